This design comes from an exercise in tuning for small area on the open sky130 flow, not from production work.
RTL that was checked went through simulation tests only; none was proved equivalent to the original.
Order is by start time. A run may have started before the one above it ended, and the first run may already hold edits.
Not every run is shown, and edits may drop behaviour that the tests do not exercise.
The RTL of run 1 was laid out without a check of its function.
Power and IR drop assume default switching activity. The clock port is modelled as an ideal driver; clocking choices that lean on that would not hold on a real chip.

`flow/config.mk`:
```
export PLATFORM = sky130hd
export DESIGN_NAME = HuffmanCoding
export DESIGN_NICKNAME = HuffmanCoding
export VERILOG_FILES = /design/flow/design.v
export SDC_FILE = /design/flow/constraint.sdc
export NUM_CORES = 4
export LEC_CHECK = 0
export CAP_MARGIN = 20
export CORE_MARGIN = 2
export CORE_UTILIZATION = 45
export PLACE_DENSITY = 0.6
export SLEW_MARGIN = 20
```
`flow/constraint.sdc`:
```
create_clock -name core_clock -period 8.0 [get_ports {clk}]
set_input_delay 1.6000 -clock core_clock [delete_from_list [all_inputs] [get_ports {clk}]]
set_output_delay 1.6000 -clock core_clock [all_outputs]
set_load 0.01 [all_outputs]
```
`flow/design.v`:
```
`timescale 1ns/10ps
module codenum(clk,rst_n,en_1,en_2,data_in,id0_r,id1_r,code_0,code_1,code_2,code_3,code_4,code_5,code_6,code_7,code_8,code_9);
  input clk;
  input rst_n;
  input [3:0]data_in;
  input en_1; 
  input en_2; 
  input [3:0]id0_r;
  input [3:0]id1_r;
  output [8:0]code_0;
  output [8:0]code_1;
  output [8:0]code_2;
  output [8:0]code_3;
  output [8:0]code_4;
  output [8:0]code_5;
  output [8:0]code_6;
  output [8:0]code_7;
  output [8:0]code_8;
  output [8:0]code_9; 
  reg [8:0]code_num[9:0]; 
  parameter times_max=9'h1FF;
  integer i;
  always@(posedge clk)
    begin
      if(!rst_n)
        for(i=0;i<10;i=i+1)
          code_num[i]<=0;
      else if(en_1) 
    case(data_in)
		4'b0000: code_num[0]<=code_num[0]+1;
		4'b0001: code_num[1]<=code_num[1]+1;
		4'b0010: code_num[2]<=code_num[2]+1;
		4'b0011: code_num[3]<=code_num[3]+1;
		4'b0100: code_num[4]<=code_num[4]+1;
		4'b0101: code_num[5]<=code_num[5]+1;
		4'b0110: code_num[6]<=code_num[6]+1;
		4'b0111: code_num[7]<=code_num[7]+1;
		4'b1000: code_num[8]<=code_num[8]+1;
		4'b1001: code_num[9]<=code_num[9]+1;
    endcase
      else if(en_2) 
       begin
		code_num[id1_r]<=code_num[id1_r]+code_num[id0_r];
		code_num[id0_r]<=times_max;
      end
   end
  assign code_0=code_num[0];
  assign code_1=code_num[1];
  assign code_2=code_num[2];
  assign code_3=code_num[3];
  assign code_4=code_num[4];
  assign code_5=code_num[5];
  assign code_6=code_num[6];
  assign code_7=code_num[7];
  assign code_8=code_num[8];
  assign code_9=code_num[9];
endmodule
module codetree(clk,rst_n,en,vic0,vic1,tree0_tmp,tree1_tmp);
  input clk;
  input rst_n;
  input en; 
  input [3:0]vic0;
  input [3:0]vic1; 
  output [9:0]tree0_tmp;
  output [9:0]tree1_tmp;
  reg [9:0]code_tree[9:0]; 
  always@(posedge clk)
    begin
     if(!rst_n)
        begin
           code_tree[0]<=10'b0000000001;
           code_tree[1]<=10'b0000000010;
           code_tree[2]<=10'b0000000100;
           code_tree[3]<=10'b0000001000;
           code_tree[4]<=10'b0000010000;
           code_tree[5]<=10'b0000100000;
           code_tree[6]<=10'b0001000000;
           code_tree[7]<=10'b0010000000;
           code_tree[8]<=10'b0100000000;
           code_tree[9]<=10'b1000000000;
        end
     else if(en) 
        code_tree[vic1]<=code_tree[vic0]+code_tree[vic1];
  end
  assign tree0_tmp=code_tree[vic0];
  assign tree1_tmp=code_tree[vic1];
endmodule
module control(clk,rst_n,start,start_keep,coding_sign,
               pipe1,pipe2,pipe3,pipe4,pipe5,pipe6,pipe7,pipe8,
               refresh,coding_encoder,fsm_start);
  input clk;
  input rst_n;
  input start;
  output start_keep;
  output coding_sign;
  output reg pipe1;
  output reg pipe2;
  output reg pipe3;
  output reg pipe4;
  output reg pipe5;
  output reg pipe6;
  output reg pipe7;
  output reg pipe8;
  output reg refresh;
  output reg coding_encoder; 
  output  fsm_start; 
  parameter times=256; 
  parameter times_code=9; 
  reg start_reg;
  reg fsm_start_reg;
  reg [7:0]counter;
  always@(posedge clk)
    begin
      if(!rst_n)
        start_reg<=0;
      else if(counter==times-1)
        start_reg<=0;
      else if(start)
        start_reg<=1;
    end
  always@(posedge clk)
    begin
      if(!rst_n)
        counter<=0;
      else if(counter==times-1)
        counter<=0;
      else if(start_reg)
        counter<=counter+1;
    end
  assign start_keep=start_reg;
  reg [3:0]curr_st;
  reg [3:0]next_st;
  reg [7:0]counter_code;
  parameter S0=0;
  parameter S1=1;
  parameter S2=2;
  parameter S3=3;
  parameter S4=4;
  parameter S5=5;
  parameter S6=6;
  parameter S7=7;
  parameter S8=8;
  parameter S9=9;
  parameter S10=10;
  always@(posedge clk)
    begin
    if(!rst_n)
	curr_st<=S0;
    else
	curr_st<=next_st;
	end
  always@(posedge clk)
    begin
     if(next_st==S0)
      counter_code<=0;
     else if(next_st==S1)
      counter_code<=counter_code+1;
    end
  always@(*)
    case(curr_st)
     S0:
      if(counter==times-1)
        next_st=S1;
      else
        next_st=S0;
     S1:next_st=S2;
     S2:next_st=S3;
     S3:next_st=S4;
     S4:next_st=S5;
     S5:next_st=S6;
     S6:next_st=S7;
     S7:next_st=S8;
     S8:next_st=S9;
     S9:next_st=S10;
     S10:
      if(counter_code==times_code)
        next_st=S0;
      else
        next_st=S1;
     default:next_st=S0;
    endcase
 assign coding_sign=(curr_st==S1);
  always@(posedge clk)
    begin
	  if(!rst_n)
        fsm_start_reg<=0;
      else if((curr_st==S10)&&(next_st==S0))
        fsm_start_reg<=1;
	  else
	    fsm_start_reg<=0;
    end
assign fsm_start=fsm_start_reg;
   always@(posedge clk)
    begin
        pipe1<=coding_sign;
    end
   always@(posedge clk)
    begin
        pipe2<=pipe1;
    end
   always@(posedge clk)
    begin
        pipe3<=pipe2;
    end
   always@(posedge clk)
    begin
        pipe4<=pipe3;
    end
   always@(posedge clk)
    begin
        pipe5<=pipe4;
    end
   always@(posedge clk)
    begin
        pipe6<=pipe5;
    end
   always@(posedge clk)
    begin
        pipe7<=pipe6;
    end
   always@(posedge clk)
    begin
        pipe8<=pipe7;
    end
   always@(posedge clk)
    begin
       refresh<=pipe8;
    end
   always@(posedge clk)
    begin
       coding_encoder<=refresh;
    end
 endmodule
 module data_fifo ( rst, clk, rd_en, wr_en, wr_data, rd_data);
 parameter DEPTH=256; 
 parameter WIDTH=4;     
 input                                    rst;
 input                                    clk;
 input                                    rd_en;                 
 input                                    wr_en;                 
 input    [WIDTH-1:0]            wr_data;             
 output[WIDTH-1:0]            rd_data;             
 reg [7:0]                      rd_ptr;               
 reg [7:0]                      wr_ptr;               
 reg                            rd_turn;             
 reg                            wr_turn;             
 reg [WIDTH-1:0]                rd_data_reg;    
 reg [WIDTH-1:0]                fifo_mem [DEPTH-1:0];     
 integer i;
 always @(posedge clk or negedge rst)
   begin
     if (~rst)
       begin
                 rd_ptr <= 0;
                 rd_turn <= 0;
       end
     else if (rd_en)
       begin
                 if (rd_ptr==DEPTH-1)
                     begin
                         rd_ptr <= 0;
                         rd_turn <= ~rd_turn;
                     end
                 else
                     begin
                         rd_ptr <= rd_ptr + 1;
                     end
       end
   end
 always @(posedge clk or negedge rst)
   begin
     if (~rst)
       begin
                 wr_ptr <= 0;
                 wr_turn <= 0;
       end
     else if (wr_en)
       begin
                 if (wr_ptr==DEPTH-1)
                     begin
                         wr_ptr <= 0;
                         wr_turn <= ~wr_turn;
                     end
                 else
                     begin
                         wr_ptr <= wr_ptr + 1;
                     end
       end
   end
 always @(posedge clk or negedge rst)
   begin
     if (~rst)
       begin
           for(i=0;i<DEPTH;i=i+1)
                     begin
                         fifo_mem[i] <= 0;
                     end
       end
     else if (wr_en)
       begin
           fifo_mem[wr_ptr] <= wr_data;
       end
   end
 always @(posedge clk or negedge rst)
   begin
     if (~rst)
       begin
           rd_data_reg <= 0;
       end
     else if (rd_en)
       begin
           rd_data_reg <= fifo_mem[rd_ptr];
       end
   end
 assign rd_data = rd_data_reg;
 endmodule
module encoder(clk,rst_n,en,r_tree,
 tree_r0,tree_r1,codehf_0,codehf_1,codehf_2,codehf_3,codehf_4,codehf_5,codehf_6,codehf_7,codehf_8,codehf_9,
 code_length_0,code_length_1,code_length_2,code_length_3,code_length_4,code_length_5,code_length_6,code_length_7,code_length_8,code_length_9);
   input clk;
   input rst_n;
   input en; 
   input r_tree; 
   input [9:0]tree_r0; 
   input [9:0]tree_r1; 
   output [8:0]codehf_0;
   output [8:0]codehf_1;
   output [8:0]codehf_2;
   output [8:0]codehf_3;
   output [8:0]codehf_4;
   output [8:0]codehf_5;
   output [8:0]codehf_6;
   output [8:0]codehf_7;
   output [8:0]codehf_8;
   output [8:0]codehf_9; 
   output [3:0]code_length_0;
   output [3:0]code_length_1;
   output [3:0]code_length_2;
   output [3:0]code_length_3;
   output [3:0]code_length_4;
   output [3:0]code_length_5;
   output [3:0]code_length_6;
   output [3:0]code_length_7;
   output [3:0]code_length_8;
   output [3:0]code_length_9;  
   reg [8:0]code_hoff[9:0];  
   reg [8:0]code_sign[9:0];  
   reg [3:0]code_length[9:0];
   reg [9:0]tree_sum;
   reg [9:0]tree_1;
   integer i,j;
 always@(posedge clk)
   begin
   if (!rst_n)
     begin
     code_hoff[0]<=9'b0_0000_0000;
     code_hoff[1]<=9'b0_0000_0000;
     code_hoff[2]<=9'b0_0000_0000;
     code_hoff[3]<=9'b0_0000_0000;
     code_hoff[4]<=9'b0_0000_0000;
     code_hoff[5]<=9'b0_0000_0000;
     code_hoff[6]<=9'b0_0000_0000;
     code_hoff[7]<=9'b0_0000_0000;
     code_hoff[8]<=9'b0_0000_0000;
     code_hoff[9]<=9'b0_0000_0000; 
     code_sign[0]<=9'b0_0000_0001;
     code_sign[1]<=9'b0_0000_0001;
     code_sign[2]<=9'b0_0000_0001;
     code_sign[3]<=9'b0_0000_0001;
     code_sign[4]<=9'b0_0000_0001;
     code_sign[5]<=9'b0_0000_0001;
     code_sign[6]<=9'b0_0000_0001;
     code_sign[7]<=9'b0_0000_0001;
     code_sign[8]<=9'b0_0000_0001;
     code_sign[9]<=9'b0_0000_0001; 
     code_length[0]<=0;
     code_length[1]<=0;
     code_length[2]<=0;
     code_length[3]<=0;
     code_length[4]<=0;
     code_length[5]<=0;
     code_length[6]<=0;
     code_length[7]<=0;
     code_length[8]<=0;
     code_length[9]<=0;
     end
   else if(en)
    begin
     for(i=0;i<10;i=i+1)
     if(tree_1[i]==1)
      code_hoff[i]<=code_hoff[i]|code_sign[i];
     for(j=0;j<10;j=j+1)
      if(tree_sum[j]==1)
       begin
        code_sign[j]<=code_sign[j]<<1;
        code_length[j]<=code_length[j]+1;
       end
    end
 end
 always@(posedge clk)
    begin
     if(r_tree)
      begin
       tree_sum<=tree_r0+tree_r1;
       tree_1<=tree_r1;
      end
    end
    assign codehf_0=code_hoff[0];
    assign codehf_1=code_hoff[1];
    assign codehf_2=code_hoff[2];
    assign codehf_3=code_hoff[3];
    assign codehf_4=code_hoff[4];
    assign codehf_5=code_hoff[5];
    assign codehf_6=code_hoff[6];
    assign codehf_7=code_hoff[7];
    assign codehf_8=code_hoff[8];
    assign codehf_9=code_hoff[9];
    assign code_length_0=code_length[0];
    assign code_length_1=code_length[1];
    assign code_length_2=code_length[2];
    assign code_length_3=code_length[3];
    assign code_length_4=code_length[4];
    assign code_length_5=code_length[5];
    assign code_length_6=code_length[6];
    assign code_length_7=code_length[7];
    assign code_length_8=code_length[8];
    assign code_length_9=code_length[9];
 endmodule
module Output(clk,data_in,rst_n,fsm_start,
              codehf_r0,codehf_r1,codehf_r2,codehf_r3,codehf_r4,codehf_r5,codehf_r6,codehf_r7,codehf_r8,codehf_r9,
              length_r0,length_r1,length_r2,length_r3,length_r4,length_r5,length_r6,length_r7,length_r8,length_r9,
              output_data,output_start,output_done,fifo_rd);
input clk;
input [3:0]data_in; 
input rst_n;
input [8:0]codehf_r0;
input [8:0]codehf_r1;
input [8:0]codehf_r2;
input [8:0]codehf_r3;
input [8:0]codehf_r4;
input [8:0]codehf_r5;
input [8:0]codehf_r6;
input [8:0]codehf_r7;
input [8:0]codehf_r8;
input [8:0]codehf_r9; 
input [3:0]length_r0;
input [3:0]length_r1;
input [3:0]length_r2;
input [3:0]length_r3;
input [3:0]length_r4;
input [3:0]length_r5;
input [3:0]length_r6;
input [3:0]length_r7;
input [3:0]length_r8;
input [3:0]length_r9; 
input fsm_start; 
output reg output_data; 
output reg output_start; 
output reg output_done; 
output fifo_rd; 
parameter S_IDLE=2'b00;
parameter S_TABLE=2'b01; 
parameter S_DATA=2'b10; 
parameter L2=9; 
parameter L4=255; 
reg [1:0]curr_st;
reg [3:0]cnt_10; 
reg [8:0]cnt_256; 
reg [3:0]cnt_output; 
wire [3:0]sym=(curr_st==S_TABLE)?cnt_10:data_in;
reg [8:0]hoff_sel;
reg [3:0]length_sel;
always@(*)
  begin
   case(sym)
     4'b0000: begin hoff_sel=codehf_r0; length_sel=length_r0; end
     4'b0001: begin hoff_sel=codehf_r1; length_sel=length_r1; end
     4'b0010: begin hoff_sel=codehf_r2; length_sel=length_r2; end
     4'b0011: begin hoff_sel=codehf_r3; length_sel=length_r3; end
     4'b0100: begin hoff_sel=codehf_r4; length_sel=length_r4; end
     4'b0101: begin hoff_sel=codehf_r5; length_sel=length_r5; end
     4'b0110: begin hoff_sel=codehf_r6; length_sel=length_r6; end
     4'b0111: begin hoff_sel=codehf_r7; length_sel=length_r7; end
     4'b1000: begin hoff_sel=codehf_r8; length_sel=length_r8; end
     4'b1001: begin hoff_sel=codehf_r9; length_sel=length_r9; end
     default: begin hoff_sel=0; length_sel=0; end
   endcase
  end
wire [3:0]length_m1=length_sel-4'd1;
wire [3:0]bit_idx=length_m1-cnt_output; 
wire last_bit=(cnt_output==length_m1);
wire table_end=(curr_st==S_TABLE)&&last_bit&&(cnt_10==L2);
wire data_end=(curr_st==S_DATA)&&last_bit&&(cnt_256==L4);
always@(posedge clk)
  begin
   if(!rst_n)
    begin
     curr_st<=S_IDLE;
     cnt_10<=0;
     cnt_256<=0;
     cnt_output<=0;
    end
   else
    case(curr_st)
     S_IDLE:
      if(fsm_start)
       begin
        curr_st<=S_TABLE;
        cnt_10<=0;
        cnt_output<=0;
       end
     S_TABLE:
      if(last_bit)
       begin
        cnt_output<=0;
        if(cnt_10==L2)
         begin
          curr_st<=S_DATA;
          cnt_256<=0;
         end
        else
         cnt_10<=cnt_10+1;
       end
      else
       cnt_output<=cnt_output+1;
     S_DATA:
      if(last_bit)
       begin
        cnt_output<=0;
        if(cnt_256==L4)
         curr_st<=S_IDLE;
        else
         cnt_256<=cnt_256+1;
       end
      else
       cnt_output<=cnt_output+1;
     default: curr_st<=S_IDLE;
    endcase
  end
always@(posedge clk)
  begin
   if(!rst_n)
    begin
     output_data<=0;
     output_start<=0;
     output_done<=0;
    end
   else
    begin
     output_data<=(curr_st==S_IDLE)?1'b0:hoff_sel[bit_idx];
     output_start<=(curr_st==S_TABLE)&&(cnt_10==0)&&(cnt_output==0);
     output_done<=data_end;
    end
  end
assign fifo_rd=table_end|((curr_st==S_DATA)&&last_bit&&(cnt_256!=L4));
endmodule
module selector(clk,rst_n,coding_sign,pipe1,pipe2,pipe3,pipe4,pipe5,pipe6,pipe7,pipe8,code_r0,code_r1,code_r2,code_r3,code_r4,code_r5,code_r6,code_r7,code_r8,code_r9,id0,id1);
  input clk;
  input rst_n;
  input coding_sign; 
  input pipe1;
  input pipe2;
  input pipe3;
  input pipe4;
  input pipe5;
  input pipe6;
  input pipe7;
  input pipe8; 
  input [8:0]code_r0;
  input [8:0]code_r1;
  input [8:0]code_r2;
  input [8:0]code_r3;
  input [8:0]code_r4;
  input [8:0]code_r5;
  input [8:0]code_r6;
  input [8:0]code_r7;
  input [8:0]code_r8;
  input [8:0]code_r9; 
  output  [3:0]id0;
  output  [3:0]id1;
  reg [8:0]code_num_tmp[3:0];
  reg [3:0]code_idx[5:0];
  reg [8:0]code_num_1[9:0]; 
  always@(posedge clk)
  begin
    if(coding_sign)
	 begin
		code_num_tmp[0]<=(code_r0>=code_r1)?code_r1:code_r0;
		code_num_tmp[1]<=(code_r2>=code_r3)?code_r3:code_r2;
		code_num_tmp[2]<=(code_r4>=code_r5)?code_r5:code_r4;
		code_num_tmp[3]<=(code_r6>=code_r7)?code_r7:code_r6;
		code_idx[0]<=(code_r0>=code_r1)?1:0;
		code_idx[1]<=(code_r2>=code_r3)?3:2;
		code_idx[2]<=(code_r4>=code_r5)?5:4;
		code_idx[3]<=(code_r6>=code_r7)?7:6;
     end
    else if(pipe1)
     begin
		code_num_tmp[0]<=(code_num_tmp[0]>=code_num_tmp[1])?code_num_tmp[1]:code_num_tmp[0];
		code_num_tmp[1]<=(code_num_tmp[2]>=code_num_tmp[3])?code_num_tmp[3]:code_num_tmp[2];
		code_idx[0]<=(code_num_tmp[0]>=code_num_tmp[1])?code_idx[1]:code_idx[0];
		code_idx[1]<=(code_num_tmp[2]>=code_num_tmp[3])?code_idx[3]:code_idx[2];
     end
    else if(pipe2)
     begin
		code_num_tmp[0]<=(code_num_tmp[0]>=code_num_tmp[1])?code_num_tmp[1]:code_num_tmp[0];
		code_idx[0]<=(code_num_tmp[0]>=code_num_tmp[1])?code_idx[1]:code_idx[0];
		code_num_tmp[1]<=(code_r8>=code_r9)?code_r9:code_r8; 
		code_idx[1]<=(code_r8>=code_r9)?9:8;
     end
    else if(pipe3)
		code_idx[4]<=(code_num_tmp[0]>=code_num_tmp[1])?code_idx[1]:code_idx[0];
    else if(pipe4)
     begin
		code_num_1[0]<=(id0==0)?9'h1FF:code_r0;
		code_num_1[1]<=(id0==1)?9'h1FF:code_r1;
		code_num_1[2]<=(id0==2)?9'h1FF:code_r2;
		code_num_1[3]<=(id0==3)?9'h1FF:code_r3;
		code_num_1[4]<=(id0==4)?9'h1FF:code_r4;
		code_num_1[5]<=(id0==5)?9'h1FF:code_r5;
		code_num_1[6]<=(id0==6)?9'h1FF:code_r6;
		code_num_1[7]<=(id0==7)?9'h1FF:code_r7;
		code_num_1[8]<=(id0==8)?9'h1FF:code_r8;
		code_num_1[9]<=(id0==9)?9'h1FF:code_r9;
     end
    else if(pipe5) 
	 begin
		code_num_tmp[0]<=(code_num_1[0]>=code_num_1[1])?code_num_1[1]:code_num_1[0];
		code_num_tmp[1]<=(code_num_1[2]>=code_num_1[3])?code_num_1[3]:code_num_1[2];
		code_num_tmp[2]<=(code_num_1[4]>=code_num_1[5])?code_num_1[5]:code_num_1[4];
		code_num_tmp[3]<=(code_num_1[6]>=code_num_1[7])?code_num_1[7]:code_num_1[6];
		code_idx[0]<=(code_num_1[0]>=code_num_1[1])?1:0;
		code_idx[1]<=(code_num_1[2]>=code_num_1[3])?3:2;
		code_idx[2]<=(code_num_1[4]>=code_num_1[5])?5:4;
		code_idx[3]<=(code_num_1[6]>=code_num_1[7])?7:6;
	 end
    else if(pipe6)
     begin
		code_num_tmp[0]<=(code_num_tmp[0]>=code_num_tmp[1])?code_num_tmp[1]:code_num_tmp[0];
		code_num_tmp[1]<=(code_num_tmp[2]>=code_num_tmp[3])?code_num_tmp[3]:code_num_tmp[2];
		code_idx[0]<=(code_num_tmp[0]>=code_num_tmp[1])?code_idx[1]:code_idx[0];
		code_idx[1]<=(code_num_tmp[2]>=code_num_tmp[3])?code_idx[3]:code_idx[2]; 
     end
    else if(pipe7)
     begin
		code_num_tmp[0]<=(code_num_tmp[0]>=code_num_tmp[1])?code_num_tmp[1]:code_num_tmp[0];
		code_idx[0]<=(code_num_tmp[0]>=code_num_tmp[1])?code_idx[1]:code_idx[0];
		code_num_tmp[1]<=(code_num_1[8]>=code_num_1[9])?code_num_1[9]:code_num_1[8];
		code_idx[1]<=(code_num_1[8]>=code_num_1[9])?9:8;
     end
    else if(pipe8)
     code_idx[5]<=(code_num_tmp[0]>=code_num_tmp[1])?code_idx[1]:code_idx[0];
  end
  assign id0=code_idx[4];
  assign id1=code_idx[5];
endmodule
module HuffmanCoding(clk,rst_n,start,data_in,output_start,output_data,output_done);
  input rst_n;
  input clk;
  input start;
  input [3:0]data_in;
  output output_data;
  output output_done;
  output output_start;
   wire start_keep;
   wire coding_sign;
   wire [8:0]code_r0;
   wire [8:0]code_r1;
   wire [8:0]code_r2;
   wire [8:0]code_r3;
   wire [8:0]code_r4;
   wire [8:0]code_r5;
   wire [8:0]code_r6;
   wire [8:0]code_r7;
   wire [8:0]code_r8;
   wire [8:0]code_r9;
   wire [3:0]id0;
   wire [3:0]id1;
   wire [9:0]tree0_tmp;
   wire [9:0]tree1_tmp;
   wire  [8:0]codehf_0;
   wire  [8:0]codehf_1;
   wire  [8:0]codehf_2;
   wire  [8:0]codehf_3;
   wire  [8:0]codehf_4;
   wire  [8:0]codehf_5;
   wire  [8:0]codehf_6;
   wire  [8:0]codehf_7;
   wire  [8:0]codehf_8;
   wire  [8:0]codehf_9;
   wire  [3:0]code_length_0;
   wire  [3:0]code_length_1;
   wire  [3:0]code_length_2;
   wire  [3:0]code_length_3;
   wire  [3:0]code_length_4;
   wire  [3:0]code_length_5;
   wire  [3:0]code_length_6;
   wire  [3:0]code_length_7;
   wire  [3:0]code_length_8;
   wire  [3:0]code_length_9;
   wire fifo_rd;
   wire fsm_start;
   wire [3:0]data_in_out;
 control control(.clk(clk),.rst_n(rst_n),.start(start),.start_keep(start_keep),.coding_sign(coding_sign),.fsm_start(fsm_start),.pipe1(coding_sign_delay),.pipe2(coding_sign_delay2),.pipe3(coding_sign_delay3),.pipe4(coding_sign_delay4),.pipe5(coding_sign_delay5),.pipe6(coding_sign_delay6),.pipe7(coding_sign_delay7),.pipe8(coding_sign_delay8),.refresh(coding_sign_delay9),.coding_encoder(coding_sign_tree));
 codenum codenum(.clk(clk),.rst_n(rst_n),.en_1(start_keep),.en_2(coding_sign_delay9),.data_in(data_in),.code_0(code_r0),.code_1(code_r1),.code_2(code_r2),.code_3(code_r3),.code_4(code_r4),.code_5(code_r5),.code_6(code_r6),.code_7(code_r7),.code_8(code_r8),.code_9(code_r9),.id0_r(id0),.id1_r(id1));
 selector selector(.clk(clk),.rst_n(rst_n),.coding_sign(coding_sign),.pipe1(coding_sign_delay),.pipe2(coding_sign_delay2),.pipe3(coding_sign_delay3),.pipe4(coding_sign_delay4),.pipe5(coding_sign_delay5),.pipe6(coding_sign_delay6),.pipe7(coding_sign_delay7),.pipe8(coding_sign_delay8),.code_r0(code_r0),.code_r1(code_r1),.code_r2(code_r2),.code_r3(code_r3),.code_r4(code_r4),.code_r5(code_r5),.code_r6(code_r6),.code_r7(code_r7),.code_r8(code_r8),.code_r9(code_r9),.id0(id0),.id1(id1));
 codetree codetree(.clk(clk),.rst_n(rst_n),.en(coding_sign_delay9),.vic0(id0),.vic1(id1),.tree0_tmp(tree0_tmp),.tree1_tmp(tree1_tmp));
 encoder encoder(.clk(clk),.rst_n(rst_n),.en(coding_sign_tree),.r_tree(coding_sign_delay9),.tree_r0(tree0_tmp),.tree_r1(tree1_tmp),.codehf_0(codehf_0),.codehf_1(codehf_1),.codehf_2(codehf_2),.codehf_3(codehf_3),.codehf_4(codehf_4),.codehf_5(codehf_5),.codehf_6(codehf_6),.codehf_7(codehf_7),.codehf_8(codehf_8),.codehf_9(codehf_9),.
 code_length_0(code_length_0),.code_length_1(code_length_1),.code_length_2(code_length_2),.code_length_3(code_length_3),.code_length_4(code_length_4),.code_length_5(code_length_5),.code_length_6(code_length_6),.code_length_7(code_length_7),.code_length_8(code_length_8),.code_length_9(code_length_9));
 Output Output(.clk(clk),.rst_n(rst_n),
 .codehf_r0(codehf_0),.codehf_r1(codehf_1),.codehf_r2(codehf_2),.codehf_r3(codehf_3),.codehf_r4(codehf_4),.codehf_r5(codehf_5),.codehf_r6(codehf_6),.codehf_r7(codehf_7),.codehf_r8(codehf_8),.codehf_r9(codehf_9),
 .length_r0(code_length_0),.length_r1(code_length_1),.length_r2(code_length_2),.length_r3(code_length_3),.length_r4(code_length_4),.length_r5(code_length_5),.length_r6(code_length_6),.length_r7(code_length_7),.length_r8(code_length_8),.length_r9(code_length_9),
 .output_data(output_data),.data_in(data_in_out),.output_start(output_start),.output_done(output_done),.fifo_rd(fifo_rd),.fsm_start(fsm_start));
 data_fifo data_fifo(.clk(clk),.rst(rst_n),.wr_data(data_in),.rd_data(data_in_out),.rd_en(fifo_rd),.wr_en(start_keep));
 endmodule
```
`flow/run.sh`:
```
#!/bin/bash
# synth_recipe.tcl (not shown) runs the flow's synth.tcl, then flattens the netlist and writes it again
# the make line also repeats each setting of config.mk as NAME=value (left out here)
make -C /OpenROAD-flow-scripts/flow DESIGN_CONFIG=/design/flow/config.mk WORK_HOME=/design/flow/orfs CLKGATE_MAP_FILE= SYNTH_SCRIPT=/design/flow/synth_recipe.tcl finish
```
==> summary.md, run 1 <==
| Metric | Value |
|---|---|
| Synth Area per Inst | about 11 um2 |
| Max Slew Vio Count | 0 |
| Synth Warn # | 24 |
| Grt ovf | 0 |
| Drt pass-1 iters | 9 |
| Max FFs per register | 1024 |
| Core area | 0.1926 mm2 |
| DRC violations left | 0 |
| DR WL/cell | 39.32 um |
| Commonest non-fill, non-tap cell in the layout | mux2_2 |
| Number of H-tree levels | 4 |
| Switching Fraction | 28.93% |
| Mapped Cells | 7680 |
| FFs w/ async S/R, synth | 58.19% |
| Fin Setup TNS | 0 ns |
| Die W | 444.2 um |
| Die Y-Extent | roughly 440 um |
| Worst-Skew Late Latency | 0.90 ns |
| Initial Util | 45.27% |
| #FFs+latches synth | approximately 1800 |
| Placer Congestion | 1.058 |
| Root Buffer | clkbuf_16 |
| DRT Wirelength | 402800 um |
| Largest net degree at the start of global routing | approximately 180 |
| Clock Pin Slew Worst Setup and Hold Paths | 0.06 ns |
| First-pass GRT wire length | 550500 um |
| Registers with the most flip-flops | data_fifo.fifo_mem: 1024 flops, codetree.code_tree: 160 flops, codenum.code_num: 144 flops |
| Most frequent cells in the layout | mux2_2, dfrtp_1, nor2_1, nand2_1, dfxtp_1 |
| Share of cells above drive strength 1 | 25.64% |
| Sw Pwr | 0.006785 W |
| Startpoint Class | flip-flop |
| Area of the mapped netlist | 0.08719 mm2 |
| CTS tree | built |
| Cell Pwr Density | 241.5 mW/mm2 |
| Yosys top cell by area | dfrtp_1 |
| Reg2Reg Setup Slack | 2.37 ns |
| Final net count | a little under 8000 |
| Setup violators final | 0 |
| Worst-margin pin slew | 1.288 ns |
| # fillers | 17060 |
| Clock network power share | 40.5% |
| Final Hold Viols | 0 |
| Worst Setup End Kind | flip-flop |
| Hold Path End | control.pipe8 |
| Final design utilization | between 50% and 60% |
| Initial antenna violation count | 51 |
| Top_reg_cell synth | dfrtp_1 |
| Number of setup buffers added after CTS | 0 |
| HP Class | reg -> reg |
| Hold Path Cell Cnt | 0 |
| I/O pin count | 10 |
| Total number of vias | around 70000 |
| Status | complete, no violations |
| Port bufs | 9 |
| Top fanout value on the critical path | 33 |
| Seq pwr share | 44.9% |
| Cell count after placement | a little under 10000 |
| Critical R2R Launch | data_fifo.rd_ptr[3] |
| DR vias/cell | roughly 6.9 |
| Final Non-Filler Cells | 10240 |
| Register bank with the most flops | data_fifo.fifo_mem |
| Post-CTS Resized | 0 |
| Synth-to-Final Area Change | 11.40% |
| Total CTS buffers | ~190 |
| R2R Path End | data_fifo.rd_data_reg[3] |
| VDD IR max | 231.0 uV |
| # Max-Cap Violations | 0 |
| Leak | 40.12 nW |
| Clock Tree Buf Depth | 3 |
| Clock skew | 0.05313 ns |
| EDFF count, synth | 324 |
| Post-Synthesis Net Count | just under 8000 |
| Vias in the first global route | between 60000 and 70000 |
| Post-route total power | 0.02345 W |
| Fin crit period | approximately 5.6 ns |
| Register area share after synthesis | about half |
| Worst setup path startpoint | data_fifo.rd_ptr[3] |
| Logic pwr share | 14.6% |
| Critical path class | reg -> reg |
| Iteration-0 DRC Markers | 10310 |
| Final HPWL DP | 279900 um |
| Post-cts hold buffer count | 0 |
| Int Pwr | 0.01667 W |
| Top-area cell type share of the netlist area | 29.96% |
| HP Start | control.pipe7 |
| Site Rows | 161 |
| Slew HR | 13.92% |
| Period Utilization, post-route | a little over two thirds |
| DIE AREA | 0.1973 mm2 |
| Reg2Reg Depth | 11 |
| Synth top area cells | dfrtp_1, mux2_2, edfxtp_1 |
| Fmax achieved | 0.1776 GHz |
| Gr usage total | 40.10% |
| Arr. time, crit path | 6.39 ns |
| TritonCTS Sinks | between 1500 and 2000 |
| Antenna Nets Post-Route | 0 |
| RSZ-0062 raised after global routing | false |
| Number of distinct library cells after synthesis | 88 |
| Worst EP required | 8.76 ns |
[critical path: stages, from the launching register on]
cell and delay [ns]:
dfrtp_1 1.00, inv_1 0.54, and3_2 0.62, buf_4 0.40
a22oi_1 0.26, o22ai_1 0.10, nor4_1 0.97, o2111ai_1 0.27
nor3_1 0.55, nand4_1 0.23, a2111oi_0 0.42, o21ai_1 0.09
[layout make-up]
type                            count  area, um2  area share (%)
Clock buffer                      285       5744           5.914
Inverter                          165      626.9          0.6454
Sequential cell                  1794      44400           45.71
Clock inverter                     78      955.9          0.9841
Multi-Input combinational cell   5156      40430           41.63
Timing Repair Buffer              216       1752           1.803
Antenna cell                       23      57.56         0.05925
Tap cell                         2526       3161           3.254
[how the worst max path moves through the flow]
stage | slack, ns | end | depth (start not counted)
2_1_floorplan | 1.66 | selector.code_num_1[0][0] | 4
3_3_place_gp | 2.54 | data_fifo.rd_ptr[7] | 15
3_5_place_dp | 2.62 | data_fifo.rd_ptr[7] | 15
4_1_cts | 2.61 | data_fifo.rd_ptr[7] | 15
5_1_grt | 2.39 | codenum.code_num[8][8] | 13
6_report | 2.37 | data_fifo.rd_data_reg[3] | 11
[power by group through the flow]
stage / Sequential (W) / Combinational, W / Clock (W)
after CTS: 0.0105 / 0.00337 / 0.00958
after floorplan: 0.0103 / 0.00227 / 0
after global routing: 0.0106 / 0.00364 / 0.00991
after global placement: 0.0107 / 0.00330 / 0
final: 0.0105 / 0.00342 / 0.00951
after detailed placement: 0.0107 / 0.00335 / 0
[cell usage after synthesis (100+ instances only)]
| master | number |
|---|---|
| o22ai_1 | 119 |
| clkbuf_1 | 498 |
| mux2_2 | 1066 |
| inv_1 | 165 |
| nand3_1 | 279 |
| nand2_1 | 586 |
| o21ai_0 | 158 |
| ha_1 | 170 |
| dfrtp_1 | 1044 |
| mux2i_1 | 120 |
| mux4_2 | 192 |
| nor2_1 | 678 |
| dfxtp_1 | 426 |
| edfxtp_1 | 324 |
| a22oi_1 | 254 |
| a21oi_1 | 327 |
| a32oi_1 | 100 |
[layer usage]
layer | track usage (%) | wire [um] | part of all wire, %
met2 | 54.13 | 160400 | 40
met5 | 1.441 | 790 | 0.20
met4 | 19.56 | 23280 | 5.8
met3 | 18.28 | 57270 | 14
met1 | 53.88 | 161000 | 40
[metrics by stage]
step | instance area (um2) | worst slack, ns | hold slack [ns]
after floorplan | 87200 | 1.659 | 0.3236
after global placement | 90270 | 2.544 | 0.3323
after detailed placement | 90350 | 2.621 | 0.3372
after CTS | 97050 | 2.611 | 0.3490
after global routing | 97090 | 2.388 | 0.3670
final | 97130 | 2.369 | 0.3498
[cells by family after synthesis]
| family | Yosys count | synth area share [%] |
|---|---|---|
| multiplexers | 1381 | 20.16 |
| adder cells (fa/ha/maj) | 173 | 2.508 |
| XOR/XNOR | 122 | 1.234 |
| buffers and inverters | 730 | 3.170 |
| AO/OA/AOI/OAI | 1388 | 10.99 |
| flip-flops | 1794 | 50.90 |
| AND/OR/NAND/NOR | 2092 | 11.04 |
==> inputs of run 2 (changes only) <==
==> flow/design.v (replaced) <==
`timescale 1ns/10ps
module HuffmanCoding(clk,rst_n,start,data_in,output_start,output_data,output_done);
  input rst_n;
  input clk;
  input start;
  input [3:0]data_in;
  output output_data;
  output output_done;
  output output_start;
  localparam [2:0] S_IDLE=3'd0, S_CNT=3'd1, S_WAIT=3'd2, S_TREE=3'd3, S_OUT0=3'd4, S_OUT=3'd5, S_DONE=3'd6;
  localparam [8:0] INF=9'h1FF;
  reg [2:0] st;
  reg [8:0] n;       
  reg [3:0] c;       
  reg [1:0] ph;      
  reg [6:0] rp;      
  reg tab;           
  reg [9:0] sr;      
  reg ostart;
  reg [3:0] d1, d0;
  reg [9:0] mem [0:85];
  function [9:0] dpd_enc;
    input [3:0] a; input [3:0] b; input [3:0] e;
    begin
      case ({a[3],b[3],e[3]})
        3'b000: dpd_enc = {a[2:0], b[2:0], 1'b0, e[2:0]};
        3'b001: dpd_enc = {a[2:0], b[2:0], 1'b1, 2'b00, e[0]};
        3'b010: dpd_enc = {a[2:0], e[2:1], b[0], 1'b1, 2'b01, e[0]};
        3'b011: dpd_enc = {a[2:0], 2'b10, b[0], 1'b1, 2'b11, e[0]};
        3'b100: dpd_enc = {e[2:1], a[0], b[2:0], 1'b1, 2'b10, e[0]};
        3'b101: dpd_enc = {b[2:1], a[0], 2'b01, b[0], 1'b1, 2'b11, e[0]};
        3'b110: dpd_enc = {e[2:1], a[0], 2'b00, b[0], 1'b1, 2'b11, e[0]};
        default: dpd_enc = {2'b00, a[0], 2'b11, b[0], 1'b1, 2'b11, e[0]};
      endcase
    end
  endfunction
  function [3:0] dpd_dig;
    input [9:0] w; input [1:0] k;
    reg p,q,r,s,t,u,v,x,y,z;
    reg [3:0] h2,h1,h0;
    begin
      {p,q,r,s,t,u,v,x,y,z} = w;
      h2 = {1'b0,p,q,r}; h1 = {1'b0,s,t,u}; h0 = {1'b0,x,y,z};
      if (v) begin
        case ({x,y})
          2'b00: begin h0 = {3'b100,z}; end
          2'b01: begin h1 = {3'b100,u}; h0 = {1'b0,s,t,z}; end
          2'b10: begin h2 = {3'b100,r}; h0 = {1'b0,p,q,z}; end
          default:
            case ({s,t})
              2'b00: begin h2 = {3'b100,r}; h1 = {3'b100,u}; h0 = {1'b0,p,q,z}; end
              2'b01: begin h2 = {3'b100,r}; h1 = {1'b0,p,q,u}; h0 = {3'b100,z}; end
              2'b10: begin h1 = {3'b100,u}; h0 = {3'b100,z}; end
              default: begin h2 = {3'b100,r}; h1 = {3'b100,u}; h0 = {3'b100,z}; end
            endcase
        endcase
      end
      dpd_dig = (k==2'd0) ? h2 : (k==2'd1) ? h1 : h0;
    end
  endfunction
  wire wr = (st==S_CNT) && (ph==2'd2);
  integer i;
  always @(posedge clk) begin
    d1 <= d0;
    d0 <= data_in;
    mem[0] <= wr ? dpd_enc(d1, d0, data_in) : mem[85];
    for (i=1; i<86; i=i+1) mem[i] <= mem[i-1];
  end
  wire [3:0] rdig = dpd_dig(mem[rp], ph);
  reg [8:0] w [0:9];    
  reg [3:0] pt [0:9];   
  reg [9:0] cd [0:9];   
  wire [3:0] s_next = tab ? n[3:0] : rdig;
  wire [3:0] s_sel = (st==S_CNT) ? data_in : s_next;
  wire [4:0] pos_raw = {1'b0,c} + 5'd9 - {1'b0,s_sel};
  wire [3:0] pos = (pos_raw >= 5'd10) ? pos_raw[3:0] - 4'd10 : pos_raw[3:0];
  wire cnt_en = (st==S_CNT) && !n[8];
  reg [8:0] m1v, m2v;
  reg [3:0] m1i, m2i;
  reg [3:0] ra, rb;
  reg [8:0] rsum;
  wire upd = (st==S_TREE) && (n >= 9'd10);
  wire [8:0] hw = w[9];
  wire [8:0] hw_t = (upd && c==ra) ? INF : (upd && c==rb) ? rsum : hw;
  wire le1 = (hw_t <= m1v);
  wire le2 = (hw_t <= m2v);
  wire [8:0] nm1v = le1 ? hw_t : m1v;
  wire [3:0] nm1i = le1 ? c : m1i;
  wire [8:0] nm2v = le1 ? m1v : le2 ? hw_t : m2v;
  wire [3:0] nm2i = le1 ? m1i : le2 ? c : m2i;
  always @(posedge clk) begin
    for (i=0; i<9; i=i+1)
      w[i+1] <= w[i] + ((cnt_en && pos==i) ? 9'd1 : 9'd0);
    if (st==S_IDLE)
      w[0] <= 9'd0;
    else if (st==S_TREE)
      w[0] <= hw_t;
    else
      w[0] <= hw + ((cnt_en && pos==4'd9) ? 9'd1 : 9'd0);
    if (st==S_TREE) begin
      if (c==4'd9) begin
        ra <= nm1i; rb <= nm2i; rsum <= nm1v + nm2v;
        m1v <= INF; m2v <= INF;
      end else begin
        m1v <= nm1v; m1i <= nm1i; m2v <= nm2v; m2i <= nm2i;
      end
    end else begin
      m1v <= INF; m2v <= INF;
    end
  end
  always @(posedge clk) begin
    for (i=0; i<9; i=i+1) begin
      pt[i+1] <= pt[i];
      cd[i+1] <= cd[i];
    end
    if (st==S_IDLE || st==S_CNT || st==S_WAIT) begin
      pt[0] <= c; cd[0] <= 10'd1;
    end else if (upd && pt[9]==ra) begin
      pt[0] <= rb; cd[0] <= {cd[9][8:0], 1'b0};
    end else if (upd && pt[9]==rb) begin
      pt[0] <= pt[9]; cd[0] <= {cd[9][8:0], 1'b1};
    end else begin
      pt[0] <= pt[9]; cd[0] <= cd[9];
    end
  end
  reg [9:0] code_sel;
  always @(*) begin
    code_sel = 10'd0;
    for (i=0; i<10; i=i+1)
      if (pos==i) code_sel = cd[i];
  end
  wire sr_last = (sr[9:1] == 9'd1);
  wire ld = (st==S_OUT0) || ((st==S_OUT) && sr_last);
  always @(posedge clk) begin
    c <= (!rst_n || c==4'd9) ? 4'd0 : c + 4'd1;
    if (!rst_n) begin
      st <= S_IDLE;
      ostart <= 1'b0;
    end else begin
      ostart <= (st==S_OUT0);
      case (st)
        S_IDLE: if (start) begin st <= S_CNT; n <= 9'd0; ph <= 2'd0; end
        S_CNT: begin
          n <= n + 9'd1;
          ph <= (ph==2'd2) ? 2'd0 : ph + 2'd1;
          if (n==9'd257) st <= S_WAIT;
        end
        S_WAIT: if (c==4'd9) begin st <= S_TREE; n <= 9'd0; end
        S_TREE: begin
          n <= n + 9'd1;
          if (n==9'd99) begin st <= S_OUT0; n <= 9'd0; tab <= 1'b1; end
        end
        S_OUT0, S_OUT: if (ld) begin
          st <= S_OUT;
          if (tab) begin
            if (n[3:0]==4'd9) begin tab <= 1'b0; n <= 9'd0; ph <= 2'd0; end
            else n <= n + 9'd1;
          end else if (n[8]) begin
            st <= S_DONE;
          end else begin
            n <= n + 9'd1;
            ph <= (ph==2'd2) ? 2'd0 : ph + 2'd1;
          end
        end
        default: ;
      endcase
    end
  end
  wire rp_back = (st==S_OUT) && ld && !tab && !n[8] && (ph==2'd2);
  always @(posedge clk) begin
    if (st==S_CNT && n==9'd2)
      rp <= 7'd0;
    else if (rp_back)
      rp <= (rp < 7'd2) ? rp + 7'd84 : rp - 7'd2;
    else
      rp <= (rp == 7'd85) ? 7'd0 : rp + 7'd1;
  end
  always @(posedge clk) begin
    if (ld && !(st==S_OUT && !tab && n[8]))
      sr <= code_sel;
    else
      sr <= {1'b0, sr[9:1]};
  end
  assign output_data = sr[0];
  assign output_start = ostart;
  assign output_done = (st==S_OUT) && !tab && n[8] && sr_last;
endmodule
--- a/flow/config.mk
+++ b/flow/config.mk
@@ -7,6 +7,6 @@
 export LEC_CHECK = 0
 export CAP_MARGIN = 20
 export CORE_MARGIN = 2
-export CORE_UTILIZATION = 45
-export PLACE_DENSITY = 0.6
+export CORE_UTILIZATION = 65
+export PLACE_DENSITY = 0.75
 export SLEW_MARGIN = 20
==> summary.md, run 2 <==
| Metric | Value |
|---|---|
| Logic pwr share | 29.3% (+15 points) |
| Core area | 0.05650 mm2 (-71%) |
| Fmax achieved | 0.1294 GHz (-27%) |
| TritonCTS Sinks | 1178 (-34%) |
| Setup violators final | 0 (unchanged) |
| Total number of vias | 29820 (-58%) |
| Clock skew | 0.04569 ns (-0.007437 ns) |
| Largest net degree at the start of global routing | 61 (-66%) |
| Die Y-Extent | 243.3 um (-45%) |
| DR WL/cell | 34.00 um (-14%) |
| CTS tree | built |
| Most instantiated library cell after synthesis | dfxtp_1 |
| Arr. time, crit path | 8.27 ns (+1.88 ns) |
| Registers with the most flip-flops | mem: 860 flops, cd: 100 flops, w: 90 flops |
| Hold Path Cell Cnt | 0 (unchanged) |
| Vias in the first global route | 29290 (-56%) |
| Root Buffer | clkbuf_16 |
| Site Rows | 87 (-46%) |
| I/O pin count | 10 (unchanged) |
| Stages on the worst setup path | 31 (+20) |
| Hold slack | 0.3090 ns (-0.04086 ns) |
| Die W | 243.3 um (-45%) |
| Synth Warn # | 5 (-79%) |
| Clock Tree Buf Depth | 3 (unchanged) |
| Sw Pwr | 0.005923 W (-13%) |
| Clock Pin Slew Worst Setup and Hold Paths | 0.06 ns (about the same) |
| Grt ovf | 0 (unchanged) |
| Critical path class | reg -> reg |
| Startpoint Class | flip-flop |
| Area occupied by registers | 0.02396 mm2 (-46%) |
| FFs w/ async S/R, synth | 0% (-58 points) |
| Synth Area per Inst | 11.73 um2 (+3.3%) |
| Max FFs per register | 860 (-16%) |
| Final Cell Area | 0.04338 mm2 (-55%) |
| Most frequent cells in the layout | dfxtp_1, a22oi_1, buf_4, nor2_1, nand2_1 |
| Post-cts hold buffer count | 0 (unchanged) |
| Clock network power share | 31.8% (-8.7 points) |
| Iteration-0 DRC Markers | 4738 (-54%) |
| Antenna Nets Post-Route | 0 (unchanged) |
| Mapped Cells | 3172 (-59%) |
| Pre-CTS WS | 0.1355 ns (-2.485 ns) |
| Top fanout value on the critical path | 18 (-45%) |
| Total CTS buffers | 107 (-45%) |
| Area of the mapped netlist | 0.03721 mm2 (-57%) |
| Worst EP required | 8.54 ns (-0.22 ns) |
| # fillers | 3461 (-80%) |
| Register area share after synthesis | 64.37% (+13 points) |
| Final Hold Viols | 0 (unchanged) |
| Final design utilization | 76.79% (+26 points) |
| HP Class | reg -> reg |
| Period Utilization, post-route | 96.59% (+26 points) |
| Gr usage total | 48.11% (+8.0 points) |
| DRC violations left | 0 (unchanged) |
| Initial Util | 65.87% (+21 points) |
| VDD IR max | 404.6 uV (+75%) |
| Register bank with the most flops | mem |
| Number of H-tree levels | 3 (-1) |
| Top cell family by delay on the critical path | compound AO/OA/AOI/OAI gates |
| Drt pass-1 iters | 8 (-1) |
| Crit-path most repeated cell | ha_1 |
| Worst Setup End Kind | flip-flop |
| Crit path buffers/inverters | 3 (+1) |
| Final HPWL DP | 100100 um (-64%) |
| Port bufs | 9 (unchanged) |
| #FFs+latches synth | 1178 (-34%) |
| EDFF count, synth | 37 (-89%) |
| Initial antenna violation count | 10 (-80%) |
| Final worst-path setup slack | 0.2724 ns (-2.097 ns) |
| Switching Fraction | 35.36% (+6.4 points) |
| Placer Congestion | 1.093 (+3.3%) |
| Critical Path Max Stage Delay | 0.73 ns (-0.27 ns) |
| Number of distinct library cells after synthesis | 97 (+10%) |
| DR vias/cell | 7.047 (+2.9%) |
| Yosys top cell by area | dfxtp_1 |
| Synth top area cells | dfxtp_1, a22oi_1, edfxtp_1 |
| DRT Wirelength | 143900 um (-64%) |
| Post-Synthesis Net Count | 3253 (-59%) |
| DIE AREA | 0.05918 mm2 (-70%) |
| Slew HR | 16.10% (+2.2 points) |
| Area after DPL | 0.03944 mm2 (-56%) |
| Fin crit period | 7.728 ns (+2.097 ns) |
| Fin Setup TNS | 0 ns (unchanged) |
| Worst-margin pin slew | 1.256 ns (-0.03223 ns) |
| Critical-path top delay cell | o2bb2ai_1 |
| Seq pwr share | 38.9% (-6.0 points) |
| Share of cells above drive strength 1 | 15.06% (-11 points) |
| Int Pwr | 0.01083 W (-35%) |
| Status | complete, no violations |
| Worst-Skew Late Latency | 0.72 ns (-0.18 ns) |
| Synth-to-Final Area Change | 16.58% |
| Most frequent cells after synthesis | dfxtp_1, a22oi_1, nor2_1 |
| Top_reg_cell synth | dfxtp_1 |
| Max Slew Vio Count | 0 (unchanged) |
| # Max-Cap Violations | 0 (unchanged) |
| Multi-input gate area | 0.01254 mm2 (-69%) |
| Top-area cell type share of the netlist area | 61.38% (+31 points) |
| Reg2Reg Depth | 31 (+20) |
| Commonest non-fill, non-tap cell in the layout | dfxtp_1 |
| First-pass GRT wire length | 204800 um (-63%) |
| Final net count | 3459 (-55%) |
| RSZ-0062 raised after global routing | false |
| Leak | 17.43 nW (-57%) |
| Cell Pwr Density | 386.1 mW/mm2 (+60%) |
==> run 2: cell types whose count changed after synthesis, moves of 105 or more <==
| cell | previous run | this run |
|---|---|---|
| nor2_1 | 678 | 191 |
| mux2_2 | 1066 | 17 |
| inv_1 | 165 | 60 |
| nand2_1 | 586 | 175 |
| edfxtp_1 | 324 | 37 |
| a21oi_1 | 327 | 89 |
| mux4_2 | 192 | 16 |
| dfrtp_1 | 1044 | 0 |
| dfxtp_1 | 426 | 1141 |
| clkbuf_1 | 498 | 93 |
| nand3_1 | 279 | 94 |
==> run 2: final timing paths <==
| check | slack (ns) | startpoint | to |
|---|---|---|---|
| max | 0.27 | rp[2] | w[0][8] |
| min | 0.31 | pt[0][2] | pt[1][2] |
| max reg2reg | 0.27 | rp[2] | w[0][8] |
| min reg2reg | 0.31 | pt[0][2] | pt[1][2] |
==> run 2: final cells by class <==
class / count / area share [%]
Sequential cell: 1178 / 55.23
Tap cell: 756 / 2.180
Antenna cell: 9 / 0.05191
Multi-Input combinational cell: 1783 / 28.91
Timing Repair Buffer: 246 / 4.557
Clock inverter: 54 / 1.572
Inverter: 62 / 0.5364
Clock buffer: 144 / 6.959
==> run 2: repair_timing <==
action                     in CTS  in global routing
setup buffers                   0                  9
gates cloned                    0                  0
resized for setup               5                 30
pin swaps                       1                  5
setup endpoints to repair       1                 82
==> run 2: worst register-to-register path, delay by kind of cell (launching register included) <==
family	cells	cell delay [ns]
fa+ha+maj	5	1.51
simple gates	7	1.34
xor+xnor	2	0.48
flops	1	0.36
buf+inv	3	0.67
compound gates	14	3.21
==> run 2: metrics by stage <==
step / total power (W) / cells
global route: 0.01703 / 4223
global placement: 0.01086 / 4015
finish: 0.01675 / 4232
floorplan: 0.008964 / 3172
detailed placement: 0.01099 / 4016
CTS: 0.01627 / 4214
==> run 2: power by group through the flow <==
stage                     Sequential [W]  Combinational (W)  Clock [W]
after floorplan                  0.00646            0.00251          0
after global placement           0.00662            0.00424          0
after detailed placement         0.00663            0.00435          0
after CTS                        0.00652            0.00445    0.00530
after global routing             0.00654            0.00495    0.00554
final                            0.00652            0.00490    0.00532
==> run 2: cell families (layout without fill, tap and decap cells) <==
group / count (synthesis) / in the layout / synth area share (%)
AO/OA/AOI/OAI: 723 / 723 / 14.39
adder cells (fa/ha/maj): 74 / 74 / 2.528
other: 0 / 9 / 0
XOR/XNOR: 107 / 107 / 2.518
flip-flops: 1178 / 1178 / 64.37
multiplexers: 78 / 78 / 2.697
buffers and inverters: 211 / 506 / 2.485
AND/OR/NAND/NOR: 801 / 801 / 11.02
==> run 2: metal layers <==
layer	share of wire [%]	vias up	GRT usage (%)
met2	43	2735	72.60
met1	34	14160	57.44
met3	14	915	17.85
met5	0.049	-	0
li1	-	12000	-
met4	9.1	10	32.55
==> inputs of run 3 (changes only) <==
--- a/flow/design.v
+++ b/flow/design.v
@@ -13,7 +13,8 @@
   reg [8:0] n;       
   reg [3:0] c;       
   reg [1:0] ph;      
-  reg [6:0] rp;      
+  reg [4:0] tq;      
+  reg [1:0] tr;      
   reg tab;           
   reg [9:0] sr;      
   reg ostart;
@@ -66,8 +67,16 @@
     mem[0] <= wr ? dpd_enc(d1, d0, data_in) : mem[85];
     for (i=1; i<86; i=i+1) mem[i] <= mem[i-1];
   end
-  wire [3:0] rdig = dpd_dig(mem[rp], ph);
-  reg [8:0] w [0:9];    
+  reg [9:0] nw, cw;
+  reg [9:0] tapw;
+  always @(*) begin
+    tapw = 10'd0;
+    for (i=0; i<29; i=i+1)
+      if (tq==i) tapw = tapw | mem[3*i];
+  end
+  wire [3:0] rdig = dpd_dig((ph==2'd0) ? nw : cw, ph);
+  reg [8:0] w [0:9];
+  reg pd [0:9];
   reg [3:0] pt [0:9];   
   reg [9:0] cd [0:9];   
   wire [3:0] s_next = tab ? n[3:0] : rdig;
@@ -79,8 +88,9 @@
   reg [3:0] m1i, m2i;
   reg [3:0] ra, rb;
   reg [8:0] rsum;
+  reg [4:0] t5;
   wire upd = (st==S_TREE) && (n >= 9'd10);
-  wire [8:0] hw = w[9];
+  wire [8:0] hw = {w[9][8:4] + {4'd0,pd[9]}, w[9][3:0]};
   wire [8:0] hw_t = (upd && c==ra) ? INF : (upd && c==rb) ? rsum : hw;
   wire le1 = (hw_t <= m1v);
   wire le2 = (hw_t <= m2v);
@@ -89,14 +99,20 @@
   wire [8:0] nm2v = le1 ? m1v : le2 ? hw_t : m2v;
   wire [3:0] nm2i = le1 ? m1i : le2 ? c : m2i;
   always @(posedge clk) begin
-    for (i=0; i<9; i=i+1)
-      w[i+1] <= w[i] + ((cnt_en && pos==i) ? 9'd1 : 9'd0);
-    if (st==S_IDLE)
-      w[0] <= 9'd0;
-    else if (st==S_TREE)
-      w[0] <= hw_t;
-    else
-      w[0] <= hw + ((cnt_en && pos==4'd9) ? 9'd1 : 9'd0);
+    for (i=0; i<9; i=i+1) begin
+      t5 = {1'b0, w[i][3:0]} + ((cnt_en && pos==i) ? 5'd1 : 5'd0);
+      w[i+1] <= {w[i][8:4], t5[3:0]};
+      pd[i+1] <= pd[i] | t5[4];
+    end
+    if (st==S_IDLE) begin
+      w[0] <= 9'd0; pd[0] <= 1'b0;
+    end else if (st==S_TREE) begin
+      w[0] <= hw_t; pd[0] <= 1'b0;
+    end else begin
+      t5 = {1'b0, hw[3:0]} + ((cnt_en && pos==4'd9) ? 5'd1 : 5'd0);
+      w[0] <= {hw[8:4], t5[3:0]};
+      pd[0] <= t5[4];
+    end
     if (st==S_TREE) begin
       if (c==4'd9) begin
         ra <= nm1i; rb <= nm2i; rsum <= nm1v + nm2v;
@@ -166,14 +182,23 @@
       endcase
     end
   end
-  wire rp_back = (st==S_OUT) && ld && !tab && !n[8] && (ph==2'd2);
-  always @(posedge clk) begin
-    if (st==S_CNT && n==9'd2)
-      rp <= 7'd0;
-    else if (rp_back)
-      rp <= (rp < 7'd2) ? rp + 7'd84 : rp - 7'd2;
-    else
-      rp <= (rp == 7'd85) ? 7'd0 : rp + 7'd1;
+  wire rp_back = (st==S_OUT || st==S_OUT0) && ld && (tab ? (n[3:0]==4'd9) : (!n[8] && ph==2'd2));
+  always @(posedge clk) begin
+    if (st==S_CNT && n==9'd2) begin
+      tq <= 5'd0; tr <= 2'd0;
+    end else if (rp_back) begin
+      if (tr==2'd2) tr <= 2'd0;
+      else if (tq==5'd0) begin tq <= 5'd28; tr <= tr; end
+      else begin tq <= tq - 5'd1; tr <= tr + 2'd1; end
+    end else begin
+      if (tq==5'd28 && tr==2'd1) begin tq <= 5'd0; tr <= 2'd0; end
+      else if (tr==2'd2) begin tq <= tq + 5'd1; tr <= 2'd0; end
+      else tr <= tr + 2'd1;
+    end
+    if (tr==2'd0 && (tab || ph!=2'd0 || ld))
+      nw <= tapw;
+    if (ph==2'd0)
+      cw <= nw;
   end
   always @(posedge clk) begin
     if (ld && !(st==S_OUT && !tab && n[8]))
--- a/flow/config.mk
+++ b/flow/config.mk
@@ -5,8 +5,12 @@
 export SDC_FILE = /design/flow/constraint.sdc
 export NUM_CORES = 4
 export LEC_CHECK = 0
+export ABC_AREA = 1
 export CAP_MARGIN = 20
 export CORE_MARGIN = 2
 export CORE_UTILIZATION = 65
+export CTS_BUF_LIST = sky130_fd_sc_hd__clkbuf_16
+export CTS_CLUSTER_DIAMETER = 80
+export CTS_CLUSTER_SIZE = 30
 export PLACE_DENSITY = 0.75
 export SLEW_MARGIN = 20
==> summary.md, run 3 <==
| Metric | Value |
|---|---|
| Status | complete, no violations |
| Switching Fraction | 32.07% (-3.3 points) |
| Synth top area cells | dfxtp_1, edfxtp_1, nand2_1 |
| Synth Warn # | 6 (+1) |
| DRT Wirelength | 60190 um (-58%) |
| Grt ovf | 0 (unchanged) |
| Stages on the worst setup path | 29 (-6.5%) |
| Die W | 228.1 um (-6.2%) |
| TritonCTS Sinks | 1207 (+2.5%) |
| Most frequent cells in the layout | dfxtp_1, nand2_1, inv_1, nor2_1, nand3_1 |
| Initial Util | 65.47% (-0.39 points) |
| Area of the mapped netlist | 0.03265 mm2 (-12%) |
| Met2 usage | 38.25% (-34 points) |
| Mapped Cells | 2680 (-16%) |
| Int Pwr | 0.008630 W (-20%) |
| Registers with the most flip-flops | mem: 860 flops, cd: 100 flops, w: 90 flops |
| Drt pass-1 iters | 5 (-3) |
| Pre-CTS WS | 1.764 ns (+1.628 ns) |
| Reg2Reg Setup Slack | 2.10 ns (+1.83 ns) |
| Reg2Reg Depth | 29 (-6.5%) |
| Max Slew Vio Count | 0 (unchanged) |
| Seq pwr share | 54.3% (+15 points) |
| Critical path class | reg -> reg |
| Worst-Skew Late Latency | 0.64 ns (-0.08 ns) |
| Port bufs | 9 (unchanged) |
| FFs w/ async S/R, synth | 0% (unchanged) |
| Fin crit period | 5.901 ns (-1.827 ns) |
| Setup violators final | 0 (unchanged) |
| CTS tree | built |
| Gr usage total | 23.28% (-25 points) |
| I/O pin count | 10 (unchanged) |
| HP Class | reg -> reg |
| Clock Tree Buf Depth | 3 (unchanged) |
| Antenna Nets Post-Route | 0 (unchanged) |
| Crit-path most repeated cell | nand2_1 |
| Met3 usage | 2.550% (-15 points) |
| Clock Pin Slew Worst Setup and Hold Paths | 0.10 ns (+0.04 ns) |
| Startpoint Class | flip-flop |
| Critical Path Max Stage Delay | 0.53 ns (-0.20 ns) |
| Most frequent cells after synthesis | dfxtp_1, nand2_1, inv_1 |
| # Max-Cap Violations | 0 (unchanged) |
| Total CTS buffers | 48 (-55%) |
| DRC violations left | 0 (unchanged) |
| Fmax achieved | 0.1695 GHz (+31%) |
| Arr. time, crit path | 6.44 ns (-1.83 ns) |
| Period Utilization, post-route | 73.76% (-23 points) |
| Worst EP required | 8.53 ns (about the same) |
| Share of cells above drive strength 1 | 6.551% (-8.5 points) |
| Final net count | 2780 (-20%) |
| Final HPWL DP | 40890 um (-59%) |
| Register bank with the most flops | mem |
| Worst Setup End Kind | flip-flop |
| Final Hold Viols | 0 (unchanged) |
| RSZ-0062 raised after global routing | false |
| Hold Path Cell Cnt | 0 (unchanged) |
| DR WL/cell | 17.75 um (-48%) |
| Top fanout value on the critical path | 23 (+5) |
| Core area | 0.04986 mm2 (-12%) |
| Max FFs per register | 860 (unchanged) |
| Fin Setup TNS | 0 ns (unchanged) |
| R2R Path End | w[0][3] |
| Critical-path top delay cell | edfxtp_1 |
| Post-cts hold buffer count | 0 (unchanged) |
| Synth-to-Final Area Change | 6.630% |
| Top-area cell type share of the netlist area | 71.13% (+9.7 points) |
| #FFs+latches synth | 1207 (+2.5%) |
| Top_reg_cell synth | dfxtp_1 |
| Total number of vias | 17750 (-40%) |
| Logic pwr share | 22.8% (-6.5 points) |
| DIE AREA | 0.05204 mm2 (-12%) |
| VDD IR max | 494.9 uV (+22%) |
| Number of H-tree levels | 2 (-1) |
| Register area share after synthesis | 75.45% (+11 points) |
| Iteration-0 DRC Markers | 1237 (-74%) |
| DR vias/cell | 5.234 (-26%) |
| Top cell family by delay on the critical path | simple AND/OR/NAND/NOR gates |
| Vias in the first global route | 17580 (-40%) |
| Number of setup buffers added after CTS | 0 (unchanged) |
| Clock skew | 0.02442 ns (-0.02127 ns) |
| First-pass GRT wire length | 95650 um (-53%) |
| Crit path to | w[0][3] |
| Placer Congestion | 0.8651 (-21%) |
| HP Start | mem[68][8] |
| Worst-margin pin slew | 1.131 ns (-0.1246 ns) |
| Largest net degree at the start of global routing | 43 (-30%) |
| Post-CTS Resized | 0 (-5) |
| Commonest non-fill, non-tap cell in the layout | dfxtp_1 |
| Post-Synthesis Net Count | 2757 (-15%) |
| Worst setup path startpoint | ph[1] |
| EDFF count, synth | 47 (+27%) |
| Most instantiated library cell after synthesis | dfxtp_1 |
| Synth Area per Inst | 12.18 um2 (+3.8%) |
| Crit path buffers/inverters | 4 (+1) |
| Slew HR | 24.31% (+8.2 points) |
| Sw Pwr | 0.004075 W (-31%) |
| Die Y-Extent | 228.1 um (-6.2%) |
| Met1 GRT Util | 32.19% (-25 points) |
| GR peak layer | met2 |
| Root Buffer | clkbuf_16 |
| Yosys top cell by area | dfxtp_1 |
| Final worst-path setup slack | 2.099 ns (+1.827 ns) |
| Cell Pwr Density | 365.0 mW/mm2 (-5.5%) |
| Initial antenna violation count | 0 (-10) |
| Leak | 14.56 nW (-16%) |
| Site Rows | 82 (-5.7%) |
| Clock network power share | 22.9% (-8.9 points) |
| Number of distinct library cells after synthesis | 63 (-35%) |
| Critical R2R Launch | ph[1] |
-- run 3: changes by cell type after synthesis, sizes merged, moves of 34 or more --
cell    change
inv       +142
a22o       -59
nand3      +61
and2       -34
xnor2      -59
nand2     +195
mux2i      -40
and3       -54
a22oi     -275
clkbuf     -76
-- run 3: stage by stage --
step	hold WS (ns)	utilization, %	instance area [um2]	total power [W]	std cells
4_1_cts	0.3145	69.81	34810	0.01274	3389
5_1_grt	0.3158	69.81	34810	0.01337	3389
3_5_place_dp	0.3121	67.02	33420	0.009883	3325
6_report	0.3114	69.82	34810	0.01271	3391
3_3_place_gp	0.3098	67.01	33410	0.009781	3325
2_1_floorplan	0.3096	-	32650	0.009278	2680
-- run 3: how the worst min path moves through the flow --
stage | endpoint
CTS | mem[69][8]
global placement | w[2][8]
floorplan | mem[11][0]
detailed placement | mem[30][9]
finish | mem[69][8]
global route | mem[69][8]
-- run 3: kinds of logic (layout without fill, tap and decap cells) --
group           after synthesis  in the layout  synth area share, %
fa+ha+maj                    70             70                2.729
mux                           4              4               0.1226
xor+xnor                     51             51                1.368
compound gates              278            278                5.676
other cells                   0              2                    0
flops                      1207           1207                75.45
simple gates                811            811                11.42
buf+inv                     259            296                3.231
-- run 3: power by group through the flow --
stage	sequential [W]	clock [W]	combinational, W
after floorplan	0.00691	0	0.00237
after global placement	0.00701	0	0.00277
after detailed placement	0.00702	0	0.00286
after CTS	0.00689	0.00296	0.00288
after global routing	0.00695	0.00317	0.00325
final	0.00689	0.00291	0.00290
-- run 3: worst reg2reg max path, delay by kind of cell, from the launching register on --
family	cells	cell delay, ns
buf+inv	4	0.39
compound gates	5	0.94
flops	1	0.53
simple gates	15	2.69
fa+ha+maj	5	1.25
-- run 3: cell type report --
class	count	area (um2)
diodes	2	5.005
clock buffers	48	1201
clock inverters	16	190.2
fillers	3488	15050
inverters	211	792.0
multi-input cells	1214	6969
flip-flops and latches	1207	24630
well taps	672	840.8
repair buffers	21	180.2
-- run 3: layer usage --
layer | up-vias | part of all wire (%)
met2 | 398 | 46
met4 | 0 | 3.4
met5 | - | 0
met3 | 111 | 3.8
li1 | 8798 | -
met1 | 8440 | 46
==> inputs of run 4 (changes only) <==
--- a/flow/design.v
+++ b/flow/design.v
@@ -13,8 +13,8 @@
   reg [8:0] n;       
   reg [3:0] c;       
   reg [1:0] ph;      
-  reg [4:0] tq;      
-  reg [1:0] tr;      
+  reg [3:0] tq;      
+  reg [2:0] tr;
   reg tab;           
   reg [9:0] sr;      
   reg ostart;
@@ -67,14 +67,17 @@
     mem[0] <= wr ? dpd_enc(d1, d0, data_in) : mem[85];
     for (i=1; i<86; i=i+1) mem[i] <= mem[i-1];
   end
-  reg [9:0] nw, cw;
+  reg [9:0] q0, q1, cw;
+  reg [1:0] qn;
+  reg [9:0] tapg [0:3];
   reg [9:0] tapw;
   always @(*) begin
-    tapw = 10'd0;
-    for (i=0; i<29; i=i+1)
-      if (tq==i) tapw = tapw | mem[3*i];
-  end
-  wire [3:0] rdig = dpd_dig((ph==2'd0) ? nw : cw, ph);
+    for (i=0; i<4; i=i+1) tapg[i] = 10'd0;
+    for (i=0; i<15; i=i+1)
+      if (tq[1:0]==(i%4)) tapg[i/4] = mem[6*i];
+    tapw = tapg[tq[3:2]];
+  end
+  wire [3:0] rdig = dpd_dig((ph==2'd0) ? q0 : cw, ph);
   reg [8:0] w [0:9];
   reg pd [0:9];
   reg [3:0] pt [0:9];   
@@ -182,23 +185,32 @@
       endcase
     end
   end
-  wire rp_back = (st==S_OUT || st==S_OUT0) && ld && (tab ? (n[3:0]==4'd9) : (!n[8] && ph==2'd2));
+  wire pop = (st==S_OUT) && ld && !tab && !n[8] && (ph==2'd0);
+  wire fetch = (st==S_TREE || st==S_OUT0 || st==S_OUT) && (tr==3'd0) && (qn!=2'd2 || pop);
   always @(posedge clk) begin
     if (st==S_CNT && n==9'd2) begin
-      tq <= 5'd0; tr <= 2'd0;
-    end else if (rp_back) begin
-      if (tr==2'd2) tr <= 2'd0;
-      else if (tq==5'd0) begin tq <= 5'd28; tr <= tr; end
-      else begin tq <= tq - 5'd1; tr <= tr + 2'd1; end
-    end else begin
-      if (tq==5'd28 && tr==2'd1) begin tq <= 5'd0; tr <= 2'd0; end
-      else if (tr==2'd2) begin tq <= tq + 5'd1; tr <= 2'd0; end
-      else tr <= tr + 2'd1;
-    end
-    if (tr==2'd0 && (tab || ph!=2'd0 || ld))
-      nw <= tapw;
-    if (ph==2'd0)
-      cw <= nw;
+      tq <= 4'd0; tr <= 3'd0; qn <= 2'd0;
+    end else begin
+      if (fetch) begin
+        if (tr>=3'd2) tr <= tr - 3'd2;
+        else if (tq==4'd0) tq <= 4'd14;
+        else begin tq <= tq - 4'd1; tr <= tr + 3'd4; end
+      end else begin
+        if (tq==4'd14 && tr==3'd1) begin tq <= 4'd0; tr <= 3'd0; end
+        else if (tr==3'd5) begin tq <= tq + 4'd1; tr <= 3'd0; end
+        else tr <= tr + 3'd1;
+      end
+      if (fetch && !pop) qn <= qn + 2'd1;
+      if (pop && !fetch) qn <= qn - 2'd1;
+    end
+    if (pop) begin
+      q0 <= (fetch && qn==2'd1) ? tapw : q1;
+      if (fetch) q1 <= tapw;
+    end else if (fetch) begin
+      if (qn==2'd0) q0 <= tapw; else q1 <= tapw;
+    end
+    if (pop)
+      cw <= q0;
   end
   always @(posedge clk) begin
     if (ld && !(st==S_OUT && !tab && n[8]))
==> flow/flow/run.sh (new file) <==
#!/bin/bash
# Own layout flow: the standard flow (standard.sh) with two changes.
#  1. Synthesis: the standard synthesis script, but ABC maps the logic with an
#     area-oriented script (flow/area.abc: dch + amap) instead of ORFS's.
#     Registers, names, flattening and renaming are exactly as standard.
#  2. CTS: larger sink clusters of clkbuf_16 and no dummy loads.
# Each tool's full output goes to a log file in the work folder.
set -euo pipefail
W=$(pwd)
cp flow/area.abc "$W/area.abc"
{
  echo 'proc abc {args} {'
  echo '  set i [lsearch -exact $args -script]'
  echo "  if {\$i >= 0} { set args [lreplace \$args \$i [expr {\$i+1}] -script $W/area.abc] }"
  echo '  yosys abc {*}$args'
  echo '}'
  cat synth_recipe.tcl
} > "$W/own_synth.tcl"
sed "s#SYNTH_SCRIPT=[^ ]*#SYNTH_SCRIPT=$W/own_synth.tcl#" standard.sh > "$W/own_standard.sh"
grep -q "SYNTH_SCRIPT=$W/own_synth.tcl" "$W/own_standard.sh"
export CTS_ARGS="-sink_clustering_enable -repair_clock_nets -sink_clustering_size 30 -sink_clustering_max_diameter 80 -buf_list sky130_fd_sc_hd__clkbuf_16 -dont_use_dummy_load"
bash "$W/own_standard.sh" finish > "$W/flow_make.log" 2>&1
==> flow/flow/area.abc (new file) <==
strash
dch
amap
topo
==> flow/standard.sh (new file) <==
#!/bin/bash
# synth_recipe.tcl (not shown) runs the flow's synth.tcl, then flattens the netlist and writes it again
# the make line also repeats each setting of config.mk as NAME=value (left out here)
make -C /OpenROAD-flow-scripts/flow DESIGN_CONFIG=/design/flow/config.mk WORK_HOME=/design/flow/orfs CLKGATE_MAP_FILE= SYNTH_SCRIPT=/design/flow/synth_recipe.tcl "${@:-finish}"
removed: flow/run.sh
==> summary.md, run 4 <==
| Metric | Value |
|---|---|
| Status | complete, no violations |
| Port bufs | 9 (unchanged) |
| #FFs+latches synth | 1219 (+0.99%) |
| # Max-Cap Violations | 0 (unchanged) |
| Registers with the most flip-flops | mem: 860 flops, cd: 100 flops, w: 90 flops |
| Diode count | 0 (-2) |
| Crit-path most repeated cell | clkinv_1 |
| Top-area cell type share of the netlist area | 74.10% (+3.0 points) |
| EDFF count, synth | 66 (+40%) |
| Commonest non-fill, non-tap cell in the layout | dfxtp_1 |
| Final design utilization | 70.47% (+0.66 points) |
| GR peak layer | met2 |
| RSZ-0062 raised after global routing | false |
| Worst-margin pin slew | 1.060 ns (-0.07107 ns) |
| DR vias/cell | 5.470 (+4.5%) |
| Startpoint Class | flip-flop |
| Largest net degree at the start of global routing | 43 (unchanged) |
| Iteration-0 DRC Markers | 1048 (-15%) |
| Mapped Cells | 2219 (-17%) |
| Drt pass-1 iters | 7 (+2) |
| Final HPWL DP | 32910 um (-20%) |
| Slew HR | 29.32% (+5.0 points) |
| Post-Synthesis Net Count | 2302 (-17%) |
| Logic pwr share | 18.3% (-4.5 points) |
| Arr. time, crit path | 7.62 ns (+1.18 ns) |
| Period Utilization, post-route | 91.05% (+17 points) |
| Final Hold Viols | 0 (unchanged) |
| Multi-input gate area | 0.005589 mm2 (-20%) |
| Register area share after synthesis | 80.47% (+5.0 points) |
| Most frequent cells in the layout | dfxtp_1, clkinv_1, nor2_1, o21ai_0, nand2_1 |
| Site Rows | 80 (-2.4%) |
| Worst setup path startpoint | n[4] |
| Leak | 12.86 nW (-12%) |
| Most instantiated library cell after synthesis | dfxtp_1 |
| Met1 GRT Util | 29.82% (-2.4 points) |
| Share of cells above drive strength 1 | 4.120% (-2.4 points) |
| I/O pin count | 10 (unchanged) |
| Worst EP required | 8.33 ns (-0.20 ns) |
| Post-cts hold buffer count | 0 (unchanged) |
| Area after DPL | 0.03227 mm2 (-3.4%) |
| Synth top area cells | dfxtp_1, edfxtp_1, ha_1 |
| Grt ovf | 0 (unchanged) |
| Gr usage total | 21.79% (-1.5 points) |
| Cell Pwr Density | 351.9 mW/mm2 (-3.6%) |
| Reg2Reg Depth | 38 (+31%) |
| Worst-Skew Late Latency | 0.63 ns (about the same) |
| Critical-path top delay cell | edfxtp_1 |
| DR WL/cell | 18.36 um (+3.5%) |
| # fillers | 3152 (-9.6%) |
| Clock Pin Slew Worst Setup and Hold Paths | 0.11 ns (about the same) |
| DIE AREA | 0.04969 mm2 (-4.5%) |
| Die Y-Extent | 222.9 um (-2.3%) |
| Number of H-tree levels | 2 (unchanged) |
| Most frequent cells after synthesis | dfxtp_1, clkinv_1, nor2_1 |
| Synth Warn # | 7 (+1) |
| Met2 usage | 36.67% (-1.6 points) |
| Placer Congestion | 0.8719 (+0.79%) |
| Seq pwr share | 58.7% (+4.4 points) |
| Area occupied by registers | 0.02506 mm2 (+1.7%) |
| VDD IR max | 247.3 uV (-50%) |
| Initial Util | 65.51% (about the same) |
| FFs w/ async S/R, synth | 0% (unchanged) |
| Crit path to | rsum[8] |
| Number of distinct library cells after synthesis | 49 (-22%) |
| Critical Path Max Stage Delay | 0.48 ns (-0.05 ns) |
| Worst Setup End Kind | flip-flop |
| Fin Setup TNS | 0 ns (unchanged) |
| Fin crit period | 7.284 ns (+1.383 ns) |
| Critical path class | reg -> reg |
| DRC violations left | 0 (unchanged) |
| Initial antenna violation count | 2 (+2) |
| HP Class | reg -> reg |
| CTS tree | built |
| Reg2Reg Setup Slack | 0.72 ns (-1.38 ns) |
| Final net count | 2391 (-14%) |
| Max Slew Vio Count | 0 (unchanged) |
| Vias in the first global route | 16120 (-8.3%) |
| Hold slack | 0.2926 ns (-0.01886 ns) |
| Sw Pwr | 0.003374 W (-17%) |
| Area of the mapped netlist | 0.03115 mm2 (-4.6%) |
| Register bank with the most flops | mem |
| Switching Fraction | 28.61% (-3.5 points) |
| R2R Path End | rsum[8] |
| Synth-to-Final Area Change | 7.572% |
| Met3 usage | 3.503% (+0.95 points) |
| Fmax achieved | 0.1373 GHz (-19%) |
| Root Buffer | clkbuf_16 |
| Total number of vias | 15980 (-10%) |
| TritonCTS Sinks | 1219 (+0.99%) |
| Int Pwr | 0.008418 W (-2.5%) |
| Yosys top cell by area | dfxtp_1 |
| Clock Tree Buf Depth | 3 (unchanged) |
| Clock skew | 0.06584 ns (+0.04143 ns) |
| Critical R2R Launch | n[4] |
| Antenna Nets Post-Route | 0 (unchanged) |
| Max FFs per register | 860 (unchanged) |
| Clock network power share | 23.0% (about the same) |
| DRT Wirelength | 53640 um (-11%) |
| Setup violators final | 0 (unchanged) |
| Die W | 222.9 um (-2.3%) |
| Core area | 0.04755 mm2 (-4.6%) |
| First-pass GRT wire length | 85770 um (-10%) |
| Final Cell Area | 0.03351 mm2 (-3.7%) |
| Top fanout value on the critical path | 13 (-43%) |
| Cell count after placement | 2872 (-14%) |
| Synth Area per Inst | 14.04 um2 (+15%) |
| Final Non-Filler Cells | 2921 (-14%) |
| Total CTS buffers | 47 (-2.1%) |
| Top_reg_cell synth | dfxtp_1 |
[run 4: cell families after synthesis]
family | share of synthesized area, %
flip-flops | 80.47
AO/OA/AOI/OAI | 9.532
buffers and inverters | 1.856
AND/OR/NAND/NOR | 5.017
XOR/XNOR | 0.02812
adder cells (fa/ha/maj) | 3.101
[run 4: how the worst min path moves through the flow]
| stage | endpoint | startpoint | slack (ns) | cells after the start |
|---|---|---|---|---|
| 2_1_floorplan | mem[10][0] | mem[9][0] | 0.31 | 0 |
| 3_3_place_gp | mem[3][1] | mem[2][1] | 0.31 | 0 |
| 3_5_place_dp | mem[10][9] | mem[9][9] | 0.31 | 0 |
| 4_1_cts | mem[82][9] | mem[81][9] | 0.29 | 0 |
| 5_1_grt | mem[15][7] | mem[14][7] | 0.31 | 0 |
| 6_report | mem[82][9] | mem[81][9] | 0.29 | 0 |
[run 4: per-layer routing]
metal | wire length (um) | vias to the layer above | part of all wire, %
li1 | - | 7836 | -
met1 | 24620 | 7657 | 46
met2 | 25310 | 376 | 47
met3 | 2481 | 104 | 4.6
met4 | 1206 | 4 | 2.2
met5 | 24 | - | 0.045
[run 4: cell type report]
class | count | share of cell area (%)
multi-input cells | 846 | 16.68
flip-flops and latches | 1219 | 74.80
well taps | 615 | 2.296
repair buffers | 40 | 0.9634
inverters | 154 | 1.748
clock buffers | 47 | 3.510
[run 4: per-stage QoR]
stage | worst slack [ns] | power (W)
global route | 0.02148 | 0.01231
CTS | 0.4203 | 0.01182
finish | 0.7158 | 0.01179
detailed placement | 0.4260 | 0.009170
global placement | 0.6568 | 0.009076
floorplan | 0.2559 | 0.008307
[run 4: power by group through the flow]
stage | clock network [W] | logic (W) | registers [W]
6_report | 0.00271 | 0.00216 | 0.00692
5_1_grt | 0.00295 | 0.00239 | 0.00698
4_1_cts | 0.00276 | 0.00214 | 0.00692
3_5_place_dp | 0 | 0.00212 | 0.00705
3_3_place_gp | 0 | 0.00205 | 0.00702
2_1_floorplan | 0 | 0.00135 | 0.00696
[run 4: critical path, delay by kind of cell, from the launching register on]
family	cells	cell delay [ns]
adders and majority gates	2	0.79
and+or+nand+nor	14	1.75
buffers and inverters	8	1.72
DFF	1	0.48
AOI/OAI and AO/OA	14	2.30
[run 4: what timing repair did]
action / 4_1_cts / 5_1_grt
endpoints found under the setup margin: 0 / 12
resized for setup: 0 / 9
buffers inserted: 0 / 2
==> inputs of run 5 (changes only) <==
--- a/flow/design.v
+++ b/flow/design.v
@@ -16,7 +16,20 @@
   reg [3:0] tq;      
   reg [2:0] tr;
   reg tab;           
-  reg [9:0] sr;      
+  reg [42:0] shr;
+  wire [9:0] q0 = shr[9:0];      
+  wire [9:0] q1 = shr[19:10];    
+  wire [9:0] cw = shr[29:20];    
+  wire [9:0] sr = shr[39:30];    
+  wire [8:0] m1v = shr[8:0];     
+  wire [3:0] m1i = shr[12:9];
+  wire [8:0] m2v = shr[21:13];   
+  wire [3:0] m2i = shr[25:22];
+  wire [3:0] ra = shr[29:26];    
+  wire [3:0] rb = shr[33:30];
+  wire [8:0] rsum = shr[42:34];
+  reg upd;           
+  wire updt = upd && (st==S_TREE);
   reg ostart;
   reg [3:0] d1, d0;
   reg [9:0] mem [0:85];
@@ -67,7 +80,6 @@
     mem[0] <= wr ? dpd_enc(d1, d0, data_in) : mem[85];
     for (i=1; i<86; i=i+1) mem[i] <= mem[i-1];
   end
-  reg [9:0] q0, q1, cw;
   reg [1:0] qn;
   reg [9:0] tapg [0:3];
   reg [9:0] tapw;
@@ -87,14 +99,9 @@
   wire [4:0] pos_raw = {1'b0,c} + 5'd9 - {1'b0,s_sel};
   wire [3:0] pos = (pos_raw >= 5'd10) ? pos_raw[3:0] - 4'd10 : pos_raw[3:0];
   wire cnt_en = (st==S_CNT) && !n[8];
-  reg [8:0] m1v, m2v;
-  reg [3:0] m1i, m2i;
-  reg [3:0] ra, rb;
-  reg [8:0] rsum;
   reg [4:0] t5;
-  wire upd = (st==S_TREE) && (n >= 9'd10);
   wire [8:0] hw = {w[9][8:4] + {4'd0,pd[9]}, w[9][3:0]};
-  wire [8:0] hw_t = (upd && c==ra) ? INF : (upd && c==rb) ? rsum : hw;
+  wire [8:0] hw_t = (updt && c==ra) ? INF : (updt && c==rb) ? rsum : hw;
   wire le1 = (hw_t <= m1v);
   wire le2 = (hw_t <= m2v);
   wire [8:0] nm1v = le1 ? hw_t : m1v;
@@ -116,16 +123,6 @@
       w[0] <= {hw[8:4], t5[3:0]};
       pd[0] <= t5[4];
     end
-    if (st==S_TREE) begin
-      if (c==4'd9) begin
-        ra <= nm1i; rb <= nm2i; rsum <= nm1v + nm2v;
-        m1v <= INF; m2v <= INF;
-      end else begin
-        m1v <= nm1v; m1i <= nm1i; m2v <= nm2v; m2i <= nm2i;
-      end
-    end else begin
-      m1v <= INF; m2v <= INF;
-    end
   end
   always @(posedge clk) begin
     for (i=0; i<9; i=i+1) begin
@@ -134,9 +131,9 @@
     end
     if (st==S_IDLE || st==S_CNT || st==S_WAIT) begin
       pt[0] <= c; cd[0] <= 10'd1;
-    end else if (upd && pt[9]==ra) begin
+    end else if (updt && pt[9]==ra) begin
       pt[0] <= rb; cd[0] <= {cd[9][8:0], 1'b0};
-    end else if (upd && pt[9]==rb) begin
+    end else if (updt && pt[9]==rb) begin
       pt[0] <= pt[9]; cd[0] <= {cd[9][8:0], 1'b1};
     end else begin
       pt[0] <= pt[9]; cd[0] <= cd[9];
@@ -186,7 +183,7 @@
     end
   end
   wire pop = (st==S_OUT) && ld && !tab && !n[8] && (ph==2'd0);
-  wire fetch = (st==S_TREE || st==S_OUT0 || st==S_OUT) && (tr==3'd0) && (qn!=2'd2 || pop);
+  wire fetch = (st==S_OUT0 || st==S_OUT) && (tr==3'd0) && (qn!=2'd2 || pop);
   always @(posedge clk) begin
     if (st==S_CNT && n==9'd2) begin
       tq <= 4'd0; tr <= 3'd0; qn <= 2'd0;
@@ -203,20 +200,33 @@
       if (fetch && !pop) qn <= qn + 2'd1;
       if (pop && !fetch) qn <= qn - 2'd1;
     end
-    if (pop) begin
-      q0 <= (fetch && qn==2'd1) ? tapw : q1;
-      if (fetch) q1 <= tapw;
-    end else if (fetch) begin
-      if (qn==2'd0) q0 <= tapw; else q1 <= tapw;
-    end
-    if (pop)
-      cw <= q0;
-  end
-  always @(posedge clk) begin
-    if (ld && !(st==S_OUT && !tab && n[8]))
-      sr <= code_sel;
-    else
-      sr <= {1'b0, sr[9:1]};
+  end
+  always @(posedge clk) begin
+    if (st==S_TREE) begin
+      if (c==4'd9) begin
+        upd <= 1'b1;
+        shr[29:26] <= nm1i; shr[33:30] <= nm2i; shr[42:34] <= nm1v + nm2v;
+        shr[8:0] <= INF; shr[21:13] <= INF;
+      end else begin
+        shr[8:0] <= nm1v; shr[12:9] <= nm1i; shr[21:13] <= nm2v; shr[25:22] <= nm2i;
+      end
+    end else if (st==S_OUT0 || st==S_OUT || st==S_DONE) begin
+      if (pop) begin
+        shr[9:0] <= (fetch && qn==2'd1) ? tapw : q1;
+        if (fetch) shr[19:10] <= tapw;
+      end else if (fetch) begin
+        if (qn==2'd0) shr[9:0] <= tapw; else shr[19:10] <= tapw;
+      end
+      if (pop)
+        shr[29:20] <= q0;
+      if (ld && !(st==S_OUT && !tab && n[8]))
+        shr[39:30] <= code_sel;
+      else
+        shr[39:30] <= {1'b0, sr[9:1]};
+    end else begin
+      upd <= 1'b0;
+      shr[8:0] <= INF; shr[21:13] <= INF;
+    end
   end
   assign output_data = sr[0];
   assign output_start = ostart;
--- a/flow/config.mk
+++ b/flow/config.mk
@@ -8,9 +8,9 @@
 export ABC_AREA = 1
 export CAP_MARGIN = 20
 export CORE_MARGIN = 2
-export CORE_UTILIZATION = 65
+export CORE_UTILIZATION = 75
 export CTS_BUF_LIST = sky130_fd_sc_hd__clkbuf_16
 export CTS_CLUSTER_DIAMETER = 80
 export CTS_CLUSTER_SIZE = 30
-export PLACE_DENSITY = 0.75
+export PLACE_DENSITY = 0.85
 export SLEW_MARGIN = 20
==> summary.md, run 5 <==
| Metric | Value |
|---|---|
| Status | complete, no violations |
| Slew HR | 30.58% (+1.3 points) |
| DR WL/cell | 26.64 um (+45%) |
| Largest net degree at the start of global routing | 43 (unchanged) |
| Worst-margin pin slew | 1.033 ns (-0.02743 ns) |
| Most instantiated library cell after synthesis | dfxtp_1 |
| Post-Synth XOR/XNOR Area | 0.02876% (+0.00064 points) |
| Leak | 12.57 nW (-2.2%) |
| Number of H-tree levels | 2 (unchanged) |
| Cell Pwr Density | 370.9 mW/mm2 (+5.4%) |
| RSZ-0062 raised after global routing | false |
| Commonest non-fill, non-tap cell in the layout | dfxtp_1 |
| Max Slew Vio Count | 0 (unchanged) |
| Most frequent cells after synthesis | dfxtp_1, nor2_1, clkinv_1 |
| Max FFs per register | 860 (unchanged) |
| Compound-gate portion of the synthesized area | 10.18% (+0.65 points) |
| # fillers | 1794 (-43%) |
| Root Buffer | clkbuf_16 |
| Most frequent cells in the layout | dfxtp_1, nor2_1, clkinv_1, nand2_1, o21ai_0 |
| Site Rows | 73 (-8.8%) |
| Critical Path Max Stage Delay | 0.52 ns (+0.04 ns) |
| Post-Synthesis Net Count | 2302 (unchanged) |
| Top-area cell type share of the netlist area | 73.96% (-0.15 points) |
| DRC violations left | 0 (unchanged) |
| FFs w/ async S/R, synth | 0% (unchanged) |
| Grt ovf | 0 (unchanged) |
| Area after DPL | 0.03155 mm2 (-2.2%) |
| Synth top area cells | dfxtp_1, edfxtp_1, ha_1 |
| Die Y-Extent | 205.5 um (-7.8%) |
| Startpoint Class | flip-flop |
| Worst EP required | 8.35 ns (+0.02 ns) |
| Total CTS buffers | 46 (-2.1%) |
| Post-Synth Simple-Gate Area | 5.538% (+0.52 points) |
| VDD IR max | 282.5 uV (+14%) |
| Critical path class | reg -> reg |
| Vias in the first global route | 18580 (+15%) |
| Final HPWL DP | 45260 um (+38%) |
| CTS tree | built |
| Number of setup buffers added after CTS | 0 (unchanged) |
| Top_reg_cell synth | dfxtp_1 |
| Synth Warn # | 7 (unchanged) |
| Clock skew | 0.08588 ns (+0.02004 ns) |
| Arr. time, crit path | 7.71 ns (+0.09 ns) |
| Mapped Cells | 2219 (unchanged) |
| Setup violators final | 0 (unchanged) |
| I/O pin count | 10 (unchanged) |
| Antenna Nets Post-Route | 0 (unchanged) |
| Number of distinct library cells after synthesis | 46 (-6.1%) |
| Final Hold Viols | 0 (unchanged) |
| Register area share after synthesis | 79.48% (-0.99 points) |
| Gr usage total | 36.52% (+15 points) |
| Initial Util | 76.30% (+11 points) |
| Iteration-0 DRC Markers | 2034 (+94%) |
| Synth Area per Inst | 13.72 um2 (-2.2%) |
| Worst Setup End Kind | flip-flop |
| Placer Congestion | 0.9357 (+7.3%) |
| Mux cell area share after synthesis | 0% (unchanged) |
| Synth-to-Final Area Change | 7.486% (about the same) |
| Post-cts hold buffer count | 0 (unchanged) |
| Top fanout value on the critical path | 11 (-2) |
| Die W | 205.5 um (-7.8%) |
| Port bufs | 9 (unchanged) |
| Registers with the most flip-flops | mem: 860 flops, cd: 100 flops, w: 90 flops |
| DR vias/cell | 6.353 (+16%) |
| Area of the mapped netlist | 0.03045 mm2 (-2.2%) |
| Fin Setup TNS | 0 ns (unchanged) |
| Synth Area in Adders | 3.172% (+0.071 points) |
| TritonCTS Sinks | 1181 (-3.1%) |
| # Max-Cap Violations | 0 (unchanged) |
| DRT Wirelength | 75740 um (+41%) |
| First-pass GRT wire length | 113800 um (+33%) |
| Fin crit period | 7.362 ns (+0.07787 ns) |
| Drt pass-1 iters | 8 (+1) |
| Largest family of logic cells by synthesized area | compound AO/OA/AOI/OAI gates |
| Final net count | 2402 (+0.46%) |
| Clock Pin Slew Worst Setup and Hold Paths | 0.11 ns (about the same) |
| HP Class | reg -> reg |
| Total number of vias | 18060 (+13%) |
| Initial antenna violation count | 3 (+1) |
| EDFF count, synth | 56 (-15%) |
| Period Utilization, post-route | 92.03% (+0.97 points) |
| Register bank with the most flops | mem |
| Core area | 0.03991 mm2 (-16%) |
| #FFs+latches synth | 1181 (-3.1%) |
| Yosys top cell by area | dfxtp_1 |
| DIE AREA | 0.04223 mm2 (-15%) |
| Critical-path top delay cell | o311ai_0 |
| Final Cell Area | 0.03273 mm2 (-2.3%) |
| Fmax achieved | 0.1358 GHz (-1.1%) |
| Clock Tree Buf Depth | 3 (unchanged) |
| Worst-Skew Late Latency | 0.66 ns (+0.03 ns) |
| Share of cells above drive strength 1 | 4.273% (+0.15 points) |
| Crit-path most repeated cell | clkinv_1 |
[run 5: cell count changes after synthesis, sizes merged, moves of 10 or more]
cell	change
clkinv	-24
o221ai	+10
or2	-13
edfxtp	-10
nor2	+29
nand2	+22
a31oi	+15
o21a	+11
dfxtp	-28
[run 5: power breakdown]
part	switching, W	internal, W	total (W)
registers	0.000336	0.00646	0.00680
logic	0.00186	0.000774	0.00263
clock network	0.00167	0.00104	0.00271
total	0.00386	0.00828	0.0121
[run 5: kinds of logic after synthesis]
group	count (synthesis)
buffers and inverters	130
AND/OR/NAND/NOR	390
adder cells (fa/ha/maj)	76
AO/OA/AOI/OAI	441
flip-flops	1181
XOR/XNOR	1
[run 5: repair_timing]
action / in CTS / in global routing
setup endpoints to repair: 0 / 10
endpoints found under the hold margin: 0 / 0
gates resized for setup: 0 / 2
[run 5: final cells by class]
class	instances	area [um2]	share of cell area [%]
multi-input cells	908	5821	17.78
flip-flops and latches	1181	24200	73.94
inverters	130	488.0	1.491
clock buffers	46	1151	3.517
well taps	525	656.9	2.007
repair buffers	52	410.4	1.254
diodes	1	2.502	0.007645
[run 5: worst paths after layout]
kind	slack (ns)	cells after the start	from	end
max	0.64	30	ph[0]	shr[34]
min	0.28	0	mem[16][5]	mem[17][5]
max reg2reg	0.64	30	ph[0]	shr[34]
min reg2reg	0.28	0	mem[16][5]	mem[17][5]
[run 5: through the flow]
step,setup WS (ns),util (%),power [W],instances,hold WS [ns]
detailed placement,0.4066,79.05,0.009307,2796,0.3121
floorplan,0.4611,-,0.008216,2219,0.3096
global placement,0.6456,79.01,0.009096,2795,0.3100
global route,0.01548,82.00,0.01248,2842,0.2743
finish,0.6379,82.01,0.01214,2843,0.2806
CTS,0.3606,81.94,0.01204,2842,0.2719
[run 5: critical path: cells and delay by family (launching register included)]
family	cells	cell delay (ns)
adders and majority gates	4	1.09
buffers and inverters	6	0.82
DFF	1	0.47
and+or+nand+nor	6	1.06
AOI/OAI and AO/OA	14	3.66
[run 5: layer usage]
layer	GRT usage [%]	wire length (um)	vias to the layer above
met5	0	0	-
met4	19.01	4271	0
met3	7.301	6340	306
met2	60.75	36310	1068
met1	45.41	28820	8782
li1	-	-	7907
==> inputs of run 6 (changes only) <==
--- a/flow/design.v
+++ b/flow/design.v
@@ -16,7 +16,7 @@
   reg [3:0] tq;      
   reg [2:0] tr;
   reg tab;           
-  reg [42:0] shr;
+  reg [41:0] shr;
   wire [9:0] q0 = shr[9:0];      
   wire [9:0] q1 = shr[19:10];    
   wire [9:0] cw = shr[29:20];    
@@ -27,9 +27,10 @@
   wire [3:0] m2i = shr[25:22];
   wire [3:0] ra = shr[29:26];    
   wire [3:0] rb = shr[33:30];
-  wire [8:0] rsum = shr[42:34];
+  wire [7:0] rsum = shr[41:34];
   reg upd;           
-  wire updt = upd && (st==S_TREE);
+  wire updt = upd;
+  reg isa, isb;      
   reg ostart;
   reg [3:0] d1, d0;
   reg [9:0] mem [0:85];
@@ -90,7 +91,7 @@
     tapw = tapg[tq[3:2]];
   end
   wire [3:0] rdig = dpd_dig((ph==2'd0) ? q0 : cw, ph);
-  reg [8:0] w [0:9];
+  reg [7:0] w [0:9];
   reg pd [0:9];
   reg [3:0] pt [0:9];   
   reg [9:0] cd [0:9];   
@@ -100,8 +101,8 @@
   wire [3:0] pos = (pos_raw >= 5'd10) ? pos_raw[3:0] - 4'd10 : pos_raw[3:0];
   wire cnt_en = (st==S_CNT) && !n[8];
   reg [4:0] t5;
-  wire [8:0] hw = {w[9][8:4] + {4'd0,pd[9]}, w[9][3:0]};
-  wire [8:0] hw_t = (updt && c==ra) ? INF : (updt && c==rb) ? rsum : hw;
+  wire [7:0] hw = {(w[9][7:4]==4'hF && pd[9]) ? 4'hF : w[9][7:4] + {3'd0,pd[9]}, w[9][3:0]};
+  wire [8:0] hw_t = isa ? INF : isb ? {1'b0, rsum} : {pd[9], w[9]};
   wire le1 = (hw_t <= m1v);
   wire le2 = (hw_t <= m2v);
   wire [8:0] nm1v = le1 ? hw_t : m1v;
@@ -111,16 +112,16 @@
   always @(posedge clk) begin
     for (i=0; i<9; i=i+1) begin
       t5 = {1'b0, w[i][3:0]} + ((cnt_en && pos==i) ? 5'd1 : 5'd0);
-      w[i+1] <= {w[i][8:4], t5[3:0]};
+      w[i+1] <= {w[i][7:4], t5[3:0]};
       pd[i+1] <= pd[i] | t5[4];
     end
     if (st==S_IDLE) begin
-      w[0] <= 9'd0; pd[0] <= 1'b0;
+      w[0] <= 8'd0; pd[0] <= 1'b0;
     end else if (st==S_TREE) begin
-      w[0] <= hw_t; pd[0] <= 1'b0;
+      w[0] <= hw_t[7:0]; pd[0] <= hw_t[8];
     end else begin
       t5 = {1'b0, hw[3:0]} + ((cnt_en && pos==4'd9) ? 5'd1 : 5'd0);
-      w[0] <= {hw[8:4], t5[3:0]};
+      w[0] <= {hw[7:4], t5[3:0]};
       pd[0] <= t5[4];
     end
   end
@@ -161,7 +162,10 @@
           ph <= (ph==2'd2) ? 2'd0 : ph + 2'd1;
           if (n==9'd257) st <= S_WAIT;
         end
-        S_WAIT: if (c==4'd9) begin st <= S_TREE; n <= 9'd0; end
+        S_WAIT: begin
+          n <= n + 9'd1;
+          if (c==4'd9 && n>=9'd266) begin st <= S_TREE; n <= 9'd0; end
+        end
         S_TREE: begin
           n <= n + 9'd1;
           if (n==9'd99) begin st <= S_OUT0; n <= 9'd0; tab <= 1'b1; end
@@ -204,10 +208,14 @@
   always @(posedge clk) begin
     if (st==S_TREE) begin
       if (c==4'd9) begin
-        upd <= 1'b1;
-        shr[29:26] <= nm1i; shr[33:30] <= nm2i; shr[42:34] <= nm1v + nm2v;
+        upd <= (n != 9'd99);
+        isa <= (n != 9'd99) && (nm1i == 4'd0);
+        isb <= (n != 9'd99) && (nm2i == 4'd0);
+        shr[29:26] <= nm1i; shr[33:30] <= nm2i; shr[41:34] <= nm1v[7:0] + nm2v[7:0];
         shr[8:0] <= INF; shr[21:13] <= INF;
       end else begin
+        isa <= upd && (c + 4'd1 == ra);
+        isb <= upd && (c + 4'd1 == rb);
         shr[8:0] <= nm1v; shr[12:9] <= nm1i; shr[21:13] <= nm2v; shr[25:22] <= nm2i;
       end
     end else if (st==S_OUT0 || st==S_OUT || st==S_DONE) begin
@@ -224,7 +232,7 @@
       else
         shr[39:30] <= {1'b0, sr[9:1]};
     end else begin
-      upd <= 1'b0;
+      upd <= 1'b0; isa <= 1'b0; isb <= 1'b0;
       shr[8:0] <= INF; shr[21:13] <= INF;
     end
   end
--- a/flow/flow/run.sh
+++ b/flow/flow/run.sh
@@ -18,5 +18,5 @@
 } > "$W/own_synth.tcl"
 sed "s#SYNTH_SCRIPT=[^ ]*#SYNTH_SCRIPT=$W/own_synth.tcl#" standard.sh > "$W/own_standard.sh"
 grep -q "SYNTH_SCRIPT=$W/own_synth.tcl" "$W/own_standard.sh"
-export CTS_ARGS="-sink_clustering_enable -repair_clock_nets -sink_clustering_size 30 -sink_clustering_max_diameter 80 -buf_list sky130_fd_sc_hd__clkbuf_16 -dont_use_dummy_load"
+export CTS_ARGS="-sink_clustering_enable -repair_clock_nets -sink_clustering_size 25 -sink_clustering_max_diameter 60 -buf_list sky130_fd_sc_hd__clkbuf_16 -dont_use_dummy_load"
 bash "$W/own_standard.sh" finish > "$W/flow_make.log" 2>&1
--- a/flow/config.mk
+++ b/flow/config.mk
@@ -10,7 +10,7 @@
 export CORE_MARGIN = 2
 export CORE_UTILIZATION = 75
 export CTS_BUF_LIST = sky130_fd_sc_hd__clkbuf_16
-export CTS_CLUSTER_DIAMETER = 80
-export CTS_CLUSTER_SIZE = 30
+export CTS_CLUSTER_DIAMETER = 60
+export CTS_CLUSTER_SIZE = 25
 export PLACE_DENSITY = 0.85
 export SLEW_MARGIN = 20
==> summary.md, run 6 <==
| Metric | Value |
|---|---|
| Top cell family by delay on the critical path | compound AO/OA/AOI/OAI gates |
| DR vias/cell | 6.339 (-0.23%) |
| Most frequent cells after synthesis | dfxtp_1, nor2_1, clkinv_1 |
| Critical path class | reg -> reg |
| Initial Util | 76.28% (about the same) |
| Antenna Nets Post-Route | 0 (unchanged) |
| Post-route total power | 0.01314 W (+8.3%) |
| Gr usage total | 35.08% (-1.4 points) |
| Synth top area cells | dfxtp_1, edfxtp_1, ha_1 |
| Synth Warn # | 7 (unchanged) |
| Logic pwr share | 24.5% (+2.8 points) |
| Largest net degree at the start of global routing | 41 (-4.7%) |
| Commonest non-fill, non-tap cell in the layout | dfxtp_1 |
| Arr. time, crit path | 7.96 ns (+0.25 ns) |
| Grt ovf | 0 (unchanged) |
| First-pass GRT wire length | 109800 um (-3.5%) |
| DRC violations left | 0 (unchanged) |
| Top-area cell type share of the netlist area | 73.49% (-0.47 points) |
| Root Buffer | clkbuf_16 |
| Worst-margin pin slew | 1.002 ns (-0.03072 ns) |
| Top fanout value on the critical path | 11 (unchanged) |
| CTS tree | built |
| Number of distinct library cells after synthesis | 50 (+8.7%) |
| Most frequent cells in the layout | dfxtp_1, nor2_1, clkinv_1, a21oi_1, o21ai_0 |
| Setup violators final | 0 (unchanged) |
| Switching Fraction | 33.29% (+1.5 points) |
| Int Pwr | 0.008767 W (+5.9%) |
| Final Non-Filler Cells | 2832 (-0.39%) |
| Crit-path most repeated cell | clkinv_1 |
| # fillers | 1885 (+5.1%) |
| Final Hold Viols | 0 (unchanged) |
| Top_reg_cell synth | dfxtp_1 |
| Number of setup buffers added after CTS | 0 (unchanged) |
| Registers with the most flip-flops | mem: 860 flops, cd: 100 flops, w: 80 flops |
| Clock skew | 0.09156 ns (+0.005684 ns) |
| Area occupied by registers | 0.02403 mm2 (-0.70%) |
| Multi-input gate area | 0.005897 mm2 (+1.3%) |
| Fmax achieved | 0.1316 GHz (-3.1%) |
| Total number of vias | 17950 (-0.62%) |
| DIE AREA | 0.04213 mm2 (-0.25%) |
| Fin crit period | 7.598 ns (+0.2356 ns) |
| TritonCTS Sinks | 1172 (-0.76%) |
| Area of the mapped netlist | 0.03038 mm2 (-0.25%) |
| Worst Setup End Kind | flip-flop |
| Leak | 12.58 nW (about the same) |
| Number of H-tree levels | 2 (unchanged) |
| Initial antenna violation count | 0 (-3) |
| Worst setup path startpoint | ph[0] |
| Sw Pwr | 0.004375 W (+13%) |
| Yosys top cell by area | dfxtp_1 |
| Site Rows | 73 (unchanged) |
| Die W | 205.2 um (-0.13%) |
| Synth Area per Inst | 13.69 um2 (-0.21%) |
| Cell Pwr Density | 401.3 mW/mm2 (+8.2%) |
| Most instantiated library cell after synthesis | dfxtp_1 |
| HP Class | reg -> reg |
| I/O pin count | 10 (unchanged) |
| Port bufs | 9 (unchanged) |
| Period Utilization, post-route | 94.97% (+2.9 points) |
| Worst EP required | 8.36 ns (about the same) |
| EDFF count, synth | 57 (+1.8%) |
| Total CTS buffers | 56 (+22%) |
| Slew HR | 32.58% (+2.0 points) |
| DRT Wirelength | 72650 um (-4.1%) |
| Worst-Skew Late Latency | 0.65 ns (about the same) |
| Vias in the first global route | 18610 (+0.16%) |
| Diode count | 0 (-1) |
| Critical R2R Launch | ph[0] |
| VDD IR max | 313.2 uV (+11%) |
| Fin Setup TNS | 0 ns (unchanged) |
| Startpoint Class | flip-flop |
| Die Y-Extent | 205.2 um (-0.13%) |
| Clock Pin Slew Worst Setup and Hold Paths | 0.10 ns (about the same) |
| DR WL/cell | 25.65 um (-3.7%) |
| Core area | 0.03982 mm2 (-0.23%) |
| #FFs+latches synth | 1172 (-0.76%) |
| Synth-to-Final Area Change | 7.806% |
| Mapped Cells | 2218 (-0.045%) |
| Cell count after placement | 2776 (-0.72%) |
| Status | complete, no violations |
| FFs w/ async S/R, synth | 0% (unchanged) |
| Iteration-0 DRC Markers | 2375 (+17%) |
| Critical-path top delay cell | edfxtp_1 |
| Clock Tree Buf Depth | 3 (unchanged) |
| Final net count | 2391 (-0.46%) |
| Drt pass-1 iters | 10 (+2) |
| Max Slew Vio Count | 0 (unchanged) |
| Critical Path Max Stage Delay | 0.52 ns (about the same) |
| Reg2Reg Setup Slack | 0.40 ns (-0.24 ns) |
| Clock network power share | 22.5% (+0.2 points) |
| Register area share after synthesis | 79.12% (-0.36 points) |
| Crit path buffers/inverters | 6 (unchanged) |
| Final HPWL DP | 42630 um (-5.8%) |
| RSZ-0062 raised after global routing | false |
| Share of cells above drive strength 1 | 3.814% (-0.46 points) |
| Placer Congestion | 0.9541 (+2.0%) |
| HP Start | mem[7][6] |
| Seq pwr share | 53.0% (-3.0 points) |
| # Max-Cap Violations | 0 (unchanged) |
| Register bank with the most flops | mem |
| Max FFs per register | 860 (unchanged) |
| Post-Synthesis Net Count | 2300 (-0.087%) |
run 6: cell count changes after synthesis, moves of 7 or more:
| cell | before | now |
|---|---|---|
| a21oi_1 | 75 | 101 |
| a31oi_1 | 19 | 8 |
| nor2_1 | 165 | 174 |
| nor3_1 | 50 | 40 |
| nand2_1 | 103 | 86 |
| o221ai_1 | 24 | 12 |
| o22ai_1 | 43 | 36 |
| dfxtp_1 | 1125 | 1115 |
run 6: worst paths after layout:
check	to	cells past startpoint
setup reg to reg	shr[31]	29
hold reg to reg	mem[8][6]	0
setup / recovery	shr[31]	29
hold / removal	mem[8][6]	0
run 6: area by class of cell:
class	instances	share of cell area, %
multi-input combinational	916	18.01
clock buffer	56	4.279
timing repair buffer	33	0.8253
tap	525	2.006
inverter	130	1.490
sequential	1172	73.39
run 6: through the flow:
stage / utilization [%] / worst slack [ns] / instance area (um2) / hold slack (ns)
2_1_floorplan: - / 1.369 / 30380 / 0.3096
3_3_place_gp: 78.65 / 0.9190 / 31320 / 0.3097
3_5_place_dp: 78.65 / 0.3448 / 31320 / 0.3121
5_1_grt: 82.23 / 0.05007 / 32750 / 0.3020
4_1_cts: 82.17 / 0.1582 / 32720 / 0.2915
6_report: 82.23 / 0.4023 / 32750 / 0.3021
run 6: power by group through the flow:
stage / clock network, W / registers [W] / logic (W)
finish: 0.00296 / 0.00697 / 0.00321
global route: 0.00316 / 0.00700 / 0.00343
CTS: 0.00297 / 0.00695 / 0.00308
detailed placement: 0 / 0.00703 / 0.00295
global placement: 0 / 0.00698 / 0.00277
floorplan: 0 / 0.00688 / 0.00192
run 6: cells by family after synthesis:
group / synth area share, %
buffers and inverters: 1.606
AND/OR/NAND/NOR: 5.272
flip-flops: 79.12
AO/OA/AOI/OAI: 10.86
adder cells (fa/ha/maj): 3.139
run 6: repair_timing:
item | in CTS | in global routing
hold buffers | 0 | 0
setup endpoints to repair | 0 | 17
gates resized for setup | 0 | 3
run 6: per-layer routing:
| layer | vias to the layer above | GRT usage (%) | share of wire, % | routed length, um |
|---|---|---|---|---|
| met5 | - | 0 | 0 | 0 |
| met1 | 8525 | 43.97 | 38 | 27580 |
| met4 | 0 | 16.98 | 5.7 | 4154 |
| met2 | 1134 | 58.53 | 48 | 34720 |
| met3 | 385 | 7.222 | 8.5 | 6195 |
| li1 | 7907 | - | - | - |
run 6: worst register-to-register path: cells and delay by family, from the launching register on:
kind,cells,cell delay [ns]
flops,1,0.52
compound gates,15,3.91
fa+ha+maj,4,1.14
simple gates,4,0.75
buf+inv,6,1.00
==> inputs of run 7 (changes only) <==
--- a/flow/flow/run.sh
+++ b/flow/flow/run.sh
@@ -18,5 +18,5 @@
 } > "$W/own_synth.tcl"
 sed "s#SYNTH_SCRIPT=[^ ]*#SYNTH_SCRIPT=$W/own_synth.tcl#" standard.sh > "$W/own_standard.sh"
 grep -q "SYNTH_SCRIPT=$W/own_synth.tcl" "$W/own_standard.sh"
-export CTS_ARGS="-sink_clustering_enable -repair_clock_nets -sink_clustering_size 25 -sink_clustering_max_diameter 60 -buf_list sky130_fd_sc_hd__clkbuf_16 -dont_use_dummy_load"
+export CTS_ARGS="-sink_clustering_enable -repair_clock_nets -sink_clustering_size 30 -sink_clustering_max_diameter 80 -buf_list sky130_fd_sc_hd__clkbuf_16 -dont_use_dummy_load"
 bash "$W/own_standard.sh" finish > "$W/flow_make.log" 2>&1
==> flow/flow/area.abc (replaced) <==
strash
dch
amap -A 8 -F 8
topo
--- a/flow/config.mk
+++ b/flow/config.mk
@@ -10,7 +10,7 @@
 export CORE_MARGIN = 2
 export CORE_UTILIZATION = 75
 export CTS_BUF_LIST = sky130_fd_sc_hd__clkbuf_16
-export CTS_CLUSTER_DIAMETER = 60
-export CTS_CLUSTER_SIZE = 25
+export CTS_CLUSTER_DIAMETER = 80
+export CTS_CLUSTER_SIZE = 30
 export PLACE_DENSITY = 0.85
 export SLEW_MARGIN = 20
==> summary.md, run 7 <==
| Metric | Value |
|---|---|
| Cell Pwr Density | 387.8 mW/mm2 (-3.4%) |
| Placer Congestion | 0.9476 (-0.68%) |
| Status | complete, no violations |
| Initial antenna violation count | 0 (unchanged) |
| Post-CTS Resized | 0 (unchanged) |
| # fillers | 1997 (+5.9%) |
| Initial Util | 76.24% (about the same) |
| Worst-Skew Late Latency | 0.64 ns (about the same) |
| Worst EP required | 8.35 ns (about the same) |
| Register area share after synthesis | 78.98% (-0.14 points) |
| Die W | 205.4 um (about the same) |
| Diode count | 0 (unchanged) |
| EDFF count, synth | 57 (unchanged) |
| Top-area cell type share of the netlist area | 73.35% (-0.13 points) |
| Registers with the most flip-flops | mem: 860 flops, cd: 100 flops, w: 80 flops |
| Seq pwr share | 54.7% (+1.7 points) |
| Total number of vias | 17570 (-2.1%) |
| Post-cts hold buffer count | 0 (unchanged) |
| Iteration-0 DRC Markers | 2007 (-15%) |
| Startpoint Class | flip-flop |
| Reg2Reg Setup Slack | 0.51 ns (+0.11 ns) |
| Final design utilization | 81.61% (-0.62 points) |
| Arr. time, crit path | 7.83 ns (-0.13 ns) |
| Setup violators final | 0 (unchanged) |
| DRT Wirelength | 66830 um (-8.0%) |
| Worst Setup End Kind | flip-flop |
| Most frequent cells after synthesis | dfxtp_1, a21oi_1, clkinv_1 |
| Number of H-tree levels | 2 (unchanged) |
| Hold slack | 0.2670 ns (-0.03508 ns) |
| Critical Path Max Stage Delay | 0.52 ns (about the same) |
| Most instantiated library cell after synthesis | dfxtp_1 |
| Antenna Nets Post-Route | 0 (unchanged) |
| Fin crit period | 7.487 ns (-0.1107 ns) |
| Worst-margin pin slew | 1.104 ns (+0.1022 ns) |
| First-pass GRT wire length | 101800 um (-7.3%) |
| Area of the mapped netlist | 0.03043 mm2 (+0.18%) |
| Die Y-Extent | 205.4 um (about the same) |
| Final Hold Viols | 0 (unchanged) |
| Fin Setup TNS | 0 ns (unchanged) |
| Share of cells above drive strength 1 | 3.659% (-0.16 points) |
| Crit path buffers/inverters | 5 (-1) |
| Synth-to-Final Area Change | 7.047% |
| Most frequent cells in the layout | dfxtp_1, a21oi_1, clkinv_1, nor2_1, o21ai_0 |
| HP Class | reg -> reg |
| Leak | 12.46 nW (-0.91%) |
| Port bufs | 9 (unchanged) |
| Cell count after placement | 2803 (+0.97%) |
| DR vias/cell | 6.171 (-2.7%) |
| Critical path class | reg -> reg |
| Clock Tree Buf Depth | 3 (unchanged) |
| #FFs+latches synth | 1172 (unchanged) |
| # Max-Cap Violations | 0 (unchanged) |
| Core area | 0.03991 mm2 (+0.23%) |
| Vias in the first global route | 17500 (-6.0%) |
| Clock network power share | 21.0% (-1.5 points) |
| Slew HR | 24.48% (-8.1 points) |
| Root Buffer | clkbuf_16 |
| Switching Fraction | 32.74% (-0.56 points) |
| Sw Pwr | 0.004136 W (-5.5%) |
| Logic pwr share | 24.3% (-0.2 points) |
| Int Pwr | 0.008498 W (-3.1%) |
| Final net count | 2407 (+0.67%) |
| Max FFs per register | 860 (unchanged) |
| Number of distinct library cells after synthesis | 47 (-6.0%) |
| Gr usage total | 32.16% (-2.9 points) |
| Final Non-Filler Cells | 2848 (+0.56%) |
| Yosys top cell by area | dfxtp_1 |
| Register bank with the most flops | mem |
| Fmax achieved | 0.1336 GHz (+1.5%) |
| Max Slew Vio Count | 0 (unchanged) |
| Period Utilization, post-route | 93.59% (-1.4 points) |
| Largest net degree at the start of global routing | 52 (+27%) |
| CTS tree | built |
| DRC violations left | 0 (unchanged) |
| Critical-path top delay cell | fa_1 |
| Site Rows | 73 (unchanged) |
| Clock skew | 0.07832 ns (-0.01324 ns) |
| Top fanout value on the critical path | 12 (+1) |
| Clock Pin Slew Worst Setup and Hold Paths | 0.11 ns (about the same) |
| DR WL/cell | 23.46 um (-8.5%) |
| Grt ovf | 0 (unchanged) |
| DIE AREA | 0.04220 mm2 (+0.18%) |
| TritonCTS Sinks | 1172 (unchanged) |
| Top cell family by delay on the critical path | compound AO/OA/AOI/OAI gates |
| Number of setup buffers added after CTS | 0 (unchanged) |
| Synth Warn # | 7 (unchanged) |
| Drt pass-1 iters | 6 (-4) |
| I/O pin count | 10 (unchanged) |
| Post-Synthesis Net Count | 2320 (+0.87%) |
| Top_reg_cell synth | dfxtp_1 |
| Synth Area per Inst | 13.60 um2 (-0.71%) |
| Synth top area cells | dfxtp_1, edfxtp_1, ha_1 |
| Mapped Cells | 2238 (+0.90%) |
| Crit-path most repeated cell | a21oi_1 |
| Total CTS buffers | 45 (-20%) |
| Commonest non-fill, non-tap cell in the layout | dfxtp_1 |
| VDD IR max | 283.6 uV (-9.5%) |
| Final HPWL DP | 41570 um (-2.5%) |
| FFs w/ async S/R, synth | 0% (unchanged) |
==> run 7: cell count changes after synthesis, moves of 13 or more <==
cell      change
nand2_1      -18
o22ai_1      +18
a221o_1      -21
nor2_1       -36
a21oi_1      +61
a32o_1       +23
a22o_1       -22
o221ai_1     +14
a221oi_1     -13
o21ai_0      +32
==> run 7: cell families after synthesis <==
family / count (synthesis) / share of synthesized area, %
DFF: 1172 / 78.98
AOI/OAI and AO/OA: 546 / 11.79
and+or+nand+nor: 303 / 4.346
adders and majority gates: 75 / 3.133
buffers and inverters: 142 / 1.752
==> run 7: power groups by stage <==
stage / sequential (W) / clock, W / combinational, W
after floorplan: 0.00686 / 0 / 0.00189
after global placement: 0.00697 / 0 / 0.00278
after detailed placement: 0.00700 / 0 / 0.00291
after CTS: 0.00690 / 0.00267 / 0.00298
after global routing: 0.00695 / 0.00285 / 0.00331
final: 0.00691 / 0.00265 / 0.00307
==> run 7: through the flow <==
| stage | setup slack [ns] | power (W) | area [um2] |
|---|---|---|---|
| final | 0.5130 | 0.01263 | 32580 |
| after global routing | -0.04579 | 0.01311 | 32580 |
| after CTS | 0.1581 | 0.01255 | 32560 |
| after detailed placement | 0.2535 | 0.009908 | 31440 |
| after global placement | 0.7673 | 0.009742 | 31440 |
| after floorplan | 1.274 | 0.008745 | 30430 |
==> run 7: per-layer routing <==
layer | track usage (%) | up-vias | share of wire (%)
met3 | 4.245 | 177 | 7.6
met1 | 43.85 | 8527 | 42
met2 | 53.41 | 853 | 47
met5 | 0 | - | 0
li1 | - | 8017 | -
met4 | 11.49 | 0 | 3.4
==> run 7: final timing paths <==
kind	startpoint	to	depth (start not counted)
worst max-delay path	ph[1]	shr[38]	33
worst min-delay path	mem[7][4]	mem[8][4]	0
worst max register to register	ph[1]	shr[38]	33
worst min register to register	mem[7][4]	mem[8][4]	0
==> run 7: worst register-to-register path: cells and delay by family, from the launching register on <==
kind / cells / cell delay (ns)
DFF: 1 / 0.50
buffers and inverters: 5 / 0.72
AOI/OAI and AO/OA: 18 / 3.56
and+or+nand+nor: 6 / 1.19
adders and majority gates: 4 / 1.22
==> run 7: final cells by class <==
cell class | instances | area, um2 | share of cell area, %
sequential | 1172 | 24030 | 73.78
multi-input combinational | 924 | 5903 | 18.12
clock buffer | 45 | 1126 | 3.457
tap | 525 | 656.9 | 2.017
inverter | 142 | 533.0 | 1.636
timing repair buffer | 40 | 322.8 | 0.9910

separate check: timing with driven ports:
In the flow no input, the clock included, has a driving cell. The finished layouts below were timed again as built, in two steps. Step 1, drivers: a clkbuf_16 drives clk and a buf_2 each remaining input, both assumed. Step 2 adds t to the input delays and takes it off the output delays; t is the mean of the earliest and latest rising clock arrival at the registers after step 1. Input paths then give back, and output paths get back, about the clock's delay inside the block. Slacks: no drivers / after step 1 / after step 2; pairs: no drivers / after step 1.
| run | shift t [ns] | slack for setup (ns) | worst setup path after step 2 | slew at the worst register clock pin (ns) | worst data-port slew with drivers (ns) |
|---|---|---|---|---|---|
| run 1 | 0.961 | 2.369 / 2.369 / 2.369 | register to register | 0.07 / 0.07 | 0.13 |
| run 2 | 0.763 | 0.272 / 0.272 / 0.272 | register to register | 0.07 / 0.07 | 0.08 |
| run 3 | 0.686 | 2.099 / 2.099 / 1.717 | input to register | 0.11 / 0.11 | 0.08 |
| run 4 | 0.647 | 0.716 / 0.716 / 0.716 | register to register | 0.11 / 0.11 | 0.07 |
| run 5 | 0.668 | 0.638 / 0.638 / 0.637 | input to register | 0.12 / 0.12 | 0.09 |
| run 6 | 0.663 | 0.402 / 0.402 / 0.402 | register to register | 0.10 / 0.10 | 0.08 |
| run 7 | 0.665 | 0.513 / 0.513 / 0.513 | register to register | 0.12 / 0.12 | 0.13 |
After both steps every run listed still meets setup and hold. For run 3, which loses most, drivers alone change the setup slack by 0.000 ns; drivers and shift together by -0.382 ns.
